What follows belongs to an exercise in optimizing a design on an open flow for small area and a short achievable clock period; a production flow would make more cautious choices. The RTL was checked by simulation tests, not by an equivalence proof against the original design. Order is by start time. A run may have started before the one above it ended, and the first run may already hold edits. Not every run is shown, and edits may drop behaviour that the tests do not exercise.

$ cat flow/config.mk
export PLATFORM = sky130hd
export DESIGN_NAME = fp32_mul
export DESIGN_NICKNAME = fp32_mul
export VERILOG_FILES = /design/flow/design.v
export SDC_FILE = /design/flow/constraint.sdc
export NUM_CORES = 4
export LEC_CHECK = 0
export CAP_MARGIN = 20
export CORE_MARGIN = 2
export CORE_UTILIZATION = 40
export SLEW_MARGIN = 20
$ cat flow/constraint.sdc
create_clock -name core_clock -period 9.5 [get_ports {clk}]
set_input_delay 1.9000 -clock core_clock [delete_from_list [all_inputs] [get_ports {clk}]]
set_output_delay 1.9000 -clock core_clock [all_outputs]
set_load 0.01 [all_outputs]
$ cat flow/design.v
module fp32_mul (
    input  logic        clk,
    input  logic [31:0] a,
    input  logic [31:0] b,
    output logic [31:0] result
);
  logic [7:0] exp_a, exp_b;
  logic [22:0] frac_a, frac_b;
  logic [23:0] mant_a, mant_b;
  logic [47:0] mant_res;
  logic signed [9:0] exp_sum;
  logic [7:0] exp_res;
  logic [31:0] res_next;
  logic is_zero_a;
  logic is_zero_b;
  logic is_inf_a;
  logic is_inf_b;
  logic is_nan_a;
  logic is_nan_b;
  always_comb begin
    exp_a    = a[30:23];
    exp_b    = b[30:23];
    frac_a   = a[22:0];
    frac_b   = b[22:0];
    is_zero_a = (exp_a == 8'd0) && (frac_a == 23'd0);
    is_zero_b = (exp_b == 8'd0) && (frac_b == 23'd0);
    is_inf_a  = (exp_a == 8'hFF) && (frac_a == 23'd0);
    is_inf_b  = (exp_b == 8'hFF) && (frac_b == 23'd0);
    is_nan_a  = (exp_a == 8'hFF) && (frac_a != 23'd0);
    is_nan_b  = (exp_b == 8'hFF) && (frac_b != 23'd0);
  end
  always_comb begin
    mant_a   = {1'b1, frac_a};
    mant_b   = {1'b1, frac_b};
    mant_res = 48'd0;
    exp_sum  = 10'sd0;
    exp_res  = 8'd0;
    if (is_nan_a || is_nan_b) res_next = 32'h7FC00000;
    else if ((is_inf_a && is_zero_b) || (is_inf_b && is_zero_a)) res_next = 32'h7FC00000;
    else if (is_inf_a || is_inf_b) res_next = 32'h7F800000;
    else if (is_zero_a || is_zero_b) res_next = 32'h00000000;
    else begin
      mant_res = (mant_a * mant_b);
      exp_sum  = $signed({2'b00, exp_a}) + $signed({2'b00, exp_b}) - 10'sd127;
      if (mant_res[47]) begin
        mant_res = mant_res >> 1;
        exp_sum  = exp_sum + 10'sd1;
      end
      if (exp_sum >= 10'sd255) res_next = 32'h7F800000;
      else if (exp_sum <= 10'sd0) res_next = 32'h00000000;
      else begin
        exp_res  = exp_sum[7:0];
        res_next = {1'b0, exp_res, mant_res[45:23]};
      end
    end
  end
  always_ff @(posedge clk) begin
    result <= res_next;
  end
endmodule
$ cat flow/run.sh
#!/bin/bash
# synth_recipe.tcl (not shown) runs the flow's synth.tcl, then flattens the netlist and writes it again
# the make line also repeats each setting of config.mk as NAME=value (left out here)
make -C /OpenROAD-flow-scripts/flow DESIGN_CONFIG=/design/flow/config.mk WORK_HOME=/design/flow/orfs CLKGATE_MAP_FILE= SYNTH_SCRIPT=/design/flow/synth_recipe.tcl finish
==> results of run 1 <==
[kinds of logic (layout without fill, tap and decap cells)]
group / after synthesis / after routing / synth area share
adder cells (fa/ha/maj): 667 / 667 / 0.587
flip-flops: 31 / 31 / 0.0305
other: 1 / 1 / 0.000184
multiplexers: 3 / 3 / 0.00154
AO/OA/AOI/OAI: 180 / 180 / 0.0603
AND/OR/NAND/NOR: 749 / 749 / 0.177
XOR/XNOR: 36 / 36 / 0.0155
buffers and inverters: 684 / 979 / 0.128
[metal layers]
metal | wire (um) | global-route usage | part of all wire
met1 | 25100 | 0.296 | 0.39
met2 | 33000 | 0.447 | 0.51
met3 | 3740 | 0.0242 | 0.058
met4 | 2880 | 0.0891 | 0.045
met5 | 13 | 0 | 0.00020
[cells in the final DEF (no fill, tap or decap), types with 13 or more instances in the layout]
cell and n:
sky130_fd_sc_hd__ha_1 171, sky130_fd_sc_hd__a21oi_1 47, sky130_fd_sc_hd__fa_2 19, sky130_fd_sc_hd__xnor2_1 21, sky130_fd_sc_hd__nand4_1 14, sky130_fd_sc_hd__o21ai_1 13, sky130_fd_sc_hd__nand2_1 352, sky130_fd_sc_hd__a21o_1 21
sky130_fd_sc_hd__and2_1 214, sky130_fd_sc_hd__inv_1 566, sky130_fd_sc_hd__clkbuf_16 15, sky130_fd_sc_hd__dlymetal6s2s_1 21, sky130_fd_sc_hd__nor4_1 14, sky130_fd_sc_hd__fa_1 463, sky130_fd_sc_hd__xor2_1 14, sky130_fd_sc_hd__clkdlybuf4s50_1 72
sky130_fd_sc_hd__nor2_1 77, sky130_fd_sc_hd__buf_12 60, sky130_fd_sc_hd__buf_4 216, sky130_fd_sc_hd__dfxtp_1 31, sky130_fd_sc_hd__o21ai_0 15
[stage by stage]
step,cell area (sq um),utilization,setup WS (ps)
after floorplan,20400,-,731
final,25600,0.510,199
after global placement,24200,0.482,-306
after global routing,25600,0.510,-29.6
after CTS,24400,0.485,11.2
after detailed placement,24200,0.482,-491
[tightest hold or removal path, cell delays in order]
cell	delay, ps
sky130_fd_sc_hd__dlymetal6s2s_1	130
sky130_fd_sc_hd__buf_12	150
sky130_fd_sc_hd__buf_4	130
sky130_fd_sc_hd__nor4_1	40
sky130_fd_sc_hd__nand2_1	50
sky130_fd_sc_hd__nor2_1	100
sky130_fd_sc_hd__nand2b_1	110
sky130_fd_sc_hd__a22oi_1	130
sky130_fd_sc_hd__o41ai_1	90
[final timing paths]
path	cells past startpoint	endpoint	slack, ps	start
worst max-delay path	28	result[7]$_SDFF_PP0_	200	a[5]
worst min-delay path	9	result[22]$_SDFF_PP1_	2600	b[12]
[final cells by class]
| type | count | area, sq um |
|---|---|---|
| Clock buffer | 5 | 125 |
| Fill cell | 4599 | 24600 |
| Sequential cell | 31 | 621 |
| Clock inverter | 3 | 20.0 |
| Multi-Input combinational cell | 1636 | 17600 |
| Inverter | 579 | 2180 |
| Tap cell | 672 | 841 |
| Timing Repair Buffer | 392 | 4200 |
[timing repair]
action	CTS	global route
pin swaps	1	65
setup endpoints to repair	14	30
gates cloned	0	11
buffers inserted	0	49
resized for setup	4	134
==> run summary, run 1 <==
For the final-report max-slew violation count, the log shows 0. The run gives 1 as the number of warnings printed during yosys synthesis. The CTS root buffer is sky130_fd_sc_hd__clkbuf_16.

The number of clock buffers added by TritonCTS is 5. The headroom to the max-slew limit came out at 0.432. The detailed-route wire length per cell is 19.5 um. TritonCTS built the clock tree. The type of element capturing the critical path is a flop. Across all hold checks on the routed design, the worst slack comes to 2600 ps. The sort of element at the start of the critical path is an input pin.

The routed layout has 17000 vias. In this design, the largest share of critical-path delay is due to adder cells. The worst hold path belongs to the class in -> reg. By startpoint and endpoint, the worst setup path is classified as in -> reg.

The die height works out to 230 um. For the finished layout, the period the worst path requires is 9300 ps. The first global-routing pass estimated 101000 um of wire. Derived from the worst setup path, the maximum achievable clock frequency is 108 MHz. After technology mapping, the gate count stands at 2351. The die covers 52700 sq um. After synthesis, the most frequently instantiated cells are 576 x sky130_fd_sc_hd__inv_1, 482 x sky130_fd_sc_hd__fa_1, 355 x sky130_fd_sc_hd__nand2_1.

The flow ran to the end and the layout has no timing, DRC or antenna violations. The number of hold violations in the final report came out at 0. The register with the most flip-flops in the layout has 31 of them. The count of buffers added on input and output ports is 93.

The number of vias per cell after detailed routing was 5.12; the number of cell rows was 82. Share of flip-flops with an asynchronous set or reset: 0. The tools report the total nets after synthesis as 3083. The logs give 0.406 for the initial cell density of the core and 0 for the DRC violations left. Among the stages of the critical path, the cell type that occurs most often is sky130_fd_sc_hd__fa_1.

The core region is 50200 sq um. The logs give 97 for the number of placed I/O pins and 3250 for the number of cells after detailed placement. Max-cap violations in this run came to 0.

STA puts the critical path data arrival time at 9470 ps. The share of layout cells above drive strength 1 was 0.153. The final HPWL from detailed placement is 50700 um, and the fraction of post-synthesis cell area in the top cell type by area is 0.474. The clock drives 31 sinks. By instance count, the leading cell after synthesis is sky130_fd_sc_hd__inv_1. Largest net degree at the start of global routing: 26. In this run the mean area of a mapped cell was 8.66 sq um. Setup violations remaining at the end of the flow were counted as 0. No sink is reached through more buffers than the 2 on the longest clock path.

The number of iterations in the first detailed-routing pass is 5, and the number of DRC markers in iteration 0 is 1096. The maximum level of the CTS H-tree is 2. The tools report the number of global-route vias before repair as 19100. The master of the slowest instance on the critical path is sky130_fd_sc_hd__fa_1. The number of antenna diodes in the final layout is 0.

The relative area change from synthesis to final layout came out at 25.7%. The buffers plus inverters on the worst setup path is 9. Yosys attributes the largest share of cell area to sky130_fd_sc_hd__fa_1 47%, sky130_fd_sc_hd__ha_1 11%, sky130_fd_sc_hd__inv_1 11%, sky130_fd_sc_hd__and2_1 6.6%, sky130_fd_sc_hd__nand2_1 6.5%. The number of storage elements in the synthesis netlist is 31, and the total number of nets in the final design is 3377. Yosys mapped a number of flops with a built-in enable equal to 0. Global routing finished with a remaining overflow of 0. Along the worst path, the maximum fanout reaches 15.

The run gives 1 as the number of antenna violations at the first check in global routing. The dominant register cell in the synthesized netlist was sky130_fd_sc_hd__dfxtp_1. The register with the highest flop count is result.

The distinct cell type count of the synthesized netlist was 74; the part of the cycle the worst path needs was 0.979. For the worst setup path, the data required time is 9670 ps. The sequential-to-total area share from yosys stat is 0.0305.

The maximum cell stage delay along the critical path was 600 ps; the post-cts hold buffer count was 0. The transition time of the tightest slew-check pin came out at 851 ps. Once detail routing completed, the nets flagged for antenna violations numbered 0. The largest registers in the layout are result: 31 flops. The tools report the number of cells in the finished layout apart from fillers as 3318. The largest total area in the synthesized netlist belongs to sky130_fd_sc_hd__fa_1. The total detailed-routing wirelength is 64800 um, and the global placement routability congestion is 0.917. Clock-pin slew was measured on the worst setup and hold paths at 50 ps. The post-route setup TNS is 0 ps. The combined area of all synthesized cells was 20400 sq um; the overall die width was 230 um. The global-route total usage across every layer came out at 0.244.
Power of run 1 is left out: the tool's default activity adds up to more than one toggle a clock period on the data nets, which glitch-free logic cannot reach.
==> run 2: changes to the inputs <==
==> flow/design.v (replaced) <==
module fp32_mul (
    input  logic        clk,
    input  logic [31:0] a,
    input  logic [31:0] b,
    output logic [31:0] result
);
  wire [7:0] ea = a[30:23];
  wire [7:0] eb = b[30:23];
  wire fa_nz = |a[22:0];
  wire fb_nz = |b[22:0];
  wire ea_max = &ea;
  wire eb_max = &eb;
  wire ea_zero = ~|ea;
  wire eb_zero = ~|eb;
  wire zero_a = ea_zero & ~fa_nz;
  wire zero_b = eb_zero & ~fb_nz;
  wire inf_a = ea_max & ~fa_nz;
  wire inf_b = eb_max & ~fb_nz;
  wire nan_a = ea_max & fa_nz;
  wire nan_b = eb_max & fb_nz;
  wire is_nan = nan_a | nan_b | (inf_a & zero_b) | (inf_b & zero_a);
  wire is_inf = ~is_nan & (inf_a | inf_b);
  wire is_zero = ~is_nan & ~is_inf & (zero_a | zero_b);
  wire special = is_nan | is_inf | is_zero;
  wire signed [9:0] e0 = $signed({2'b00, ea}) + $signed({2'b00, eb}) - 10'sd127;
  wire signed [9:0] e1 = $signed({2'b00, ea}) + $signed({2'b00, eb}) - 10'sd126;
  wire ovf0 = e0 >= 10'sd255;
  wire ovf1 = e1 >= 10'sd255;
  wire unf0 = e0 <= 10'sd0;
  wire unf1 = e1 <= 10'sd0;
  wire one1 = b[0] ^ 1'b0;
  wire two2 = (b[1] & ~b[0] & ~1'b0) | (~b[1] & b[0] & 1'b0);
  wire neg3 = b[1];
  wire bp4 = ((one1 & a[0]) | (two2 & 1'b0)) ^ neg3;
  wire bp5 = ((one1 & a[1]) | (two2 & a[0])) ^ neg3;
  wire bp6 = ((one1 & a[2]) | (two2 & a[1])) ^ neg3;
  wire bp7 = ((one1 & a[3]) | (two2 & a[2])) ^ neg3;
  wire bp8 = ((one1 & a[4]) | (two2 & a[3])) ^ neg3;
  wire bp9 = ((one1 & a[5]) | (two2 & a[4])) ^ neg3;
  wire bp10 = ((one1 & a[6]) | (two2 & a[5])) ^ neg3;
  wire bp11 = ((one1 & a[7]) | (two2 & a[6])) ^ neg3;
  wire bp12 = ((one1 & a[8]) | (two2 & a[7])) ^ neg3;
  wire bp13 = ((one1 & a[9]) | (two2 & a[8])) ^ neg3;
  wire bp14 = ((one1 & a[10]) | (two2 & a[9])) ^ neg3;
  wire bp15 = ((one1 & a[11]) | (two2 & a[10])) ^ neg3;
  wire bp16 = ((one1 & a[12]) | (two2 & a[11])) ^ neg3;
  wire bp17 = ((one1 & a[13]) | (two2 & a[12])) ^ neg3;
  wire bp18 = ((one1 & a[14]) | (two2 & a[13])) ^ neg3;
  wire bp19 = ((one1 & a[15]) | (two2 & a[14])) ^ neg3;
  wire bp20 = ((one1 & a[16]) | (two2 & a[15])) ^ neg3;
  wire bp21 = ((one1 & a[17]) | (two2 & a[16])) ^ neg3;
  wire bp22 = ((one1 & a[18]) | (two2 & a[17])) ^ neg3;
  wire bp23 = ((one1 & a[19]) | (two2 & a[18])) ^ neg3;
  wire bp24 = ((one1 & a[20]) | (two2 & a[19])) ^ neg3;
  wire bp25 = ((one1 & a[21]) | (two2 & a[20])) ^ neg3;
  wire bp26 = ((one1 & a[22]) | (two2 & a[21])) ^ neg3;
  wire bp27 = ((one1 & 1'b1) | (two2 & a[22])) ^ neg3;
  wire bp28 = ((one1 & 1'b0) | (two2 & 1'b1)) ^ neg3;
  wire ns29 = ~neg3;
  wire one30 = b[2] ^ b[1];
  wire two31 = (b[3] & ~b[2] & ~b[1]) | (~b[3] & b[2] & b[1]);
  wire neg32 = b[3];
  wire bp33 = ((one30 & a[0]) | (two31 & 1'b0)) ^ neg32;
  wire bp34 = ((one30 & a[1]) | (two31 & a[0])) ^ neg32;
  wire bp35 = ((one30 & a[2]) | (two31 & a[1])) ^ neg32;
  wire bp36 = ((one30 & a[3]) | (two31 & a[2])) ^ neg32;
  wire bp37 = ((one30 & a[4]) | (two31 & a[3])) ^ neg32;
  wire bp38 = ((one30 & a[5]) | (two31 & a[4])) ^ neg32;
  wire bp39 = ((one30 & a[6]) | (two31 & a[5])) ^ neg32;
  wire bp40 = ((one30 & a[7]) | (two31 & a[6])) ^ neg32;
  wire bp41 = ((one30 & a[8]) | (two31 & a[7])) ^ neg32;
  wire bp42 = ((one30 & a[9]) | (two31 & a[8])) ^ neg32;
  wire bp43 = ((one30 & a[10]) | (two31 & a[9])) ^ neg32;
  wire bp44 = ((one30 & a[11]) | (two31 & a[10])) ^ neg32;
  wire bp45 = ((one30 & a[12]) | (two31 & a[11])) ^ neg32;
  wire bp46 = ((one30 & a[13]) | (two31 & a[12])) ^ neg32;
  wire bp47 = ((one30 & a[14]) | (two31 & a[13])) ^ neg32;
  wire bp48 = ((one30 & a[15]) | (two31 & a[14])) ^ neg32;
  wire bp49 = ((one30 & a[16]) | (two31 & a[15])) ^ neg32;
  wire bp50 = ((one30 & a[17]) | (two31 & a[16])) ^ neg32;
  wire bp51 = ((one30 & a[18]) | (two31 & a[17])) ^ neg32;
  wire bp52 = ((one30 & a[19]) | (two31 & a[18])) ^ neg32;
  wire bp53 = ((one30 & a[20]) | (two31 & a[19])) ^ neg32;
  wire bp54 = ((one30 & a[21]) | (two31 & a[20])) ^ neg32;
  wire bp55 = ((one30 & a[22]) | (two31 & a[21])) ^ neg32;
  wire bp56 = ((one30 & 1'b1) | (two31 & a[22])) ^ neg32;
  wire bp57 = ((one30 & 1'b0) | (two31 & 1'b1)) ^ neg32;
  wire ns58 = ~neg32;
  wire one59 = b[4] ^ b[3];
  wire two60 = (b[5] & ~b[4] & ~b[3]) | (~b[5] & b[4] & b[3]);
  wire neg61 = b[5];
  wire bp62 = ((one59 & a[0]) | (two60 & 1'b0)) ^ neg61;
  wire bp63 = ((one59 & a[1]) | (two60 & a[0])) ^ neg61;
  wire bp64 = ((one59 & a[2]) | (two60 & a[1])) ^ neg61;
  wire bp65 = ((one59 & a[3]) | (two60 & a[2])) ^ neg61;
  wire bp66 = ((one59 & a[4]) | (two60 & a[3])) ^ neg61;
  wire bp67 = ((one59 & a[5]) | (two60 & a[4])) ^ neg61;
  wire bp68 = ((one59 & a[6]) | (two60 & a[5])) ^ neg61;
  wire bp69 = ((one59 & a[7]) | (two60 & a[6])) ^ neg61;
  wire bp70 = ((one59 & a[8]) | (two60 & a[7])) ^ neg61;
  wire bp71 = ((one59 & a[9]) | (two60 & a[8])) ^ neg61;
  wire bp72 = ((one59 & a[10]) | (two60 & a[9])) ^ neg61;
  wire bp73 = ((one59 & a[11]) | (two60 & a[10])) ^ neg61;
  wire bp74 = ((one59 & a[12]) | (two60 & a[11])) ^ neg61;
  wire bp75 = ((one59 & a[13]) | (two60 & a[12])) ^ neg61;
  wire bp76 = ((one59 & a[14]) | (two60 & a[13])) ^ neg61;
  wire bp77 = ((one59 & a[15]) | (two60 & a[14])) ^ neg61;
  wire bp78 = ((one59 & a[16]) | (two60 & a[15])) ^ neg61;
  wire bp79 = ((one59 & a[17]) | (two60 & a[16])) ^ neg61;
  wire bp80 = ((one59 & a[18]) | (two60 & a[17])) ^ neg61;
  wire bp81 = ((one59 & a[19]) | (two60 & a[18])) ^ neg61;
  wire bp82 = ((one59 & a[20]) | (two60 & a[19])) ^ neg61;
  wire bp83 = ((one59 & a[21]) | (two60 & a[20])) ^ neg61;
  wire bp84 = ((one59 & a[22]) | (two60 & a[21])) ^ neg61;
  wire bp85 = ((one59 & 1'b1) | (two60 & a[22])) ^ neg61;
  wire bp86 = ((one59 & 1'b0) | (two60 & 1'b1)) ^ neg61;
  wire ns87 = ~neg61;
  wire one88 = b[6] ^ b[5];
  wire two89 = (b[7] & ~b[6] & ~b[5]) | (~b[7] & b[6] & b[5]);
  wire neg90 = b[7];
  wire bp91 = ((one88 & a[0]) | (two89 & 1'b0)) ^ neg90;
  wire bp92 = ((one88 & a[1]) | (two89 & a[0])) ^ neg90;
  wire bp93 = ((one88 & a[2]) | (two89 & a[1])) ^ neg90;
  wire bp94 = ((one88 & a[3]) | (two89 & a[2])) ^ neg90;
  wire bp95 = ((one88 & a[4]) | (two89 & a[3])) ^ neg90;
  wire bp96 = ((one88 & a[5]) | (two89 & a[4])) ^ neg90;
  wire bp97 = ((one88 & a[6]) | (two89 & a[5])) ^ neg90;
  wire bp98 = ((one88 & a[7]) | (two89 & a[6])) ^ neg90;
  wire bp99 = ((one88 & a[8]) | (two89 & a[7])) ^ neg90;
  wire bp100 = ((one88 & a[9]) | (two89 & a[8])) ^ neg90;
  wire bp101 = ((one88 & a[10]) | (two89 & a[9])) ^ neg90;
  wire bp102 = ((one88 & a[11]) | (two89 & a[10])) ^ neg90;
  wire bp103 = ((one88 & a[12]) | (two89 & a[11])) ^ neg90;
  wire bp104 = ((one88 & a[13]) | (two89 & a[12])) ^ neg90;
  wire bp105 = ((one88 & a[14]) | (two89 & a[13])) ^ neg90;
  wire bp106 = ((one88 & a[15]) | (two89 & a[14])) ^ neg90;
  wire bp107 = ((one88 & a[16]) | (two89 & a[15])) ^ neg90;
  wire bp108 = ((one88 & a[17]) | (two89 & a[16])) ^ neg90;
  wire bp109 = ((one88 & a[18]) | (two89 & a[17])) ^ neg90;
  wire bp110 = ((one88 & a[19]) | (two89 & a[18])) ^ neg90;
  wire bp111 = ((one88 & a[20]) | (two89 & a[19])) ^ neg90;
  wire bp112 = ((one88 & a[21]) | (two89 & a[20])) ^ neg90;
  wire bp113 = ((one88 & a[22]) | (two89 & a[21])) ^ neg90;
  wire bp114 = ((one88 & 1'b1) | (two89 & a[22])) ^ neg90;
  wire bp115 = ((one88 & 1'b0) | (two89 & 1'b1)) ^ neg90;
  wire ns116 = ~neg90;
  wire one117 = b[8] ^ b[7];
  wire two118 = (b[9] & ~b[8] & ~b[7]) | (~b[9] & b[8] & b[7]);
  wire neg119 = b[9];
  wire bp120 = ((one117 & a[0]) | (two118 & 1'b0)) ^ neg119;
  wire bp121 = ((one117 & a[1]) | (two118 & a[0])) ^ neg119;
  wire bp122 = ((one117 & a[2]) | (two118 & a[1])) ^ neg119;
  wire bp123 = ((one117 & a[3]) | (two118 & a[2])) ^ neg119;
  wire bp124 = ((one117 & a[4]) | (two118 & a[3])) ^ neg119;
  wire bp125 = ((one117 & a[5]) | (two118 & a[4])) ^ neg119;
  wire bp126 = ((one117 & a[6]) | (two118 & a[5])) ^ neg119;
  wire bp127 = ((one117 & a[7]) | (two118 & a[6])) ^ neg119;
  wire bp128 = ((one117 & a[8]) | (two118 & a[7])) ^ neg119;
  wire bp129 = ((one117 & a[9]) | (two118 & a[8])) ^ neg119;
  wire bp130 = ((one117 & a[10]) | (two118 & a[9])) ^ neg119;
  wire bp131 = ((one117 & a[11]) | (two118 & a[10])) ^ neg119;
  wire bp132 = ((one117 & a[12]) | (two118 & a[11])) ^ neg119;
  wire bp133 = ((one117 & a[13]) | (two118 & a[12])) ^ neg119;
  wire bp134 = ((one117 & a[14]) | (two118 & a[13])) ^ neg119;
  wire bp135 = ((one117 & a[15]) | (two118 & a[14])) ^ neg119;
  wire bp136 = ((one117 & a[16]) | (two118 & a[15])) ^ neg119;
  wire bp137 = ((one117 & a[17]) | (two118 & a[16])) ^ neg119;
  wire bp138 = ((one117 & a[18]) | (two118 & a[17])) ^ neg119;
  wire bp139 = ((one117 & a[19]) | (two118 & a[18])) ^ neg119;
  wire bp140 = ((one117 & a[20]) | (two118 & a[19])) ^ neg119;
  wire bp141 = ((one117 & a[21]) | (two118 & a[20])) ^ neg119;
  wire bp142 = ((one117 & a[22]) | (two118 & a[21])) ^ neg119;
  wire bp143 = ((one117 & 1'b1) | (two118 & a[22])) ^ neg119;
  wire bp144 = ((one117 & 1'b0) | (two118 & 1'b1)) ^ neg119;
  wire ns145 = ~neg119;
  wire one146 = b[10] ^ b[9];
  wire two147 = (b[11] & ~b[10] & ~b[9]) | (~b[11] & b[10] & b[9]);
  wire neg148 = b[11];
  wire bp149 = ((one146 & a[0]) | (two147 & 1'b0)) ^ neg148;
  wire bp150 = ((one146 & a[1]) | (two147 & a[0])) ^ neg148;
  wire bp151 = ((one146 & a[2]) | (two147 & a[1])) ^ neg148;
  wire bp152 = ((one146 & a[3]) | (two147 & a[2])) ^ neg148;
  wire bp153 = ((one146 & a[4]) | (two147 & a[3])) ^ neg148;
  wire bp154 = ((one146 & a[5]) | (two147 & a[4])) ^ neg148;
  wire bp155 = ((one146 & a[6]) | (two147 & a[5])) ^ neg148;
  wire bp156 = ((one146 & a[7]) | (two147 & a[6])) ^ neg148;
  wire bp157 = ((one146 & a[8]) | (two147 & a[7])) ^ neg148;
  wire bp158 = ((one146 & a[9]) | (two147 & a[8])) ^ neg148;
  wire bp159 = ((one146 & a[10]) | (two147 & a[9])) ^ neg148;
  wire bp160 = ((one146 & a[11]) | (two147 & a[10])) ^ neg148;
  wire bp161 = ((one146 & a[12]) | (two147 & a[11])) ^ neg148;
  wire bp162 = ((one146 & a[13]) | (two147 & a[12])) ^ neg148;
  wire bp163 = ((one146 & a[14]) | (two147 & a[13])) ^ neg148;
  wire bp164 = ((one146 & a[15]) | (two147 & a[14])) ^ neg148;
  wire bp165 = ((one146 & a[16]) | (two147 & a[15])) ^ neg148;
  wire bp166 = ((one146 & a[17]) | (two147 & a[16])) ^ neg148;
  wire bp167 = ((one146 & a[18]) | (two147 & a[17])) ^ neg148;
  wire bp168 = ((one146 & a[19]) | (two147 & a[18])) ^ neg148;
  wire bp169 = ((one146 & a[20]) | (two147 & a[19])) ^ neg148;
  wire bp170 = ((one146 & a[21]) | (two147 & a[20])) ^ neg148;
  wire bp171 = ((one146 & a[22]) | (two147 & a[21])) ^ neg148;
  wire bp172 = ((one146 & 1'b1) | (two147 & a[22])) ^ neg148;
  wire bp173 = ((one146 & 1'b0) | (two147 & 1'b1)) ^ neg148;
  wire ns174 = ~neg148;
  wire one175 = b[12] ^ b[11];
  wire two176 = (b[13] & ~b[12] & ~b[11]) | (~b[13] & b[12] & b[11]);
  wire neg177 = b[13];
  wire bp178 = ((one175 & a[0]) | (two176 & 1'b0)) ^ neg177;
  wire bp179 = ((one175 & a[1]) | (two176 & a[0])) ^ neg177;
  wire bp180 = ((one175 & a[2]) | (two176 & a[1])) ^ neg177;
  wire bp181 = ((one175 & a[3]) | (two176 & a[2])) ^ neg177;
  wire bp182 = ((one175 & a[4]) | (two176 & a[3])) ^ neg177;
  wire bp183 = ((one175 & a[5]) | (two176 & a[4])) ^ neg177;
  wire bp184 = ((one175 & a[6]) | (two176 & a[5])) ^ neg177;
  wire bp185 = ((one175 & a[7]) | (two176 & a[6])) ^ neg177;
  wire bp186 = ((one175 & a[8]) | (two176 & a[7])) ^ neg177;
  wire bp187 = ((one175 & a[9]) | (two176 & a[8])) ^ neg177;
  wire bp188 = ((one175 & a[10]) | (two176 & a[9])) ^ neg177;
  wire bp189 = ((one175 & a[11]) | (two176 & a[10])) ^ neg177;
  wire bp190 = ((one175 & a[12]) | (two176 & a[11])) ^ neg177;
  wire bp191 = ((one175 & a[13]) | (two176 & a[12])) ^ neg177;
  wire bp192 = ((one175 & a[14]) | (two176 & a[13])) ^ neg177;
  wire bp193 = ((one175 & a[15]) | (two176 & a[14])) ^ neg177;
  wire bp194 = ((one175 & a[16]) | (two176 & a[15])) ^ neg177;
  wire bp195 = ((one175 & a[17]) | (two176 & a[16])) ^ neg177;
  wire bp196 = ((one175 & a[18]) | (two176 & a[17])) ^ neg177;
  wire bp197 = ((one175 & a[19]) | (two176 & a[18])) ^ neg177;
  wire bp198 = ((one175 & a[20]) | (two176 & a[19])) ^ neg177;
  wire bp199 = ((one175 & a[21]) | (two176 & a[20])) ^ neg177;
  wire bp200 = ((one175 & a[22]) | (two176 & a[21])) ^ neg177;
  wire bp201 = ((one175 & 1'b1) | (two176 & a[22])) ^ neg177;
  wire bp202 = ((one175 & 1'b0) | (two176 & 1'b1)) ^ neg177;
  wire ns203 = ~neg177;
  wire one204 = b[14] ^ b[13];
  wire two205 = (b[15] & ~b[14] & ~b[13]) | (~b[15] & b[14] & b[13]);
  wire neg206 = b[15];
  wire bp207 = ((one204 & a[0]) | (two205 & 1'b0)) ^ neg206;
  wire bp208 = ((one204 & a[1]) | (two205 & a[0])) ^ neg206;
  wire bp209 = ((one204 & a[2]) | (two205 & a[1])) ^ neg206;
  wire bp210 = ((one204 & a[3]) | (two205 & a[2])) ^ neg206;
  wire bp211 = ((one204 & a[4]) | (two205 & a[3])) ^ neg206;
  wire bp212 = ((one204 & a[5]) | (two205 & a[4])) ^ neg206;
  wire bp213 = ((one204 & a[6]) | (two205 & a[5])) ^ neg206;
  wire bp214 = ((one204 & a[7]) | (two205 & a[6])) ^ neg206;
  wire bp215 = ((one204 & a[8]) | (two205 & a[7])) ^ neg206;
  wire bp216 = ((one204 & a[9]) | (two205 & a[8])) ^ neg206;
  wire bp217 = ((one204 & a[10]) | (two205 & a[9])) ^ neg206;
  wire bp218 = ((one204 & a[11]) | (two205 & a[10])) ^ neg206;
  wire bp219 = ((one204 & a[12]) | (two205 & a[11])) ^ neg206;
  wire bp220 = ((one204 & a[13]) | (two205 & a[12])) ^ neg206;
  wire bp221 = ((one204 & a[14]) | (two205 & a[13])) ^ neg206;
  wire bp222 = ((one204 & a[15]) | (two205 & a[14])) ^ neg206;
  wire bp223 = ((one204 & a[16]) | (two205 & a[15])) ^ neg206;
  wire bp224 = ((one204 & a[17]) | (two205 & a[16])) ^ neg206;
  wire bp225 = ((one204 & a[18]) | (two205 & a[17])) ^ neg206;
  wire bp226 = ((one204 & a[19]) | (two205 & a[18])) ^ neg206;
  wire bp227 = ((one204 & a[20]) | (two205 & a[19])) ^ neg206;
  wire bp228 = ((one204 & a[21]) | (two205 & a[20])) ^ neg206;
  wire bp229 = ((one204 & a[22]) | (two205 & a[21])) ^ neg206;
  wire bp230 = ((one204 & 1'b1) | (two205 & a[22])) ^ neg206;
  wire bp231 = ((one204 & 1'b0) | (two205 & 1'b1)) ^ neg206;
  wire ns232 = ~neg206;
  wire one233 = b[16] ^ b[15];
  wire two234 = (b[17] & ~b[16] & ~b[15]) | (~b[17] & b[16] & b[15]);
  wire neg235 = b[17];
  wire bp236 = ((one233 & a[0]) | (two234 & 1'b0)) ^ neg235;
  wire bp237 = ((one233 & a[1]) | (two234 & a[0])) ^ neg235;
  wire bp238 = ((one233 & a[2]) | (two234 & a[1])) ^ neg235;
  wire bp239 = ((one233 & a[3]) | (two234 & a[2])) ^ neg235;
  wire bp240 = ((one233 & a[4]) | (two234 & a[3])) ^ neg235;
  wire bp241 = ((one233 & a[5]) | (two234 & a[4])) ^ neg235;
  wire bp242 = ((one233 & a[6]) | (two234 & a[5])) ^ neg235;
  wire bp243 = ((one233 & a[7]) | (two234 & a[6])) ^ neg235;
  wire bp244 = ((one233 & a[8]) | (two234 & a[7])) ^ neg235;
  wire bp245 = ((one233 & a[9]) | (two234 & a[8])) ^ neg235;
  wire bp246 = ((one233 & a[10]) | (two234 & a[9])) ^ neg235;
  wire bp247 = ((one233 & a[11]) | (two234 & a[10])) ^ neg235;
  wire bp248 = ((one233 & a[12]) | (two234 & a[11])) ^ neg235;
  wire bp249 = ((one233 & a[13]) | (two234 & a[12])) ^ neg235;
  wire bp250 = ((one233 & a[14]) | (two234 & a[13])) ^ neg235;
  wire bp251 = ((one233 & a[15]) | (two234 & a[14])) ^ neg235;
  wire bp252 = ((one233 & a[16]) | (two234 & a[15])) ^ neg235;
  wire bp253 = ((one233 & a[17]) | (two234 & a[16])) ^ neg235;
  wire bp254 = ((one233 & a[18]) | (two234 & a[17])) ^ neg235;
  wire bp255 = ((one233 & a[19]) | (two234 & a[18])) ^ neg235;
  wire bp256 = ((one233 & a[20]) | (two234 & a[19])) ^ neg235;
  wire bp257 = ((one233 & a[21]) | (two234 & a[20])) ^ neg235;
  wire bp258 = ((one233 & a[22]) | (two234 & a[21])) ^ neg235;
  wire bp259 = ((one233 & 1'b1) | (two234 & a[22])) ^ neg235;
  wire bp260 = ((one233 & 1'b0) | (two234 & 1'b1)) ^ neg235;
  wire ns261 = ~neg235;
  wire one262 = b[18] ^ b[17];
  wire two263 = (b[19] & ~b[18] & ~b[17]) | (~b[19] & b[18] & b[17]);
  wire neg264 = b[19];
  wire bp265 = ((one262 & a[0]) | (two263 & 1'b0)) ^ neg264;
  wire bp266 = ((one262 & a[1]) | (two263 & a[0])) ^ neg264;
  wire bp267 = ((one262 & a[2]) | (two263 & a[1])) ^ neg264;
  wire bp268 = ((one262 & a[3]) | (two263 & a[2])) ^ neg264;
  wire bp269 = ((one262 & a[4]) | (two263 & a[3])) ^ neg264;
  wire bp270 = ((one262 & a[5]) | (two263 & a[4])) ^ neg264;
  wire bp271 = ((one262 & a[6]) | (two263 & a[5])) ^ neg264;
  wire bp272 = ((one262 & a[7]) | (two263 & a[6])) ^ neg264;
  wire bp273 = ((one262 & a[8]) | (two263 & a[7])) ^ neg264;
  wire bp274 = ((one262 & a[9]) | (two263 & a[8])) ^ neg264;
  wire bp275 = ((one262 & a[10]) | (two263 & a[9])) ^ neg264;
  wire bp276 = ((one262 & a[11]) | (two263 & a[10])) ^ neg264;
  wire bp277 = ((one262 & a[12]) | (two263 & a[11])) ^ neg264;
  wire bp278 = ((one262 & a[13]) | (two263 & a[12])) ^ neg264;
  wire bp279 = ((one262 & a[14]) | (two263 & a[13])) ^ neg264;
  wire bp280 = ((one262 & a[15]) | (two263 & a[14])) ^ neg264;
  wire bp281 = ((one262 & a[16]) | (two263 & a[15])) ^ neg264;
  wire bp282 = ((one262 & a[17]) | (two263 & a[16])) ^ neg264;
  wire bp283 = ((one262 & a[18]) | (two263 & a[17])) ^ neg264;
  wire bp284 = ((one262 & a[19]) | (two263 & a[18])) ^ neg264;
  wire bp285 = ((one262 & a[20]) | (two263 & a[19])) ^ neg264;
  wire bp286 = ((one262 & a[21]) | (two263 & a[20])) ^ neg264;
  wire bp287 = ((one262 & a[22]) | (two263 & a[21])) ^ neg264;
  wire bp288 = ((one262 & 1'b1) | (two263 & a[22])) ^ neg264;
  wire bp289 = ((one262 & 1'b0) | (two263 & 1'b1)) ^ neg264;
  wire ns290 = ~neg264;
  wire one291 = b[20] ^ b[19];
  wire two292 = (b[21] & ~b[20] & ~b[19]) | (~b[21] & b[20] & b[19]);
  wire neg293 = b[21];
  wire bp294 = ((one291 & a[0]) | (two292 & 1'b0)) ^ neg293;
  wire bp295 = ((one291 & a[1]) | (two292 & a[0])) ^ neg293;
  wire bp296 = ((one291 & a[2]) | (two292 & a[1])) ^ neg293;
  wire bp297 = ((one291 & a[3]) | (two292 & a[2])) ^ neg293;
  wire bp298 = ((one291 & a[4]) | (two292 & a[3])) ^ neg293;
  wire bp299 = ((one291 & a[5]) | (two292 & a[4])) ^ neg293;
  wire bp300 = ((one291 & a[6]) | (two292 & a[5])) ^ neg293;
  wire bp301 = ((one291 & a[7]) | (two292 & a[6])) ^ neg293;
  wire bp302 = ((one291 & a[8]) | (two292 & a[7])) ^ neg293;
  wire bp303 = ((one291 & a[9]) | (two292 & a[8])) ^ neg293;
  wire bp304 = ((one291 & a[10]) | (two292 & a[9])) ^ neg293;
  wire bp305 = ((one291 & a[11]) | (two292 & a[10])) ^ neg293;
  wire bp306 = ((one291 & a[12]) | (two292 & a[11])) ^ neg293;
  wire bp307 = ((one291 & a[13]) | (two292 & a[12])) ^ neg293;
  wire bp308 = ((one291 & a[14]) | (two292 & a[13])) ^ neg293;
  wire bp309 = ((one291 & a[15]) | (two292 & a[14])) ^ neg293;
  wire bp310 = ((one291 & a[16]) | (two292 & a[15])) ^ neg293;
  wire bp311 = ((one291 & a[17]) | (two292 & a[16])) ^ neg293;
  wire bp312 = ((one291 & a[18]) | (two292 & a[17])) ^ neg293;
  wire bp313 = ((one291 & a[19]) | (two292 & a[18])) ^ neg293;
  wire bp314 = ((one291 & a[20]) | (two292 & a[19])) ^ neg293;
  wire bp315 = ((one291 & a[21]) | (two292 & a[20])) ^ neg293;
  wire bp316 = ((one291 & a[22]) | (two292 & a[21])) ^ neg293;
  wire bp317 = ((one291 & 1'b1) | (two292 & a[22])) ^ neg293;
  wire bp318 = ((one291 & 1'b0) | (two292 & 1'b1)) ^ neg293;
  wire ns319 = ~neg293;
  wire one320 = b[22] ^ b[21];
  wire two321 = (1'b1 & ~b[22] & ~b[21]) | (~1'b1 & b[22] & b[21]);
  wire neg322 = 1'b1;
  wire bp323 = ((one320 & a[0]) | (two321 & 1'b0)) ^ neg322;
  wire bp324 = ((one320 & a[1]) | (two321 & a[0])) ^ neg322;
  wire bp325 = ((one320 & a[2]) | (two321 & a[1])) ^ neg322;
  wire bp326 = ((one320 & a[3]) | (two321 & a[2])) ^ neg322;
  wire bp327 = ((one320 & a[4]) | (two321 & a[3])) ^ neg322;
  wire bp328 = ((one320 & a[5]) | (two321 & a[4])) ^ neg322;
  wire bp329 = ((one320 & a[6]) | (two321 & a[5])) ^ neg322;
  wire bp330 = ((one320 & a[7]) | (two321 & a[6])) ^ neg322;
  wire bp331 = ((one320 & a[8]) | (two321 & a[7])) ^ neg322;
  wire bp332 = ((one320 & a[9]) | (two321 & a[8])) ^ neg322;
  wire bp333 = ((one320 & a[10]) | (two321 & a[9])) ^ neg322;
  wire bp334 = ((one320 & a[11]) | (two321 & a[10])) ^ neg322;
  wire bp335 = ((one320 & a[12]) | (two321 & a[11])) ^ neg322;
  wire bp336 = ((one320 & a[13]) | (two321 & a[12])) ^ neg322;
  wire bp337 = ((one320 & a[14]) | (two321 & a[13])) ^ neg322;
  wire bp338 = ((one320 & a[15]) | (two321 & a[14])) ^ neg322;
  wire bp339 = ((one320 & a[16]) | (two321 & a[15])) ^ neg322;
  wire bp340 = ((one320 & a[17]) | (two321 & a[16])) ^ neg322;
  wire bp341 = ((one320 & a[18]) | (two321 & a[17])) ^ neg322;
  wire bp342 = ((one320 & a[19]) | (two321 & a[18])) ^ neg322;
  wire bp343 = ((one320 & a[20]) | (two321 & a[19])) ^ neg322;
  wire bp344 = ((one320 & a[21]) | (two321 & a[20])) ^ neg322;
  wire bp345 = ((one320 & a[22]) | (two321 & a[21])) ^ neg322;
  wire bp346 = ((one320 & 1'b1) | (two321 & a[22])) ^ neg322;
  wire bp347 = ((one320 & 1'b0) | (two321 & 1'b1)) ^ neg322;
  wire ns348 = ~neg322;
  wire hs349 = neg32 ^ bp6;
  wire hc350 = neg32 & bp6;
  wire hs351 = bp7 ^ bp34;
  wire hc352 = bp7 & bp34;
  wire s353 = neg61 ^ bp8 ^ bp35;
  wire c354 = (neg61 & bp8) | (neg61 & bp35) | (bp8 & bp35);
  wire hs355 = bp62 ^ hc352;
  wire hc356 = bp62 & hc352;
  wire s357 = bp9 ^ bp36 ^ bp63;
  wire c358 = (bp9 & bp36) | (bp9 & bp63) | (bp36 & bp63);
  wire hs359 = c354 ^ hc356;
  wire hc360 = c354 & hc356;
  wire s361 = neg90 ^ bp10 ^ bp37;
  wire c362 = (neg90 & bp10) | (neg90 & bp37) | (bp10 & bp37);
  wire s363 = bp64 ^ bp91 ^ c358;
  wire c364 = (bp64 & bp91) | (bp64 & c358) | (bp91 & c358);
  wire hs365 = s361 ^ hc360;
  wire hc366 = s361 & hc360;
  wire s367 = bp11 ^ bp38 ^ bp65;
  wire c368 = (bp11 & bp38) | (bp11 & bp65) | (bp38 & bp65);
  wire s369 = bp92 ^ c362 ^ s367;
  wire c370 = (bp92 & c362) | (bp92 & s367) | (c362 & s367);
  wire hs371 = c364 ^ hc366;
  wire hc372 = c364 & hc366;
  wire s373 = neg119 ^ bp12 ^ bp39;
  wire c374 = (neg119 & bp12) | (neg119 & bp39) | (bp12 & bp39);
  wire s375 = bp66 ^ bp93 ^ bp120;
  wire c376 = (bp66 & bp93) | (bp66 & bp120) | (bp93 & bp120);
  wire s377 = c368 ^ s373 ^ s375;
  wire c378 = (c368 & s373) | (c368 & s375) | (s373 & s375);
  wire hs379 = c370 ^ hc372;
  wire hc380 = c370 & hc372;
  wire s381 = bp13 ^ bp40 ^ bp67;
  wire c382 = (bp13 & bp40) | (bp13 & bp67) | (bp40 & bp67);
  wire s383 = bp94 ^ bp121 ^ c374;
  wire c384 = (bp94 & bp121) | (bp94 & c374) | (bp121 & c374);
  wire s385 = c376 ^ s381 ^ c378;
  wire c386 = (c376 & s381) | (c376 & c378) | (s381 & c378);
  wire hs387 = s383 ^ hc380;
  wire hc388 = s383 & hc380;
  wire s389 = neg148 ^ bp14 ^ bp41;
  wire c390 = (neg148 & bp14) | (neg148 & bp41) | (bp14 & bp41);
  wire s391 = bp68 ^ bp95 ^ bp122;
  wire c392 = (bp68 & bp95) | (bp68 & bp122) | (bp95 & bp122);
  wire s393 = bp149 ^ c382 ^ s389;
  wire c394 = (bp149 & c382) | (bp149 & s389) | (c382 & s389);
  wire s395 = s391 ^ c384 ^ s393;
  wire c396 = (s391 & c384) | (s391 & s393) | (c384 & s393);
  wire hs397 = c386 ^ hc388;
  wire hc398 = c386 & hc388;
  wire s399 = bp15 ^ bp42 ^ bp69;
  wire c400 = (bp15 & bp42) | (bp15 & bp69) | (bp42 & bp69);
  wire s401 = bp96 ^ bp123 ^ bp150;
  wire c402 = (bp96 & bp123) | (bp96 & bp150) | (bp123 & bp150);
  wire s403 = c390 ^ c392 ^ s399;
  wire c404 = (c390 & c392) | (c390 & s399) | (c392 & s399);
  wire s405 = s401 ^ c394 ^ s403;
  wire c406 = (s401 & c394) | (s401 & s403) | (c394 & s403);
  wire hs407 = c396 ^ s405;
  wire hc408 = c396 & s405;
  wire s409 = neg177 ^ bp16 ^ bp43;
  wire c410 = (neg177 & bp16) | (neg177 & bp43) | (bp16 & bp43);
  wire s411 = bp70 ^ bp97 ^ bp124;
  wire c412 = (bp70 & bp97) | (bp70 & bp124) | (bp97 & bp124);
  wire s413 = bp151 ^ bp178 ^ c400;
  wire c414 = (bp151 & bp178) | (bp151 & c400) | (bp178 & c400);
  wire s415 = c402 ^ s409 ^ s411;
  wire c416 = (c402 & s409) | (c402 & s411) | (s409 & s411);
  wire s417 = c404 ^ s413 ^ s415;
  wire c418 = (c404 & s413) | (c404 & s415) | (s413 & s415);
  wire hs419 = c406 ^ s417;
  wire hc420 = c406 & s417;
  wire s421 = bp17 ^ bp44 ^ bp71;
  wire c422 = (bp17 & bp44) | (bp17 & bp71) | (bp44 & bp71);
  wire s423 = bp98 ^ bp125 ^ bp152;
  wire c424 = (bp98 & bp125) | (bp98 & bp152) | (bp125 & bp152);
  wire s425 = bp179 ^ c410 ^ c412;
  wire c426 = (bp179 & c410) | (bp179 & c412) | (c410 & c412);
  wire s427 = s421 ^ s423 ^ c414;
  wire c428 = (s421 & s423) | (s421 & c414) | (s423 & c414);
  wire s429 = c416 ^ s425 ^ s427;
  wire c430 = (c416 & s425) | (c416 & s427) | (s425 & s427);
  wire hs431 = c418 ^ hc420;
  wire hc432 = c418 & hc420;
  wire s433 = neg206 ^ bp18 ^ bp45;
  wire c434 = (neg206 & bp18) | (neg206 & bp45) | (bp18 & bp45);
  wire s435 = bp72 ^ bp99 ^ bp126;
  wire c436 = (bp72 & bp99) | (bp72 & bp126) | (bp99 & bp126);
  wire s437 = bp153 ^ bp180 ^ bp207;
  wire c438 = (bp153 & bp180) | (bp153 & bp207) | (bp180 & bp207);
  wire s439 = c422 ^ c424 ^ s433;
  wire c440 = (c422 & c424) | (c422 & s433) | (c424 & s433);
  wire s441 = s435 ^ s437 ^ c426;
  wire c442 = (s435 & s437) | (s435 & c426) | (s437 & c426);
  wire s443 = s439 ^ c428 ^ s441;
  wire c444 = (s439 & c428) | (s439 & s441) | (c428 & s441);
  wire hs445 = c430 ^ s443;
  wire hc446 = c430 & s443;
  wire s447 = bp19 ^ bp46 ^ bp73;
  wire c448 = (bp19 & bp46) | (bp19 & bp73) | (bp46 & bp73);
  wire s449 = bp100 ^ bp127 ^ bp154;
  wire c450 = (bp100 & bp127) | (bp100 & bp154) | (bp127 & bp154);
  wire s451 = bp181 ^ bp208 ^ c434;
  wire c452 = (bp181 & bp208) | (bp181 & c434) | (bp208 & c434);
  wire s453 = c436 ^ c438 ^ s447;
  wire c454 = (c436 & c438) | (c436 & s447) | (c438 & s447);
  wire s455 = s449 ^ c440 ^ s451;
  wire c456 = (s449 & c440) | (s449 & s451) | (c440 & s451);
  wire s457 = s453 ^ c442 ^ s455;
  wire c458 = (s453 & c442) | (s453 & s455) | (c442 & s455);
  wire hs459 = c444 ^ s457;
  wire hc460 = c444 & s457;
  wire s461 = neg235 ^ bp20 ^ bp47;
  wire c462 = (neg235 & bp20) | (neg235 & bp47) | (bp20 & bp47);
  wire s463 = bp74 ^ bp101 ^ bp128;
  wire c464 = (bp74 & bp101) | (bp74 & bp128) | (bp101 & bp128);
  wire s465 = bp155 ^ bp182 ^ bp209;
  wire c466 = (bp155 & bp182) | (bp155 & bp209) | (bp182 & bp209);
  wire s467 = bp236 ^ c448 ^ c450;
  wire c468 = (bp236 & c448) | (bp236 & c450) | (c448 & c450);
  wire s469 = s461 ^ s463 ^ s465;
  wire c470 = (s461 & s463) | (s461 & s465) | (s463 & s465);
  wire s471 = c452 ^ c454 ^ s467;
  wire c472 = (c452 & c454) | (c452 & s467) | (c454 & s467);
  wire s473 = s469 ^ c456 ^ s471;
  wire c474 = (s469 & c456) | (s469 & s471) | (c456 & s471);
  wire hs475 = c458 ^ s473;
  wire hc476 = c458 & s473;
  wire s477 = bp21 ^ bp48 ^ bp75;
  wire c478 = (bp21 & bp48) | (bp21 & bp75) | (bp48 & bp75);
  wire s479 = bp102 ^ bp129 ^ bp156;
  wire c480 = (bp102 & bp129) | (bp102 & bp156) | (bp129 & bp156);
  wire s481 = bp183 ^ bp210 ^ bp237;
  wire c482 = (bp183 & bp210) | (bp183 & bp237) | (bp210 & bp237);
  wire s483 = c462 ^ c464 ^ c466;
  wire c484 = (c462 & c464) | (c462 & c466) | (c464 & c466);
  wire s485 = s477 ^ s479 ^ s481;
  wire c486 = (s477 & s479) | (s477 & s481) | (s479 & s481);
  wire s487 = c468 ^ c470 ^ s483;
  wire c488 = (c468 & c470) | (c468 & s483) | (c470 & s483);
  wire s489 = s485 ^ c472 ^ s487;
  wire c490 = (s485 & c472) | (s485 & s487) | (c472 & s487);
  wire hs491 = c474 ^ s489;
  wire hc492 = c474 & s489;
  wire s493 = neg264 ^ bp22 ^ bp49;
  wire c494 = (neg264 & bp22) | (neg264 & bp49) | (bp22 & bp49);
  wire s495 = bp76 ^ bp103 ^ bp130;
  wire c496 = (bp76 & bp103) | (bp76 & bp130) | (bp103 & bp130);
  wire s497 = bp157 ^ bp184 ^ bp211;
  wire c498 = (bp157 & bp184) | (bp157 & bp211) | (bp184 & bp211);
  wire s499 = bp238 ^ bp265 ^ c478;
  wire c500 = (bp238 & bp265) | (bp238 & c478) | (bp265 & c478);
  wire s501 = c480 ^ c482 ^ s493;
  wire c502 = (c480 & c482) | (c480 & s493) | (c482 & s493);
  wire s503 = s495 ^ s497 ^ c484;
  wire c504 = (s495 & s497) | (s495 & c484) | (s497 & c484);
  wire s505 = c486 ^ s499 ^ s501;
  wire c506 = (c486 & s499) | (c486 & s501) | (s499 & s501);
  wire s507 = c488 ^ s503 ^ s505;
  wire c508 = (c488 & s503) | (c488 & s505) | (s503 & s505);
  wire hs509 = c490 ^ s507;
  wire hc510 = c490 & s507;
  wire s511 = bp23 ^ bp50 ^ bp77;
  wire c512 = (bp23 & bp50) | (bp23 & bp77) | (bp50 & bp77);
  wire s513 = bp104 ^ bp131 ^ bp158;
  wire c514 = (bp104 & bp131) | (bp104 & bp158) | (bp131 & bp158);
  wire s515 = bp185 ^ bp212 ^ bp239;
  wire c516 = (bp185 & bp212) | (bp185 & bp239) | (bp212 & bp239);
  wire s517 = bp266 ^ c494 ^ c496;
  wire c518 = (bp266 & c494) | (bp266 & c496) | (c494 & c496);
  wire s519 = c498 ^ s511 ^ s513;
  wire c520 = (c498 & s511) | (c498 & s513) | (s511 & s513);
  wire s521 = s515 ^ c500 ^ c502;
  wire c522 = (s515 & c500) | (s515 & c502) | (c500 & c502);
  wire s523 = s517 ^ s519 ^ c504;
  wire c524 = (s517 & s519) | (s517 & c504) | (s519 & c504);
  wire s525 = c506 ^ s521 ^ s523;
  wire c526 = (c506 & s521) | (c506 & s523) | (s521 & s523);
  wire hs527 = c508 ^ s525;
  wire hc528 = c508 & s525;
  wire s529 = neg293 ^ bp24 ^ bp51;
  wire c530 = (neg293 & bp24) | (neg293 & bp51) | (bp24 & bp51);
  wire s531 = bp78 ^ bp105 ^ bp132;
  wire c532 = (bp78 & bp105) | (bp78 & bp132) | (bp105 & bp132);
  wire s533 = bp159 ^ bp186 ^ bp213;
  wire c534 = (bp159 & bp186) | (bp159 & bp213) | (bp186 & bp213);
  wire s535 = bp240 ^ bp267 ^ bp294;
  wire c536 = (bp240 & bp267) | (bp240 & bp294) | (bp267 & bp294);
  wire s537 = c512 ^ c514 ^ c516;
  wire c538 = (c512 & c514) | (c512 & c516) | (c514 & c516);
  wire s539 = s529 ^ s531 ^ s533;
  wire c540 = (s529 & s531) | (s529 & s533) | (s531 & s533);
  wire s541 = s535 ^ c518 ^ c520;
  wire c542 = (s535 & c518) | (s535 & c520) | (c518 & c520);
  wire s543 = s537 ^ s539 ^ c522;
  wire c544 = (s537 & s539) | (s537 & c522) | (s539 & c522);
  wire s545 = s541 ^ c524 ^ s543;
  wire c546 = (s541 & c524) | (s541 & s543) | (c524 & s543);
  wire hs547 = c526 ^ s545;
  wire hc548 = c526 & s545;
  wire s549 = bp25 ^ bp52 ^ bp79;
  wire c550 = (bp25 & bp52) | (bp25 & bp79) | (bp52 & bp79);
  wire s551 = bp106 ^ bp133 ^ bp160;
  wire c552 = (bp106 & bp133) | (bp106 & bp160) | (bp133 & bp160);
  wire s553 = bp187 ^ bp214 ^ bp241;
  wire c554 = (bp187 & bp214) | (bp187 & bp241) | (bp214 & bp241);
  wire s555 = bp268 ^ bp295 ^ c530;
  wire c556 = (bp268 & bp295) | (bp268 & c530) | (bp295 & c530);
  wire s557 = c532 ^ c534 ^ c536;
  wire c558 = (c532 & c534) | (c532 & c536) | (c534 & c536);
  wire s559 = s549 ^ s551 ^ s553;
  wire c560 = (s549 & s551) | (s549 & s553) | (s551 & s553);
  wire s561 = c538 ^ c540 ^ s555;
  wire c562 = (c538 & c540) | (c538 & s555) | (c540 & s555);
  wire s563 = s557 ^ s559 ^ c542;
  wire c564 = (s557 & s559) | (s557 & c542) | (s559 & c542);
  wire s565 = s561 ^ c544 ^ s563;
  wire c566 = (s561 & c544) | (s561 & s563) | (c544 & s563);
  wire hs567 = c546 ^ s565;
  wire hc568 = c546 & s565;
  wire s569 = neg322 ^ bp26 ^ bp53;
  wire c570 = (neg322 & bp26) | (neg322 & bp53) | (bp26 & bp53);
  wire s571 = bp80 ^ bp107 ^ bp134;
  wire c572 = (bp80 & bp107) | (bp80 & bp134) | (bp107 & bp134);
  wire s573 = bp161 ^ bp188 ^ bp215;
  wire c574 = (bp161 & bp188) | (bp161 & bp215) | (bp188 & bp215);
  wire s575 = bp242 ^ bp269 ^ bp296;
  wire c576 = (bp242 & bp269) | (bp242 & bp296) | (bp269 & bp296);
  wire s577 = bp323 ^ c550 ^ c552;
  wire c578 = (bp323 & c550) | (bp323 & c552) | (c550 & c552);
  wire s579 = c554 ^ s569 ^ s571;
  wire c580 = (c554 & s569) | (c554 & s571) | (s569 & s571);
  wire s581 = s573 ^ s575 ^ c556;
  wire c582 = (s573 & s575) | (s573 & c556) | (s575 & c556);
  wire s583 = c558 ^ c560 ^ s577;
  wire c584 = (c558 & c560) | (c558 & s577) | (c560 & s577);
  wire s585 = s579 ^ c562 ^ s581;
  wire c586 = (s579 & c562) | (s579 & s581) | (c562 & s581);
  wire s587 = s583 ^ c564 ^ s585;
  wire c588 = (s583 & c564) | (s583 & s585) | (c564 & s585);
  wire hs589 = c566 ^ s587;
  wire hc590 = c566 & s587;
  wire s591 = bp27 ^ bp54 ^ bp81;
  wire c592 = (bp27 & bp54) | (bp27 & bp81) | (bp54 & bp81);
  wire s593 = bp108 ^ bp135 ^ bp162;
  wire c594 = (bp108 & bp135) | (bp108 & bp162) | (bp135 & bp162);
  wire s595 = bp189 ^ bp216 ^ bp243;
  wire c596 = (bp189 & bp216) | (bp189 & bp243) | (bp216 & bp243);
  wire s597 = bp270 ^ bp297 ^ bp324;
  wire c598 = (bp270 & bp297) | (bp270 & bp324) | (bp297 & bp324);
  wire s599 = c570 ^ c572 ^ c574;
  wire c600 = (c570 & c572) | (c570 & c574) | (c572 & c574);
  wire s601 = c576 ^ s591 ^ s593;
  wire c602 = (c576 & s591) | (c576 & s593) | (s591 & s593);
  wire s603 = s595 ^ s597 ^ c578;
  wire c604 = (s595 & s597) | (s595 & c578) | (s597 & c578);
  wire s605 = c580 ^ s599 ^ s601;
  wire c606 = (c580 & s599) | (c580 & s601) | (s599 & s601);
  wire s607 = c582 ^ c584 ^ s603;
  wire c608 = (c582 & c584) | (c582 & s603) | (c584 & s603);
  wire s609 = s605 ^ c586 ^ s607;
  wire c610 = (s605 & c586) | (s605 & s607) | (c586 & s607);
  wire hs611 = c588 ^ s609;
  wire hc612 = c588 & s609;
  wire s613 = a[0] ^ bp28 ^ bp55;
  wire c614 = (a[0] & bp28) | (a[0] & bp55) | (bp28 & bp55);
  wire s615 = bp82 ^ bp109 ^ bp136;
  wire c616 = (bp82 & bp109) | (bp82 & bp136) | (bp109 & bp136);
  wire s617 = bp163 ^ bp190 ^ bp217;
  wire c618 = (bp163 & bp190) | (bp163 & bp217) | (bp190 & bp217);
  wire s619 = bp244 ^ bp271 ^ bp298;
  wire c620 = (bp244 & bp271) | (bp244 & bp298) | (bp271 & bp298);
  wire s621 = bp325 ^ c592 ^ c594;
  wire c622 = (bp325 & c592) | (bp325 & c594) | (c592 & c594);
  wire s623 = c596 ^ c598 ^ s613;
  wire c624 = (c596 & c598) | (c596 & s613) | (c598 & s613);
  wire s625 = s615 ^ s617 ^ s619;
  wire c626 = (s615 & s617) | (s615 & s619) | (s617 & s619);
  wire s627 = c600 ^ c602 ^ s621;
  wire c628 = (c600 & c602) | (c600 & s621) | (c602 & s621);
  wire s629 = s623 ^ s625 ^ c604;
  wire c630 = (s623 & s625) | (s623 & c604) | (s625 & c604);
  wire s631 = c606 ^ s627 ^ c608;
  wire c632 = (c606 & s627) | (c606 & c608) | (s627 & c608);
  wire s633 = s629 ^ c610 ^ s631;
  wire c634 = (s629 & c610) | (s629 & s631) | (c610 & s631);
  wire s635 = a[1] ^ 1'b1 ^ ns29;
  wire c636 = (a[1] & 1'b1) | (a[1] & ns29) | (1'b1 & ns29);
  wire s637 = bp56 ^ bp83 ^ bp110;
  wire c638 = (bp56 & bp83) | (bp56 & bp110) | (bp83 & bp110);
  wire s639 = bp137 ^ bp164 ^ bp191;
  wire c640 = (bp137 & bp164) | (bp137 & bp191) | (bp164 & bp191);
  wire s641 = bp218 ^ bp245 ^ bp272;
  wire c642 = (bp218 & bp245) | (bp218 & bp272) | (bp245 & bp272);
  wire s643 = bp299 ^ bp326 ^ s635;
  wire c644 = (bp299 & bp326) | (bp299 & s635) | (bp326 & s635);
  wire s645 = c614 ^ c616 ^ c618;
  wire c646 = (c614 & c616) | (c614 & c618) | (c616 & c618);
  wire s647 = c620 ^ s637 ^ s639;
  wire c648 = (c620 & s637) | (c620 & s639) | (s637 & s639);
  wire s649 = s641 ^ s643 ^ c622;
  wire c650 = (s641 & s643) | (s641 & c622) | (s643 & c622);
  wire s651 = c624 ^ c626 ^ s645;
  wire c652 = (c624 & c626) | (c624 & s645) | (c626 & s645);
  wire s653 = s647 ^ c628 ^ s649;
  wire c654 = (s647 & c628) | (s647 & s649) | (c628 & s649);
  wire s655 = s651 ^ c630 ^ s653;
  wire c656 = (s651 & c630) | (s651 & s653) | (c630 & s653);
  wire hs657 = c632 ^ s655;
  wire hc658 = c632 & s655;
  wire s659 = a[2] ^ 1'b1 ^ bp57;
  wire c660 = (a[2] & 1'b1) | (a[2] & bp57) | (1'b1 & bp57);
  wire s661 = bp84 ^ bp111 ^ bp138;
  wire c662 = (bp84 & bp111) | (bp84 & bp138) | (bp111 & bp138);
  wire s663 = bp165 ^ bp192 ^ bp219;
  wire c664 = (bp165 & bp192) | (bp165 & bp219) | (bp192 & bp219);
  wire s665 = bp246 ^ bp273 ^ bp300;
  wire c666 = (bp246 & bp273) | (bp246 & bp300) | (bp273 & bp300);
  wire s667 = bp327 ^ c636 ^ c638;
  wire c668 = (bp327 & c636) | (bp327 & c638) | (c636 & c638);
  wire s669 = c640 ^ c642 ^ s659;
  wire c670 = (c640 & c642) | (c640 & s659) | (c642 & s659);
  wire s671 = s661 ^ s663 ^ s665;
  wire c672 = (s661 & s663) | (s661 & s665) | (s663 & s665);
  wire s673 = c644 ^ c646 ^ c648;
  wire c674 = (c644 & c646) | (c644 & c648) | (c646 & c648);
  wire s675 = s667 ^ s669 ^ s671;
  wire c676 = (s667 & s669) | (s667 & s671) | (s669 & s671);
  wire s677 = c650 ^ c652 ^ s673;
  wire c678 = (c650 & c652) | (c650 & s673) | (c652 & s673);
  wire s679 = s675 ^ c654 ^ s677;
  wire c680 = (s675 & c654) | (s675 & s677) | (c654 & s677);
  wire hs681 = c656 ^ s679;
  wire hc682 = c656 & s679;
  wire s683 = a[3] ^ ns58 ^ bp85;
  wire c684 = (a[3] & ns58) | (a[3] & bp85) | (ns58 & bp85);
  wire s685 = bp112 ^ bp139 ^ bp166;
  wire c686 = (bp112 & bp139) | (bp112 & bp166) | (bp139 & bp166);
  wire s687 = bp193 ^ bp220 ^ bp247;
  wire c688 = (bp193 & bp220) | (bp193 & bp247) | (bp220 & bp247);
  wire s689 = bp274 ^ bp301 ^ bp328;
  wire c690 = (bp274 & bp301) | (bp274 & bp328) | (bp301 & bp328);
  wire s691 = c660 ^ c662 ^ c664;
  wire c692 = (c660 & c662) | (c660 & c664) | (c662 & c664);
  wire s693 = c666 ^ s683 ^ s685;
  wire c694 = (c666 & s683) | (c666 & s685) | (s683 & s685);
  wire s695 = s687 ^ s689 ^ c668;
  wire c696 = (s687 & s689) | (s687 & c668) | (s689 & c668);
  wire s697 = c670 ^ c672 ^ s691;
  wire c698 = (c670 & c672) | (c670 & s691) | (c672 & s691);
  wire s699 = s693 ^ c674 ^ s695;
  wire c700 = (s693 & c674) | (s693 & s695) | (c674 & s695);
  wire s701 = c676 ^ s697 ^ c678;
  wire c702 = (c676 & s697) | (c676 & c678) | (s697 & c678);
  wire s703 = s699 ^ c680 ^ s701;
  wire c704 = (s699 & c680) | (s699 & s701) | (c680 & s701);
  wire s705 = a[4] ^ 1'b1 ^ bp86;
  wire c706 = (a[4] & 1'b1) | (a[4] & bp86) | (1'b1 & bp86);
  wire s707 = bp113 ^ bp140 ^ bp167;
  wire c708 = (bp113 & bp140) | (bp113 & bp167) | (bp140 & bp167);
  wire s709 = bp194 ^ bp221 ^ bp248;
  wire c710 = (bp194 & bp221) | (bp194 & bp248) | (bp221 & bp248);
  wire s711 = bp275 ^ bp302 ^ bp329;
  wire c712 = (bp275 & bp302) | (bp275 & bp329) | (bp302 & bp329);
  wire s713 = c684 ^ c686 ^ c688;
  wire c714 = (c684 & c686) | (c684 & c688) | (c686 & c688);
  wire s715 = c690 ^ s705 ^ s707;
  wire c716 = (c690 & s705) | (c690 & s707) | (s705 & s707);
  wire s717 = s709 ^ s711 ^ c692;
  wire c718 = (s709 & s711) | (s709 & c692) | (s711 & c692);
  wire s719 = c694 ^ s713 ^ s715;
  wire c720 = (c694 & s713) | (c694 & s715) | (s713 & s715);
  wire s721 = c696 ^ c698 ^ s717;
  wire c722 = (c696 & c698) | (c696 & s717) | (c698 & s717);
  wire s723 = s719 ^ c700 ^ s721;
  wire c724 = (s719 & c700) | (s719 & s721) | (c700 & s721);
  wire hs725 = c702 ^ s723;
  wire hc726 = c702 & s723;
  wire s727 = a[5] ^ ns87 ^ bp114;
  wire c728 = (a[5] & ns87) | (a[5] & bp114) | (ns87 & bp114);
  wire s729 = bp141 ^ bp168 ^ bp195;
  wire c730 = (bp141 & bp168) | (bp141 & bp195) | (bp168 & bp195);
  wire s731 = bp222 ^ bp249 ^ bp276;
  wire c732 = (bp222 & bp249) | (bp222 & bp276) | (bp249 & bp276);
  wire s733 = bp303 ^ bp330 ^ c706;
  wire c734 = (bp303 & bp330) | (bp303 & c706) | (bp330 & c706);
  wire s735 = c708 ^ c710 ^ c712;
  wire c736 = (c708 & c710) | (c708 & c712) | (c710 & c712);
  wire s737 = s727 ^ s729 ^ s731;
  wire c738 = (s727 & s729) | (s727 & s731) | (s729 & s731);
  wire s739 = c714 ^ c716 ^ s733;
  wire c740 = (c714 & c716) | (c714 & s733) | (c716 & s733);
  wire s741 = s735 ^ s737 ^ c718;
  wire c742 = (s735 & s737) | (s735 & c718) | (s737 & c718);
  wire s743 = c720 ^ s739 ^ c722;
  wire c744 = (c720 & s739) | (c720 & c722) | (s739 & c722);
  wire s745 = s741 ^ c724 ^ s743;
  wire c746 = (s741 & c724) | (s741 & s743) | (c724 & s743);
  wire s747 = a[6] ^ 1'b1 ^ bp115;
  wire c748 = (a[6] & 1'b1) | (a[6] & bp115) | (1'b1 & bp115);
  wire s749 = bp142 ^ bp169 ^ bp196;
  wire c750 = (bp142 & bp169) | (bp142 & bp196) | (bp169 & bp196);
  wire s751 = bp223 ^ bp250 ^ bp277;
  wire c752 = (bp223 & bp250) | (bp223 & bp277) | (bp250 & bp277);
  wire s753 = bp304 ^ bp331 ^ c728;
  wire c754 = (bp304 & bp331) | (bp304 & c728) | (bp331 & c728);
  wire s755 = c730 ^ c732 ^ s747;
  wire c756 = (c730 & c732) | (c730 & s747) | (c732 & s747);
  wire s757 = s749 ^ s751 ^ c734;
  wire c758 = (s749 & s751) | (s749 & c734) | (s751 & c734);
  wire s759 = c736 ^ c738 ^ s753;
  wire c760 = (c736 & c738) | (c736 & s753) | (c738 & s753);
  wire s761 = s755 ^ c740 ^ s757;
  wire c762 = (s755 & c740) | (s755 & s757) | (c740 & s757);
  wire s763 = s759 ^ c742 ^ s761;
  wire c764 = (s759 & c742) | (s759 & s761) | (c742 & s761);
  wire hs765 = c744 ^ s763;
  wire hc766 = c744 & s763;
  wire s767 = a[7] ^ ns116 ^ bp143;
  wire c768 = (a[7] & ns116) | (a[7] & bp143) | (ns116 & bp143);
  wire s769 = bp170 ^ bp197 ^ bp224;
  wire c770 = (bp170 & bp197) | (bp170 & bp224) | (bp197 & bp224);
  wire s771 = bp251 ^ bp278 ^ bp305;
  wire c772 = (bp251 & bp278) | (bp251 & bp305) | (bp278 & bp305);
  wire s773 = bp332 ^ c748 ^ c750;
  wire c774 = (bp332 & c748) | (bp332 & c750) | (c748 & c750);
  wire s775 = c752 ^ s767 ^ s769;
  wire c776 = (c752 & s767) | (c752 & s769) | (s767 & s769);
  wire s777 = s771 ^ c754 ^ c756;
  wire c778 = (s771 & c754) | (s771 & c756) | (c754 & c756);
  wire s779 = s773 ^ s775 ^ c758;
  wire c780 = (s773 & s775) | (s773 & c758) | (s775 & c758);
  wire s781 = c760 ^ s777 ^ c762;
  wire c782 = (c760 & s777) | (c760 & c762) | (s777 & c762);
  wire s783 = s779 ^ c764 ^ s781;
  wire c784 = (s779 & c764) | (s779 & s781) | (c764 & s781);
  wire s785 = a[8] ^ 1'b1 ^ bp144;
  wire c786 = (a[8] & 1'b1) | (a[8] & bp144) | (1'b1 & bp144);
  wire s787 = bp171 ^ bp198 ^ bp225;
  wire c788 = (bp171 & bp198) | (bp171 & bp225) | (bp198 & bp225);
  wire s789 = bp252 ^ bp279 ^ bp306;
  wire c790 = (bp252 & bp279) | (bp252 & bp306) | (bp279 & bp306);
  wire s791 = bp333 ^ c768 ^ c770;
  wire c792 = (bp333 & c768) | (bp333 & c770) | (c768 & c770);
  wire s793 = c772 ^ s785 ^ s787;
  wire c794 = (c772 & s785) | (c772 & s787) | (s785 & s787);
  wire s795 = s789 ^ c774 ^ c776;
  wire c796 = (s789 & c774) | (s789 & c776) | (c774 & c776);
  wire s797 = s791 ^ s793 ^ c778;
  wire c798 = (s791 & s793) | (s791 & c778) | (s793 & c778);
  wire s799 = s795 ^ c780 ^ s797;
  wire c800 = (s795 & c780) | (s795 & s797) | (c780 & s797);
  wire hs801 = c782 ^ s799;
  wire hc802 = c782 & s799;
  wire s803 = a[9] ^ ns145 ^ bp172;
  wire c804 = (a[9] & ns145) | (a[9] & bp172) | (ns145 & bp172);
  wire s805 = bp199 ^ bp226 ^ bp253;
  wire c806 = (bp199 & bp226) | (bp199 & bp253) | (bp226 & bp253);
  wire s807 = bp280 ^ bp307 ^ bp334;
  wire c808 = (bp280 & bp307) | (bp280 & bp334) | (bp307 & bp334);
  wire s809 = c786 ^ c788 ^ c790;
  wire c810 = (c786 & c788) | (c786 & c790) | (c788 & c790);
  wire s811 = s803 ^ s805 ^ s807;
  wire c812 = (s803 & s805) | (s803 & s807) | (s805 & s807);
  wire s813 = c792 ^ c794 ^ s809;
  wire c814 = (c792 & c794) | (c792 & s809) | (c794 & s809);
  wire s815 = s811 ^ c796 ^ s813;
  wire c816 = (s811 & c796) | (s811 & s813) | (c796 & s813);
  wire s817 = c798 ^ s815 ^ c800;
  wire c818 = (c798 & s815) | (c798 & c800) | (s815 & c800);
  wire s819 = a[10] ^ 1'b1 ^ bp173;
  wire c820 = (a[10] & 1'b1) | (a[10] & bp173) | (1'b1 & bp173);
  wire s821 = bp200 ^ bp227 ^ bp254;
  wire c822 = (bp200 & bp227) | (bp200 & bp254) | (bp227 & bp254);
  wire s823 = bp281 ^ bp308 ^ bp335;
  wire c824 = (bp281 & bp308) | (bp281 & bp335) | (bp308 & bp335);
  wire s825 = c804 ^ c806 ^ c808;
  wire c826 = (c804 & c806) | (c804 & c808) | (c806 & c808);
  wire s827 = s819 ^ s821 ^ s823;
  wire c828 = (s819 & s821) | (s819 & s823) | (s821 & s823);
  wire s829 = c810 ^ c812 ^ s825;
  wire c830 = (c810 & c812) | (c810 & s825) | (c812 & s825);
  wire s831 = s827 ^ c814 ^ s829;
  wire c832 = (s827 & c814) | (s827 & s829) | (c814 & s829);
  wire hs833 = c816 ^ s831;
  wire hc834 = c816 & s831;
  wire s835 = a[11] ^ ns174 ^ bp201;
  wire c836 = (a[11] & ns174) | (a[11] & bp201) | (ns174 & bp201);
  wire s837 = bp228 ^ bp255 ^ bp282;
  wire c838 = (bp228 & bp255) | (bp228 & bp282) | (bp255 & bp282);
  wire s839 = bp309 ^ bp336 ^ c820;
  wire c840 = (bp309 & bp336) | (bp309 & c820) | (bp336 & c820);
  wire s841 = c822 ^ c824 ^ s835;
  wire c842 = (c822 & c824) | (c822 & s835) | (c824 & s835);
  wire s843 = s837 ^ c826 ^ c828;
  wire c844 = (s837 & c826) | (s837 & c828) | (c826 & c828);
  wire s845 = s839 ^ s841 ^ c830;
  wire c846 = (s839 & s841) | (s839 & c830) | (s841 & c830);
  wire s847 = s843 ^ c832 ^ s845;
  wire c848 = (s843 & c832) | (s843 & s845) | (c832 & s845);
  wire s849 = a[12] ^ 1'b1 ^ bp202;
  wire c850 = (a[12] & 1'b1) | (a[12] & bp202) | (1'b1 & bp202);
  wire s851 = bp229 ^ bp256 ^ bp283;
  wire c852 = (bp229 & bp256) | (bp229 & bp283) | (bp256 & bp283);
  wire s853 = bp310 ^ bp337 ^ c836;
  wire c854 = (bp310 & bp337) | (bp310 & c836) | (bp337 & c836);
  wire s855 = c838 ^ s849 ^ s851;
  wire c856 = (c838 & s849) | (c838 & s851) | (s849 & s851);
  wire s857 = c840 ^ c842 ^ s853;
  wire c858 = (c840 & c842) | (c840 & s853) | (c842 & s853);
  wire s859 = s855 ^ c844 ^ s857;
  wire c860 = (s855 & c844) | (s855 & s857) | (c844 & s857);
  wire hs861 = c846 ^ s859;
  wire hc862 = c846 & s859;
  wire s863 = a[13] ^ ns203 ^ bp230;
  wire c864 = (a[13] & ns203) | (a[13] & bp230) | (ns203 & bp230);
  wire s865 = bp257 ^ bp284 ^ bp311;
  wire c866 = (bp257 & bp284) | (bp257 & bp311) | (bp284 & bp311);
  wire s867 = bp338 ^ c850 ^ c852;
  wire c868 = (bp338 & c850) | (bp338 & c852) | (c850 & c852);
  wire s869 = s863 ^ s865 ^ c854;
  wire c870 = (s863 & s865) | (s863 & c854) | (s865 & c854);
  wire s871 = c856 ^ s867 ^ c858;
  wire c872 = (c856 & s867) | (c856 & c858) | (s867 & c858);
  wire s873 = s869 ^ c860 ^ s871;
  wire c874 = (s869 & c860) | (s869 & s871) | (c860 & s871);
  wire s875 = a[14] ^ 1'b1 ^ bp231;
  wire c876 = (a[14] & 1'b1) | (a[14] & bp231) | (1'b1 & bp231);
  wire s877 = bp258 ^ bp285 ^ bp312;
  wire c878 = (bp258 & bp285) | (bp258 & bp312) | (bp285 & bp312);
  wire s879 = bp339 ^ c864 ^ c866;
  wire c880 = (bp339 & c864) | (bp339 & c866) | (c864 & c866);
  wire s881 = s875 ^ s877 ^ c868;
  wire c882 = (s875 & s877) | (s875 & c868) | (s877 & c868);
  wire s883 = s879 ^ c870 ^ s881;
  wire c884 = (s879 & c870) | (s879 & s881) | (c870 & s881);
  wire hs885 = c872 ^ s883;
  wire hc886 = c872 & s883;
  wire s887 = a[15] ^ ns232 ^ bp259;
  wire c888 = (a[15] & ns232) | (a[15] & bp259) | (ns232 & bp259);
  wire s889 = bp286 ^ bp313 ^ bp340;
  wire c890 = (bp286 & bp313) | (bp286 & bp340) | (bp313 & bp340);
  wire s891 = c876 ^ c878 ^ s887;
  wire c892 = (c876 & c878) | (c876 & s887) | (c878 & s887);
  wire s893 = s889 ^ c880 ^ s891;
  wire c894 = (s889 & c880) | (s889 & s891) | (c880 & s891);
  wire s895 = c882 ^ s893 ^ c884;
  wire c896 = (c882 & s893) | (c882 & c884) | (s893 & c884);
  wire s897 = a[16] ^ 1'b1 ^ bp260;
  wire c898 = (a[16] & 1'b1) | (a[16] & bp260) | (1'b1 & bp260);
  wire s899 = bp287 ^ bp314 ^ bp341;
  wire c900 = (bp287 & bp314) | (bp287 & bp341) | (bp314 & bp341);
  wire s901 = c888 ^ c890 ^ s897;
  wire c902 = (c888 & c890) | (c888 & s897) | (c890 & s897);
  wire s903 = s899 ^ c892 ^ s901;
  wire c904 = (s899 & c892) | (s899 & s901) | (c892 & s901);
  wire hs905 = c894 ^ s903;
  wire hc906 = c894 & s903;
  wire s907 = a[17] ^ ns261 ^ bp288;
  wire c908 = (a[17] & ns261) | (a[17] & bp288) | (ns261 & bp288);
  wire s909 = bp315 ^ bp342 ^ c898;
  wire c910 = (bp315 & bp342) | (bp315 & c898) | (bp342 & c898);
  wire s911 = c900 ^ s907 ^ c902;
  wire c912 = (c900 & s907) | (c900 & c902) | (s907 & c902);
  wire s913 = s909 ^ c904 ^ s911;
  wire c914 = (s909 & c904) | (s909 & s911) | (c904 & s911);
  wire s915 = a[18] ^ 1'b1 ^ bp289;
  wire c916 = (a[18] & 1'b1) | (a[18] & bp289) | (1'b1 & bp289);
  wire s917 = bp316 ^ bp343 ^ c908;
  wire c918 = (bp316 & bp343) | (bp316 & c908) | (bp343 & c908);
  wire s919 = s915 ^ c910 ^ s917;
  wire c920 = (s915 & c910) | (s915 & s917) | (c910 & s917);
  wire hs921 = c912 ^ s919;
  wire hc922 = c912 & s919;
  wire s923 = a[19] ^ ns290 ^ bp317;
  wire c924 = (a[19] & ns290) | (a[19] & bp317) | (ns290 & bp317);
  wire s925 = bp344 ^ c916 ^ s923;
  wire c926 = (bp344 & c916) | (bp344 & s923) | (c916 & s923);
  wire s927 = c918 ^ s925 ^ c920;
  wire c928 = (c918 & s925) | (c918 & c920) | (s925 & c920);
  wire s929 = a[20] ^ 1'b1 ^ bp318;
  wire c930 = (a[20] & 1'b1) | (a[20] & bp318) | (1'b1 & bp318);
  wire s931 = bp345 ^ c924 ^ s929;
  wire c932 = (bp345 & c924) | (bp345 & s929) | (c924 & s929);
  wire hs933 = c926 ^ s931;
  wire hc934 = c926 & s931;
  wire s935 = a[21] ^ ns319 ^ bp346;
  wire c936 = (a[21] & ns319) | (a[21] & bp346) | (ns319 & bp346);
  wire s937 = c930 ^ s935 ^ c932;
  wire c938 = (c930 & s935) | (c930 & c932) | (s935 & c932);
  wire s939 = a[22] ^ 1'b1 ^ bp347;
  wire c940 = (a[22] & 1'b1) | (a[22] & bp347) | (1'b1 & bp347);
  wire hs941 = c936 ^ s939;
  wire hc942 = c936 & s939;
  wire s943 = 1'b1 ^ ns348 ^ c940;
  wire c944 = (1'b1 & ns348) | (1'b1 & c940) | (ns348 & c940);
  wire g945 = bp4 & neg3;
  wire p946 = bp4 ^ neg3;
  wire g947 = bp5 & 1'b0;
  wire p948 = bp5 ^ 1'b0;
  wire g949 = bp33 & hs349;
  wire p950 = bp33 ^ hs349;
  wire g951 = hc350 & hs351;
  wire p952 = hc350 ^ hs351;
  wire g953 = s353 & hs355;
  wire p954 = s353 ^ hs355;
  wire g955 = s357 & hs359;
  wire p956 = s357 ^ hs359;
  wire g957 = s363 & hs365;
  wire p958 = s363 ^ hs365;
  wire g959 = s369 & hs371;
  wire p960 = s369 ^ hs371;
  wire g961 = s377 & hs379;
  wire p962 = s377 ^ hs379;
  wire g963 = s385 & hs387;
  wire p964 = s385 ^ hs387;
  wire g965 = s395 & hs397;
  wire p966 = s395 ^ hs397;
  wire g967 = hc398 & hs407;
  wire p968 = hc398 ^ hs407;
  wire g969 = hc408 & hs419;
  wire p970 = hc408 ^ hs419;
  wire g971 = s429 & hs431;
  wire p972 = s429 ^ hs431;
  wire g973 = hc432 & hs445;
  wire p974 = hc432 ^ hs445;
  wire g975 = hc446 & hs459;
  wire p976 = hc446 ^ hs459;
  wire g977 = hc460 & hs475;
  wire p978 = hc460 ^ hs475;
  wire g979 = hc476 & hs491;
  wire p980 = hc476 ^ hs491;
  wire g981 = hc492 & hs509;
  wire p982 = hc492 ^ hs509;
  wire g983 = hc510 & hs527;
  wire p984 = hc510 ^ hs527;
  wire g985 = hc528 & hs547;
  wire p986 = hc528 ^ hs547;
  wire g987 = hc548 & hs567;
  wire p988 = hc548 ^ hs567;
  wire g989 = hc568 & hs589;
  wire p990 = hc568 ^ hs589;
  wire g991 = hc590 & hs611;
  wire p992 = hc590 ^ hs611;
  wire g993 = hc612 & s633;
  wire p994 = hc612 ^ s633;
  wire g995 = c634 & hs657;
  wire p996 = c634 ^ hs657;
  wire g997 = hc658 & hs681;
  wire p998 = hc658 ^ hs681;
  wire g999 = hc682 & s703;
  wire p1000 = hc682 ^ s703;
  wire g1001 = c704 & hs725;
  wire p1002 = c704 ^ hs725;
  wire g1003 = hc726 & s745;
  wire p1004 = hc726 ^ s745;
  wire g1005 = c746 & hs765;
  wire p1006 = c746 ^ hs765;
  wire g1007 = hc766 & s783;
  wire p1008 = hc766 ^ s783;
  wire g1009 = c784 & hs801;
  wire p1010 = c784 ^ hs801;
  wire g1011 = hc802 & s817;
  wire p1012 = hc802 ^ s817;
  wire g1013 = c818 & hs833;
  wire p1014 = c818 ^ hs833;
  wire g1015 = hc834 & s847;
  wire p1016 = hc834 ^ s847;
  wire g1017 = c848 & hs861;
  wire p1018 = c848 ^ hs861;
  wire g1019 = hc862 & s873;
  wire p1020 = hc862 ^ s873;
  wire g1021 = c874 & hs885;
  wire p1022 = c874 ^ hs885;
  wire g1023 = hc886 & s895;
  wire p1024 = hc886 ^ s895;
  wire g1025 = c896 & hs905;
  wire p1026 = c896 ^ hs905;
  wire g1027 = hc906 & s913;
  wire p1028 = hc906 ^ s913;
  wire g1029 = c914 & hs921;
  wire p1030 = c914 ^ hs921;
  wire g1031 = hc922 & s927;
  wire p1032 = hc922 ^ s927;
  wire g1033 = c928 & hs933;
  wire p1034 = c928 ^ hs933;
  wire g1035 = hc934 & s937;
  wire p1036 = hc934 ^ s937;
  wire g1037 = c938 & hs941;
  wire p1038 = c938 ^ hs941;
  wire g1039 = hc942 & s943;
  wire p1040 = hc942 ^ s943;
  wire G1041 = g947 | (p948 & g945);
  wire P1042 = p948 & p946;
  wire G1043 = g951 | (p952 & g949);
  wire P1044 = p952 & p950;
  wire G1045 = g955 | (p956 & g953);
  wire P1046 = p956 & p954;
  wire G1047 = g959 | (p960 & g957);
  wire P1048 = p960 & p958;
  wire G1049 = g963 | (p964 & g961);
  wire P1050 = p964 & p962;
  wire G1051 = g967 | (p968 & g965);
  wire P1052 = p968 & p966;
  wire G1053 = g971 | (p972 & g969);
  wire P1054 = p972 & p970;
  wire G1055 = g975 | (p976 & g973);
  wire P1056 = p976 & p974;
  wire G1057 = g979 | (p980 & g977);
  wire P1058 = p980 & p978;
  wire G1059 = g983 | (p984 & g981);
  wire P1060 = p984 & p982;
  wire G1061 = g987 | (p988 & g985);
  wire P1062 = p988 & p986;
  wire G1063 = G1043 | (P1044 & G1041);
  wire P1064 = P1044 & P1042;
  wire G1065 = G1047 | (P1048 & G1045);
  wire P1066 = P1048 & P1046;
  wire G1067 = G1051 | (P1052 & G1049);
  wire P1068 = P1052 & P1050;
  wire G1069 = G1055 | (P1056 & G1053);
  wire P1070 = P1056 & P1054;
  wire G1071 = G1059 | (P1060 & G1057);
  wire P1072 = P1060 & P1058;
  wire G1073 = g989 | (p990 & G1061);
  wire P1074 = p990 & P1062;
  wire G1075 = G1065 | (P1066 & G1063);
  wire P1076 = P1066 & P1064;
  wire G1077 = G1069 | (P1070 & G1067);
  wire P1078 = P1070 & P1068;
  wire G1079 = G1073 | (P1074 & G1071);
  wire P1080 = P1074 & P1072;
  wire G1081 = G1077 | (P1078 & G1075);
  wire P1082 = P1078 & P1076;
  wire G1083 = G1079 | (P1080 & G1081);
  wire P1084 = P1080 & P1082;
  wire G1085 = g991 | (p992 & G1083);
  wire P1086 = p992 & 1'b0;
  wire G1087 = g995 | (p996 & g993);
  wire P1088 = p996 & p994;
  wire G1089 = g999 | (p1000 & g997);
  wire P1090 = p1000 & p998;
  wire G1091 = g1003 | (p1004 & g1001);
  wire P1092 = p1004 & p1002;
  wire G1093 = g1007 | (p1008 & g1005);
  wire P1094 = p1008 & p1006;
  wire G1095 = g1011 | (p1012 & g1009);
  wire P1096 = p1012 & p1010;
  wire G1097 = g1015 | (p1016 & g1013);
  wire P1098 = p1016 & p1014;
  wire G1099 = g1019 | (p1020 & g1017);
  wire P1100 = p1020 & p1018;
  wire G1101 = g1023 | (p1024 & g1021);
  wire P1102 = p1024 & p1022;
  wire G1103 = g1027 | (p1028 & g1025);
  wire P1104 = p1028 & p1026;
  wire G1105 = g1031 | (p1032 & g1029);
  wire P1106 = p1032 & p1030;
  wire G1107 = g1035 | (p1036 & g1033);
  wire P1108 = p1036 & p1034;
  wire G1109 = g1039 | (p1040 & g1037);
  wire P1110 = p1040 & p1038;
  wire G1111 = g993 | (p994 & G1085);
  wire P1112 = p994 & P1086;
  wire G1113 = G1087 | (P1088 & G1085);
  wire P1114 = P1088 & P1086;
  wire G1115 = g1001 | (p1002 & G1089);
  wire P1116 = p1002 & P1090;
  wire G1117 = G1091 | (P1092 & G1089);
  wire P1118 = P1092 & P1090;
  wire G1119 = g1009 | (p1010 & G1093);
  wire P1120 = p1010 & P1094;
  wire G1121 = G1095 | (P1096 & G1093);
  wire P1122 = P1096 & P1094;
  wire G1123 = g1017 | (p1018 & G1097);
  wire P1124 = p1018 & P1098;
  wire G1125 = G1099 | (P1100 & G1097);
  wire P1126 = P1100 & P1098;
  wire G1127 = g1025 | (p1026 & G1101);
  wire P1128 = p1026 & P1102;
  wire G1129 = G1103 | (P1104 & G1101);
  wire P1130 = P1104 & P1102;
  wire G1131 = g1033 | (p1034 & G1105);
  wire P1132 = p1034 & P1106;
  wire G1133 = G1107 | (P1108 & G1105);
  wire P1134 = P1108 & P1106;
  wire G1135 = g997 | (p998 & G1113);
  wire P1136 = p998 & P1114;
  wire G1137 = G1089 | (P1090 & G1113);
  wire P1138 = P1090 & P1114;
  wire G1139 = G1115 | (P1116 & G1113);
  wire P1140 = P1116 & P1114;
  wire G1141 = G1117 | (P1118 & G1113);
  wire P1142 = P1118 & P1114;
  wire G1143 = g1013 | (p1014 & G1121);
  wire P1144 = p1014 & P1122;
  wire G1145 = G1097 | (P1098 & G1121);
  wire P1146 = P1098 & P1122;
  wire G1147 = G1123 | (P1124 & G1121);
  wire P1148 = P1124 & P1122;
  wire G1149 = G1125 | (P1126 & G1121);
  wire P1150 = P1126 & P1122;
  wire G1151 = g1029 | (p1030 & G1129);
  wire P1152 = p1030 & P1130;
  wire G1153 = G1105 | (P1106 & G1129);
  wire P1154 = P1106 & P1130;
  wire G1155 = G1131 | (P1132 & G1129);
  wire P1156 = P1132 & P1130;
  wire G1157 = G1133 | (P1134 & G1129);
  wire P1158 = P1134 & P1130;
  wire G1159 = g1005 | (p1006 & G1141);
  wire P1160 = p1006 & P1142;
  wire G1161 = G1093 | (P1094 & G1141);
  wire P1162 = P1094 & P1142;
  wire G1163 = G1119 | (P1120 & G1141);
  wire P1164 = P1120 & P1142;
  wire G1165 = G1121 | (P1122 & G1141);
  wire P1166 = P1122 & P1142;
  wire G1167 = G1143 | (P1144 & G1141);
  wire P1168 = P1144 & P1142;
  wire G1169 = G1145 | (P1146 & G1141);
  wire P1170 = P1146 & P1142;
  wire G1171 = G1147 | (P1148 & G1141);
  wire P1172 = P1148 & P1142;
  wire G1173 = G1149 | (P1150 & G1141);
  wire P1174 = P1150 & P1142;
  wire G1175 = g1037 | (p1038 & G1157);
  wire P1176 = p1038 & P1158;
  wire G1177 = G1109 | (P1110 & G1157);
  wire P1178 = P1110 & P1158;
  wire G1179 = g1021 | (p1022 & G1173);
  wire P1180 = p1022 & P1174;
  wire G1181 = G1101 | (P1102 & G1173);
  wire P1182 = P1102 & P1174;
  wire G1183 = G1127 | (P1128 & G1173);
  wire P1184 = P1128 & P1174;
  wire G1185 = G1129 | (P1130 & G1173);
  wire P1186 = P1130 & P1174;
  wire G1187 = G1151 | (P1152 & G1173);
  wire P1188 = P1152 & P1174;
  wire G1189 = G1153 | (P1154 & G1173);
  wire P1190 = P1154 & P1174;
  wire G1191 = G1155 | (P1156 & G1173);
  wire P1192 = P1156 & P1174;
  wire G1193 = G1157 | (P1158 & G1173);
  wire P1194 = P1158 & P1174;
  wire G1195 = G1175 | (P1176 & G1173);
  wire P1196 = P1176 & P1174;
  wire G1197 = G1177 | (P1178 & G1173);
  wire P1198 = P1178 & P1174;
  wire sum1199 = p992 ^ G1083;
  wire sum1200 = p994 ^ G1085;
  wire sum1201 = p996 ^ G1111;
  wire sum1202 = p998 ^ G1113;
  wire sum1203 = p1000 ^ G1135;
  wire sum1204 = p1002 ^ G1137;
  wire sum1205 = p1004 ^ G1139;
  wire sum1206 = p1006 ^ G1141;
  wire sum1207 = p1008 ^ G1159;
  wire sum1208 = p1010 ^ G1161;
  wire sum1209 = p1012 ^ G1163;
  wire sum1210 = p1014 ^ G1165;
  wire sum1211 = p1016 ^ G1167;
  wire sum1212 = p1018 ^ G1169;
  wire sum1213 = p1020 ^ G1171;
  wire sum1214 = p1022 ^ G1173;
  wire sum1215 = p1024 ^ G1179;
  wire sum1216 = p1026 ^ G1181;
  wire sum1217 = p1028 ^ G1183;
  wire sum1218 = p1030 ^ G1185;
  wire sum1219 = p1032 ^ G1187;
  wire sum1220 = p1034 ^ G1189;
  wire sum1221 = p1036 ^ G1191;
  wire sum1222 = p1038 ^ G1193;
  wire sum1223 = p1040 ^ G1195;
  wire [24:0] ph = {sum1223, sum1222, sum1221, sum1220, sum1219, sum1218, sum1217, sum1216, sum1215, sum1214, sum1213, sum1212, sum1211, sum1210, sum1209, sum1208, sum1207, sum1206, sum1205, sum1204, sum1203, sum1202, sum1201, sum1200, sum1199};
  wire top = ph[24];
  wire ovf = top ? ovf1 : ovf0;
  wire unf = top ? unf1 : unf0;
  wire [7:0] eres = top ? e1[7:0] : e0[7:0];
  wire [22:0] fres = top ? ph[23:1] : ph[22:0];
  logic [31:0] res_next;
  always_comb begin
    if (is_nan) res_next = 32'h7FC00000;
    else if (is_inf) res_next = 32'h7F800000;
    else if (is_zero) res_next = 32'h00000000;
    else if (ovf) res_next = 32'h7F800000;
    else if (unf) res_next = 32'h00000000;
    else res_next = {1'b0, eres, fres};
  end
  always_ff @(posedge clk) begin
    result <= res_next;
  end
endmodule
--- a/flow/config.mk
+++ b/flow/config.mk
@@ -5,6 +5,7 @@
 export SDC_FILE = /design/flow/constraint.sdc
 export NUM_CORES = 4
 export LEC_CHECK = 0
+export ABC_AREA = 1
 export CAP_MARGIN = 20
 export CORE_MARGIN = 2
 export CORE_UTILIZATION = 40
==> run summary, run 2 <==
The flip-flop count of the largest register after layout is 31 (unchanged), and the minimum clock period is 8990 ps (-314 ps). The tools report the final HPWL from detailed placement as 40800 um (-19%). The run gives 14900 (-22%) as the number of global-route vias before repair. Ranked by total cell area, the synthesized netlist is headed by sky130_fd_sc_hd__fa_1 33%, sky130_fd_sc_hd__xor2_1 15%, sky130_fd_sc_hd__o22ai_1 10%, sky130_fd_sc_hd__inv_1 9.5%, sky130_fd_sc_hd__ha_1 8.5%. The tools report the total detailed-routing wirelength as 51000 um (-21%). The run gives 15700 sq um (-23%) as the combined area of all synthesized cells. The routed wire length on met2 is 23100 um (-30%), and the total number of nets in the final design is 2510 (-26%).

The tools report the remaining global-route overflow as 0 (unchanged). The transition time of the tightest slew-check pin is 873 ps (+22.8 ps). Setup repair after global routing left no endpoint under its margin.

The overall die width is 202 um (-12%), and the headroom to the max-slew limit is 0.412 (-0.0193). Final-report max-slew violation count: 0 (unchanged). The tools report the area enclosed by the die boundary as 40800 sq um (-23%). The most common cell type on the critical path is sky130_fd_sc_hd__fa_1. The global-route wire length before repair was 81500 um (-19%). The commonest non-fill, non-tap cell in the layout was sky130_fd_sc_hd__inv_1. The tools report the number of failing setup endpoints in the final timing report as 0 (unchanged).

TritonCTS built the clock tree. Post-cts hold buffer count: 0 (unchanged). The run gives 2630 ps (+28.2 ps) as the post-route worst hold slack. By count the netlist is led by 399 x sky130_fd_sc_hd__inv_1, 273 x sky130_fd_sc_hd__xor2_1, 263 x sky130_fd_sc_hd__o22ai_1. The maximum cell stage delay along the critical path came out at 560 ps (-40 ps). The number of DRC markers in iteration 0 is 1300 (+19%), and the maximum root-to-sink buffer count is 2 (unchanged).

The area growth from synthesis to layout is 13.5%. The sort of element at the start of the critical path was an input pin. For the distinct cell type count of the synthesized netlist, the log shows 46 (-38%). In the synthesized netlist the dominant register cell turns out to be sky130_fd_sc_hd__dfxtp_1. The detailed-route wire length per cell was 19.6 um (+0.46%); the number of filler instances in the final layout was 3874 (-16%). The final critical-path setup slack is 512 ps (+314 ps), and the met1 wire length is 21600 um (-14%).

Number of storage elements in the synthesis netlist: 31 (unchanged). The top layer used by detailed routing was met4. The fraction of post-synthesis cell area in the top cell type by area was 0.327 (-0.147).

The tree is rooted in a sky130_fd_sc_hd__clkbuf_16. The data required time at the worst endpoint was 9700 ps (+30 ps); the number of max-capacitance violations reported was 0 (unchanged). For the maximum level of the CTS H-tree, the log shows 2 (unchanged).

The die height came out at 202 um (-12%). For the DRC violations left, the log shows 0 (unchanged). The largest net degree at the start of global routing was 26 (unchanged); the number of hold violations in the final report was 0 (unchanged). The maximum frequency from static timing analysis was 111 MHz (+3.5%). Port buffer count: 93 (unchanged). The kind of critical path was in -> reg. In the layout the commonest cells are 398 x sky130_fd_sc_hd__inv_1, 273 x sky130_fd_sc_hd__xor2_1, 262 x sky130_fd_sc_hd__o22ai_1.

On the critical path, the stage with the largest delay is an instance of sky130_fd_sc_hd__clkdlybuf4s50_1. The number of iterations in the first detailed-routing pass was 6 (+1). In this run the worst hold path is classified as in -> reg. The logs give 1 (unchanged) for the number of warnings printed during yosys synthesis and 621 sq um (unchanged) for the area used by sequential logic in the layout. The most used standard cell by instance count after synthesis is sky130_fd_sc_hd__inv_1. The register clock-pin slew on the reported worst setup and hold paths came out at 50 ps (about the same). The global-route total usage across every layer is 0.252 (+0.00796).

The CTS buffer count came out at 5 (unchanged). The multi-input gate area in the final layout is 13000 sq um (-26%), and the part of the cycle the worst path needs is 0.946 (-0.0330). The mean instance size in the synthesized netlist works out to 7.85 sq um (-9.4%).

The post-route antenna net violation count is 0 (unchanged), and the sequential-to-total area share from yosys stat is 0.0396 (+0.00909). The antenna diode instance count was 0 (unchanged). The tools report the number of antenna violations at the first check in global routing as 0 (-1). The run gives 2427 (-21%) as the total nets after synthesis. The number of placed I/O pins was 97 (unchanged); the number of synthesized flops with an enable pin was 0 (unchanged). The post-placement setup slack is -21.9 ps (+470 ps), and the number of cell rows is 72 (-12%). The tools report the cell count after synthesis as 1999 (-15%).

The type of element capturing the critical path was a flop. The largest registers in the layout are result: 31 flops. The peak fanout along the critical path was 11 (-4); the met3 routed wirelength was 4370 um (+17%). The arrival time of the worst setup path is 9180 ps (-290 ps). Share of layout cells above drive strength 1: 0.0864 (-0.0670). The flow ran to the end and the layout has no timing, DRC or antenna violations.

For the global placement routability congestion, the log shows 0.943 (+2.8%). For the total clock sinks, the log shows 31 (unchanged). The initial cell density of the core was 0.406 (about the same).

Total via count after detailed routing: 14300 (-16%). Area of the placeable core: 38600 sq um (-23%). Ranked by flip-flop count, first place goes to result. Leading area contributor after synthesis: sky130_fd_sc_hd__fa_1. The gate family responsible for the most delay along the worst path is adder cells. The buffers plus inverters on the worst setup path is 5 (-4). Share of flip-flops with an asynchronous set or reset: 0 (unchanged).

The number of vias per cell after detailed routing came out at 5.49 (+7.1%).
run 2: final timing paths:
check	startpoint	cells past startpoint	to
worst max-delay path	b[5]	37	result[2]$_SDFF_PP0_
worst min-delay path	a[27]	6	result[22]$_SDFF_PP1_
run 2: area by class of cell:
type	instances	area share
Timing Repair Buffer	208	0.103
Sequential cell	31	0.0349
Multi-Input combinational cell	1411	0.728
Clock buffer	6	0.00724
Tap cell	518	0.0364
Inverter	425	0.0896
Clock inverter	2	0.000703
run 2: routing by layer:
metal,GRT usage,vias up
met3,0.0334,111
met4,0.0859,0
met2,0.411,762
met5,0,-
met1,0.345,6917
li1,-,6484
run 2: through the flow:
stage | instances | cell area, sq um | util | TNS [ps]
2_1_floorplan | 1999 | 15700 | - | 0
3_3_place_gp | 2591 | 17600 | 0.456 | 0
3_5_place_dp | 2591 | 17600 | 0.456 | -82.3
4_1_cts | 2599 | 17800 | 0.459 | 0
5_1_grt | 2601 | 17800 | 0.461 | 0
6_report | 2601 | 17800 | 0.461 | 0
run 2: cells by family (layout without fill, tap and decap cells):
logic type | Yosys count | count (layout) | share of synthesized area
buffers and inverters | 558 | 641 | 0.136
and+or+nand+nor | 395 | 396 | 0.113
AOI/OAI and AO/OA | 369 | 369 | 0.142
adders and majority gates | 363 | 363 | 0.412
xor gates and xnor gates | 281 | 281 | 0.157
DFF | 31 | 31 | 0.0396
other | 1 | 1 | 0.000239
muxes | 1 | 1 | 0.000638
run 2: what timing repair did:
action / 4_1_cts / 5_1_grt
endpoints found under the hold margin: 0 / 0
endpoints found under the setup margin: 0 / 31
setup buffers: 0 / 1
gates resized for setup: 0 / 11
Power of run 2 is left out for the same reason.
==> run 3: changes to the inputs <==
--- a/flow/config.mk
+++ b/flow/config.mk
@@ -8,5 +8,6 @@
 export ABC_AREA = 1
 export CAP_MARGIN = 20
 export CORE_MARGIN = 2
-export CORE_UTILIZATION = 40
+export CORE_UTILIZATION = 60
+export GPL_TIMING_DRIVEN = 0
 export SLEW_MARGIN = 20
==> run summary, run 3 <==
The transition time of the tightest slew-check pin is 1130 ps (+259 ps). The overall die width came out at 166 um (-18%). The mean instance size in the synthesized netlist works out to 7.85 sq um (unchanged). In the final layout, the registers with the most flip-flops are result: 31 flops. STA classifies the critical path endpoint as a flop. The number of global-route vias before repair is 16100 (+8.0%), and the maximum level of the CTS H-tree is 2 (unchanged). The headroom to the max-slew limit was 0.245 (-0.167); the CTS buffer count was 5 (unchanged). The portion of netlist area occupied by mux cells was 0.000638 (unchanged). The flow ran to the end and the layout has no timing, DRC or antenna violations.

The number of warnings printed during yosys synthesis came out at 1 (unchanged). Relative to the synthesized area, the layout overhead comes to 11.9%. For the largest net degree at the start of global routing, the log shows 12 (-54%).

The number of placed I/O pins came out at 97 (unchanged). CTS root buffer: sky130_fd_sc_hd__clkbuf_16. Port buffer count: 91 (-2.2%). The tools report the global-route wire length before repair as 91800 um (+13%). The logs give 15500 (+8.7%) for the total via count after detailed routing and 60900 um (+19%) for the total detailed-routing wirelength. The first element of the critical path was b[17]. The post-placement setup slack was -1380 ps (-1360 ps). The flip-flop count of the largest register after layout was 31 (unchanged).

The fraction of post-synthesis cell area in the top cell type by area works out to 0.327 (unchanged). The final HPWL from detailed placement was 48300 um (+18%). Kind of critical path: in -> reg. The antenna diode instance count is 0 (unchanged).

After synthesis, the cell types taking the most area are sky130_fd_sc_hd__fa_1 33%, sky130_fd_sc_hd__xor2_1 15%, sky130_fd_sc_hd__o22ai_1 10%, sky130_fd_sc_hd__inv_1 9.5%, sky130_fd_sc_hd__ha_1 8.5%. The number of failing setup endpoints in the final timing report is 0 (unchanged), and the number of cells after detailed placement is 2425 (-6.4%). DRC violations left: 0 (unchanged). Leaving out fill and tap cells, the most frequent cells in the layout are 397 x sky130_fd_sc_hd__inv_1, 271 x sky130_fd_sc_hd__xor2_1, 256 x sky130_fd_sc_hd__o22ai_1. The cell count after synthesis is 1999 (unchanged). TritonCTS built the clock tree. The worst setup path is launched from an input pin. The synthesized-area fraction occupied by xor and xnor cells is 0.157 (unchanged), and the number of storage elements in the synthesis netlist is 31 (unchanged). The arrival time of the worst setup path was 9450 ps (+270 ps). For the global-route total usage across every layer, the log shows 0.440 (+0.188).

The detailed-route wire length per cell came out at 25.0 um (+27%). The part of the cycle the worst path needs was 0.980 (+0.0342). The master of the slowest instance on the critical path is sky130_fd_sc_hd__fa_1. The run gives 2 (unchanged) as the maximum root-to-sink buffer count. The number of cell rows was 59 (-18%); the share of the synthesized area in compound gates (AO/OA/AOI/OAI) was 0.142 (unchanged).

The most common cell in the synthesized netlist is sky130_fd_sc_hd__inv_1. For the number of iterations in the first detailed-routing pass, the log shows 9 (+3). Maximum frequency from static timing analysis: 107 MHz (-3.5%). The share of the core filled with cells in the final layout was 0.679 (+0.219); the share of layout cells above drive strength 1 was 0.0879 (+0.00147). The register with the highest flop count was result. The minimum clock period works out to 9310 ps (+325 ps). The tools report the capturing element of the worst setup path as result[28]$_SDFF_PP1_.

The run gives 0 (unchanged) as the final-report max-slew violation count. The maximum cell stage delay along the critical path works out to 600 ps (+40 ps). The min-delay analysis places its worst path in the category in -> reg. The run gives 0 (unchanged) as the remaining global-route overflow. The share of flip-flops with an asynchronous set or reset was 0 (unchanged). The number of max-capacitance violations reported is 0 (unchanged), and the total clock sinks is 31 (unchanged). The total number of nets in the final design was 2532 (+0.88%); the sequential-to-total area share from yosys stat was 0.0396 (unchanged).

The cell that appears most often on the critical path is sky130_fd_sc_hd__nand2_2. Among all flip-flop cells after synthesis, the most frequent one is sky130_fd_sc_hd__dfxtp_1. The run gives 27500 sq um (-33%) as the area enclosed by the die boundary. The number of antenna violations at the first check in global routing came out at 0 (unchanged). The final critical-path setup slack was 187 ps (-325 ps). The number of synthesized flops with an enable pin was 0 (unchanged). The number of cells in the finished layout apart from fillers was 2440 (-6.2%); the die height was 166 um (-18%). The tools report the total nets after synthesis as 2427 (unchanged).

After synthesis, the largest family of logic cells by area is adder cells. The worst min-delay path startpoint is b[0]. The area of the placeable core was 25800 sq um (-33%).

In the synthesized netlist, the cells that appear most often are 399 x sky130_fd_sc_hd__inv_1, 273 x sky130_fd_sc_hd__xor2_1, 263 x sky130_fd_sc_hd__o22ai_1. Summed over all instances, the cell type with the most area after synthesis is sky130_fd_sc_hd__fa_1. The arithmetic-cell share of the synthesized area counting full adders, half adders and majority gates is 0.412 (unchanged).

The peak fanout along the critical path came out at 10 (-1). The number of vias per cell after detailed routing was 6.36 (+16%). The library cell used most frequently in the layout, excluding fill and tap cells, is sky130_fd_sc_hd__inv_1. The distinct cell type count of the synthesized netlist is 46 (unchanged), and the synthesized-area fraction occupied by and/or/nand/nor cells is 0.113 (unchanged).

Number of DRC markers in iteration 0: 2534 (+95%). The register clock-pin slew on the reported worst setup and hold paths works out to 50 ps (about the same). The logs give 0 (unchanged) for the post-cts hold buffer count and 1.12 (+19%) for the global placement routability congestion.

The tools report the post-route antenna net violation count as 0 (unchanged). The run gives 0 (unchanged) as the number of hold violations in the final report. The data required time at the worst endpoint was 9630 ps (-70 ps). The initial cell density of the core is 0.607 (+0.201). The tools report the combined area of all synthesized cells as 15700 sq um (unchanged).
run 3: layout make-up:
type	count	area [sq um]
multi-input cells	1410	13100
clock buffers	7	153
flip-flops and latches	31	621
plain buffers	132	714
fillers	2210	8280
well taps	335	419
clock inverters	1	7.51
repair buffers	99	965
inverters	425	1600
run 3: timing repair:
action	4_1_cts	5_1_grt
setup buffers	1	7
pin swaps	1	5
gates resized for setup	77	112
endpoints found under the setup margin	31	31
run 3: logic make-up (layout without fill, tap and decap cells):
family,count (synthesis),after routing
and+or+nand+nor,395,395
AOI/OAI and AO/OA,369,369
adders and majority gates,363,363
buffers and inverters,558,664
xor gates and xnor gates,281,281
other,1,1
DFF,31,31
muxes,1,1
run 3: worst min path at each step:
| stage | slack (ps) | cells after the start | to |
|---|---|---|---|
| 5_1_grt | 2560 | 6 | result[22]$_SDFF_PP1_ |
| 3_5_place_dp | 2630 | 1 | result[15] |
| 3_3_place_gp | 2630 | 1 | result[16] |
| 4_1_cts | 2550 | 6 | result[22]$_SDFF_PP1_ |
| 2_1_floorplan | 2200 | 0 | result[0] |
| 6_report | 2540 | 6 | result[22]$_SDFF_PP1_ |
run 3: critical path: cells and delay by family:
kind	cells	cell delay, ps
AOI/OAI and AO/OA	8	1330
and+or+nand+nor	13	1420
adders and majority gates	7	3080
xor gates and xnor gates	1	190
buffers and inverters	7	1470
run 3: metal layers:
layer | vias up | track usage | part of all wire | wire length [um]
li1 | 6550 | - | - | -
met5 | - | 0.0139 | 0.00072 | 44
met3 | 398 | 0.146 | 0.14 | 8730
met2 | 1311 | 0.663 | 0.41 | 25100
met4 | 2 | 0.257 | 0.080 | 4890
met1 | 7249 | 0.552 | 0.36 | 22100
run 3: stage by stage:
stage | TNS, ps | area, sq um | hold WS (ps)
finish | 0 | 17600 | 2540
global route | -3130 | 17600 | 2560
CTS | 0 | 17300 | 2550
detailed placement | -40270 | 17000 | 2630
global placement | -34880 | 17000 | 2630
floorplan | 0 | 15700 | 2200
Power of run 3 is left out for the same reason.

==> port drivers added, routing unchanged <==
The results above use ideal ports. As a check the final layouts listed here were re-extracted and re-timed, cells and wires unchanged. Step 1 (the two cells are an assumption about what drives the block):
set clk [get_ports {clk}]
set_driving_cell -lib_cell sky130_fd_sc_hd__clkbuf_16 $clk
set_driving_cell -lib_cell sky130_fd_sc_hd__buf_2 [delete_from_list [all_inputs] $clk]
Step 2, shift: input delay + t, output delay - t, t = (earliest + latest rising clock arrival at the registers) / 2. This alone moves slack from input paths to output paths. Slacks: ideal / step 1 / step 2; pairs: ideal / step 1.
| run | t, ns | setup slack, ns | latest minus earliest clock arrival (ns) |
|---|---|---|---|
| run 1 | 0.308 | 0.199 / 0.199 / -0.109 | 0.003 / 0.004 |
| run 2 | 0.301 | 0.512 / 0.519 / 0.218 | 0.005 / 0.005 |
| run 3 | 0.307 | 0.187 / 0.197 / -0.110 | 0.006 / 0.005 |
With both steps, setup timing fails in run 1 and run 3, where it was met with ideal ports. For run 1, which loses most, drivers alone change the setup slack by 0.000 ns; drivers and shift together by -0.308 ns.
